This is an optimization exercise on Yosys and OpenROAD, whose aim is small area, not a production implementation. Function was checked by simulation only, so behaviour that the tests miss may differ from the original. Order is by start time. A run may have started before the one above it ended, and the first run may already hold edits. Not every run is shown, and edits may drop behaviour that the tests do not exercise. In runs 5 to 10 the design's own scripts or RTL, not TritonCTS, make the clock network. No driver is modelled on the clock port, so clock power and skew are understated where the tree is cut down; a real chip needs a root buffer or a tree. No activity file was given, so power comes from the tool's default toggle rates.

`config.mk`:
```
export PLATFORM = sky130hd
export DESIGN_NAME = main
export DESIGN_NICKNAME = main
export VERILOG_FILES = /design/flow/design.v
export SDC_FILE = /design/flow/constraint.sdc
export NUM_CORES = 4
export LEC_CHECK = 0
export CAP_MARGIN = 20
export CORE_MARGIN = 2
export CORE_UTILIZATION = 40
export SLEW_MARGIN = 20
```
`constraint.sdc`:
```
create_clock -name core_clock -period 14.0 [get_ports {clk}]
set_input_delay 2.8000 -clock core_clock [delete_from_list [all_inputs] [get_ports {clk}]]
set_output_delay 2.8000 -clock core_clock [all_outputs]
set_load 0.01 [all_outputs]
```
`design.v`:
```
`timescale 1ns / 1ps
module frequency_divider
    # ( parameter
        freq = 1000
    )
    (
        input  wire clk100MHz,  
        input  wire rst,        
        output reg  clk_div,    
        output wire tick        
    );
    localparam LOOP_COUNTER_AT = 100_000_000 / freq / 2 ;
    reg [clog2(LOOP_COUNTER_AT)-1:0] count;
    always @( posedge(clk100MHz) )
    begin
        if(rst)
        begin : counter_reset
            count   <= 0;
            clk_div <= 1'b0;
        end
        else
        begin : counter_operate
            if (count == (LOOP_COUNTER_AT - 1))
            begin : counter_loop
                count   <= 0;
                clk_div <= ~clk_div;
            end
            else
            begin : counter_increment
                count   <= count + 1;
                clk_div <= clk_div;
            end
        end
    end
    assign tick = (count == (LOOP_COUNTER_AT - 1)) && !clk_div;
    function integer clog2(input integer number);
        begin
            clog2 = 0;
            while (number)
            begin
                clog2  = clog2 + 1;
                number = number >> 1;
            end
        end
    endfunction
endmodule
`timescale 1ns / 1ps
module clock_managment_unit(
    input wire clk,
    input wire rst,
    output wire clk_100MHz,
    output wire clk_40MHz,
    output wire clk_1KHz,
    output wire tick_40MHz,   
    output wire tick_1KHz     
    );
    frequency_divider 
    #(
        .freq(1000000)   
    )    
    my_1K_divider(
        .clk100MHz(clk),
        .rst(rst),
        .clk_div(clk_1KHz),
        .tick(tick_1KHz)
    );
    frequency_divider 
    #(
        .freq(40000000)
    )    
    my_40M_divider(
        .clk100MHz(clk),
        .rst(rst),
        .clk_div(clk_40MHz),
        .tick(tick_40MHz)
    );
     assign clk_100MHz =clk;
endmodule
`timescale 1ns / 1ps
module sensor_handler(
    input wire clk,
    input wire rst,
    input wire [3:0] sensors,
    output reg [10:0] position
    );
reg [10:0] position_nxt;
always @(posedge clk) begin
    if(rst)
        position <= 0;
    else 
        position <= position_nxt;
end
always @(*) begin
    case(sensors)
    4'b1001:    position_nxt = 500;
    4'b0111:    position_nxt = 1000;
    4'b0011:    position_nxt = 750;
    4'b1110:    position_nxt = 1;
    4'b1100:    position_nxt = 250;
    4'b1011:    position_nxt = 625;
    4'b1101:    position_nxt = 375;
    4'b0001:    position_nxt = 666;
    4'b1000:    position_nxt = 333;
    default:    position_nxt = 1023;    
endcase
end
endmodule
`timescale 1ns / 1ps
module pid(
    input wire clk,
    input wire en,   
    input wire rst,
    input wire [10:0] position,
    input wire kp_sw, ki_sw, kd_sw,  
    output reg [10:0] pid_output
    );
reg signed [10:0] error, error_nxt, error_sum, error_sum_nxt, error_dif, error_dif_nxt, error_prev;
reg signed [12:0] p, p_nxt, i, i_nxt, d, d_nxt;
reg signed [10:0] output_loaded_nxt, output_buf, output_buf_nxt;
localparam  
    K_P      = 1,
    K_P_DEN  = 2,
    K_I      = 5,
    K_I_DEN  = 100,
    K_D      = 1,
    K_D_DEN  = 200,
    TIME_DIV = 100;
always @(posedge clk) begin
    if(rst) begin
        error         <= 0;
        error_sum     <= 0;
        error_dif     <= 0;
        error_prev    <= 0;
        p             <= 0;
        i             <= 0;
        d             <= 0;
        output_buf    <= 0;
        pid_output    <= 0;
    end
    else if(en) begin 
        error         <= error_nxt;
        error_sum     <= error_sum_nxt;
        error_dif     <= error_dif_nxt;
        error_prev    <= error;
        p             <= p_nxt;
        i             <= i_nxt;
        d             <= d_nxt;
        output_buf    <= output_buf_nxt;
        pid_output    <= output_loaded_nxt;
    end
end
always @(*) begin
    error_nxt = 500 - position;
    error_sum_nxt = (error == 0) ? 0 : (error_sum + error);
    error_dif_nxt = error - error_prev;
    p_nxt = kp_sw ? (K_P * error)/K_P_DEN : 0;
    i_nxt = ki_sw ? (K_I * error_sum)/(TIME_DIV * K_I_DEN) : 0;
    d_nxt = kd_sw ? (K_D * error_dif * TIME_DIV)/K_D_DEN : 0;
    output_buf_nxt = p + i + d + 500;
    if(output_buf < 0) output_loaded_nxt = 0;
    else if(output_buf > 1000) output_loaded_nxt = 0;
    else output_loaded_nxt = output_buf;
end
endmodule
`timescale 1ns / 1ps
module servo_handler(
    input  wire clk,
    input  wire en,   
    input  wire rst,
    input  wire [10:0] pid_output,
    output reg  [7:0] servo_l,
    output reg  [7:0] servo_r
    );
reg [7:0] servo_l_nxt;
reg [7:0] servo_r_nxt;
reg [3:0] state,state_nxt;
reg [20:0] counter,counter_nxt;
reg [10:0] pid_buf;
localparam        
    idle              = 3'b000,
    turn_left         = 3'b001,
    turn_right        = 3'b010,
    stop              = 3'b111,
    servo_l_on        = 8'd157,
    servo_r_on        = 8'd137,
    servo_off         = 1'd0;
always @(posedge clk) begin
    if(rst) begin
        servo_l <=0;
        servo_r <=0;
        state   <=0;
        counter <=0;
        pid_buf <=0;
    end
    else if(en) begin
        servo_l <= servo_l_nxt;
        servo_r <= servo_r_nxt;
        state   <= state_nxt;
        counter <= counter_nxt;
        pid_buf <= pid_output;
    end
end
always @(*) begin
    servo_l_nxt = 0;
    servo_r_nxt = 0;
    counter_nxt = 0;
    case (state)
        idle: begin 
            counter_nxt=0;          
            if(pid_buf == 239) begin
                state_nxt =stop;
            end
            else if(pid_buf > 500) begin
                state_nxt=turn_left;
            end  
            else if(pid_buf < 500) begin
                state_nxt=turn_right;
            end
            else begin
                state_nxt=idle;
                servo_l_nxt = servo_l_on;
                servo_r_nxt = servo_r_on; 
            end    
        end      
        turn_right: begin
            counter_nxt=counter+1;
            servo_l_nxt = servo_l_on;
            servo_r_nxt =servo_off;
            if(counter >= pid_buf)
                state_nxt=idle;
            else
                state_nxt=turn_right;
        end
        turn_left: begin
            counter_nxt=counter+1;
            servo_l_nxt = servo_off;
            servo_r_nxt =servo_r_on;
            if(pid_buf < 500 || counter >= pid_buf - 500)
                state_nxt=idle;
            else
                state_nxt=turn_left;
        end
        stop: begin
            servo_l_nxt = servo_off;
            servo_r_nxt =servo_off;
            if(pid_buf == 239)
                state_nxt =stop;
            else 
                state_nxt=idle;
        end     
        default: state_nxt=idle;        
    endcase    
end
endmodule
`timescale 1ns / 1ps
module servo_to_PWM(
   input wire clk,
   input wire rst,
   input wire [7:0] servo_L,
   input wire [7:0] servo_R,
   output reg PWM_L,
   output reg PWM_R
   );
reg PWM_L_nxt;
reg PWM_R_nxt;
reg [19:0] counter,counter_nxt;
reg [20:0] servo_l_mul,servo_r_mul;
reg [7:0] servo_L_buf, servo_R_buf;
always@ (posedge clk) begin
   if(rst) begin
      counter <=0;
      PWM_L   <=0;
      PWM_R   <=0;
   end
   else begin
      counter <=counter_nxt;
      PWM_L   <=PWM_L_nxt;
      PWM_R   <=PWM_R_nxt;
   end
end 
always @* begin
   servo_l_mul =servo_L *1000;
   servo_r_mul =servo_R *1000;
   counter_nxt = counter+1;
   if(counter > 1000000) begin
      counter_nxt=0;
   end
   if(counter > servo_l_mul) begin
      PWM_L_nxt=0;
   end
   else begin
      PWM_L_nxt =1;
   end
   if(counter >servo_r_mul) begin
      PWM_R_nxt=0;
   end
   else begin
      PWM_R_nxt =1;
   end
end 
endmodule
`timescale 1ns / 1ps
module main(
    input wire clk,
    input wire rst,
    input wire [3:0] sensor,
    input wire [2:0] sw,
    output wire [1:0] servo
    );
wire [7:0] Servo_R;
wire [7:0] Servo_L;
wire clk_40MHz;
wire clk_1KHz;
wire clk_100MHz;
wire tick_40MHz;
wire tick_1KHz;
wire [10:0] pid_output, position;
servo_handler my_servo (
    .clk(clk_100MHz),
    .en(tick_1KHz),
    .rst(rst),
    .servo_l(Servo_L),
    .servo_r(Servo_R),
    .pid_output(pid_output)
);       
servo_to_PWM my_PWM(
    .clk(clk_100MHz),
    .rst(rst),
    .servo_L(Servo_L),
    .servo_R(Servo_R),
    .PWM_L(servo[0]),
    .PWM_R(servo[1])
);
clock_managment_unit my_clk(
.clk(clk),
.rst(rst),
.clk_100MHz(clk_100MHz),
.clk_40MHz(clk_40MHz),
.clk_1KHz(clk_1KHz),
.tick_40MHz(tick_40MHz),
.tick_1KHz(tick_1KHz)
);
pid my_pid(
    .kp_sw(sw[0]),
    .ki_sw(sw[1]),
    .kd_sw(sw[2]),
    .clk(clk_100MHz),
    .en(tick_40MHz),
    .rst(rst),
    .position(position),
    .pid_output(pid_output)
);
sensor_handler my_sensors(
    .clk(clk_100MHz),
    .rst(rst),
    .sensors(sensor),
    .position(position)
);
endmodule
```
`run.sh`:
```
#!/bin/bash
# synth_recipe.tcl (not shown) runs the flow's synth.tcl, then flattens the netlist and writes it again
# the make line also repeats each setting of config.mk as NAME=value (left out here)
make -C /OpenROAD-flow-scripts/flow DESIGN_CONFIG=/design/flow/config.mk WORK_HOME=/design/flow/orfs CLKGATE_MAP_FILE= SYNTH_SCRIPT=/design/flow/synth_recipe.tcl finish
```
==> flow_summary.yaml, run 1 <==
synth:
  synth_seq_area_share_pct: 20.6
  synth_area_um2: 17000
  syn_nets: 2321
  ys_seq_elements: 175
  postSynthCellCount: 2132
  synth.avg_cell_area_um2: 7.98
  ys_warn_count: 6
  synthFlopType: "dfxtp_1"
  synth_cell_types: 129
  async_flop_share_pct: 0
  synth_edf_count: 0
clock_tree:
  cts_hold_buf: 0
  h-tree-depth: 4
  cts_tree: "done"
  path_clk_slew_ns: 0.07
  clock_sinks: 175
  worstSkewPairLatency_ns: 0.44
  clockRootBuffer: "clkbuf_16"
  cts_buffer_depth: 2
  numCtsBuffers: 17
run_status:
  outcome: "complete, no violations"
critical_path:
  worstPathArrival_ns: 13.61
  cp_slowest_stage_delay_ns: 0.58
  critPathMaxFanout: 11
  crit_required_ns: 14.29
  critPathKind: "flop to flop"
  end_kind: "flop"
  cp_slowest_cell: "or4_4"
  crit_top_cell: "ha_1"
  critPathLaunchType: "flop"
detailed_routing:
  vias: 15800
  ant_nets: 0
  dr.pass1.iters: 5
  drc_errors: 0
  drt-total-wl_um: 45100
  wl_per_cell_um: 16.7
  viasPerCell: 5.83
  drtIter0Drc: 1151
global_route:
  grt_max_degree: 81
  grt_pass1_wl_um: 74200
  grt_pass1_vias: 14500
  antenna_found_initial: 0
  grt_overflow: 0
  track_usage_pct: 20.2
final_layout:
  synthToLayoutAreaGrowth_pct: 11.1
  drive_above_1_share_pct: 13.0
  nets: 2340
  diodes: 0
  final_cells: 2703
placed_design:
  hpwl_um: 34200
  dp_slack_ns: -0.0947
  placed_cells: 2659
  io_buffers: 10
  gp_congestion: 0.956
sta:
  slew_violations: 0
  relSlewSlack_pct: 42.2
  setup_tns_ns: 0
  worst_hold_slack_ns: 0.448
  finalSetupViolCount: 0
  fin_ws_ns: 0.676
  period_share_pct: 95.2
  tightest_slew_ns: 0.867
  fin_skew_ns: 0.00930
  fmax_mhz: 75.1
  period_needed_ns: 13.32
  finalHoldViolations: 0
floorplanning:
  die_area_um2: 44200
  dieHeight_um: 210
  core_um2: 41900
  std_cell_rows: 75
  initial_utilization_pct: 40.5
  ios: 11
  die_w_um: 210
min_path:
  hp-class: "flop to flop"
run:
  drv_cap: 0
==> area by class of cell <==
cell class                 count  area, um2
clock buffer                  19        453
clock inverter                13        174
fill                        4138      23000
inverter                     106        398
multi-input combinational   1767      13000
sequential                   175       3500
tap                          539        674
timing repair buffer          84        653
==> cells in the mapped netlist (8+ instances only) <==
master / instances / area, um2
o21ai_0: 73 / 365
buf_2: 10 / 50.1
buf_1: 9 / 33.8
clkbuf_1: 51 / 191
nand3_1: 75 / 375
xnor2_1: 99 / 867
o21ai_2: 10 / 87.6
ha_1: 157 / 1960
or2_2: 12 / 75.1
a22oi_1: 29 / 218
nand4_1: 25 / 156
nand2_1: 231 / 867
a211o_1: 9 / 78.8
buf_4: 11 / 82.6
inv_1: 106 / 398
a21oi_1: 170 / 851
nand2b_1: 19 / 119
o22ai_1: 9 / 56.3
or3_1: 17 / 106
o21ai_1: 24 / 120
nor2_1: 186 / 698
fa_1: 23 / 460
and3_1: 21 / 131
dfxtp_1: 175 / 3500
o21a_1: 15 / 113
o211ai_1: 17 / 128
nor4_1: 23 / 144
a211oi_1: 23 / 173
xor2_1: 58 / 508
o31a_1: 8 / 70.1
mux2i_1: 15 / 150
nor3b_1: 9 / 67.6
a31oi_1: 21 / 131
a21o_1: 38 / 285
o31ai_1: 9 / 67.6
and2_1: 18 / 113
nor2b_1: 18 / 113
o21bai_1: 15 / 113
a311oi_1: 8 / 70.1
nor3_1: 47 / 235
==> timing repair <==
item	in CTS	in global routing
resized for setup	1	50
pin swaps	0	8
setup endpoints to repair	1	10
setup buffers	0	11
cloned	0	1
==> stage by stage <==
step | instance area, um2 | utilization (%)
3_3_place_gp | 17900 | 42.6
5_1_grt | 18900 | 45.1
6_report | 18900 | 45.1
3_5_place_dp | 17900 | 42.6
4_1_cts | 18500 | 44.1
2_1_floorplan | 17000 | -
==> worst paths after layout <==
check	end	startpoint	slack, ns	depth (start not counted)
setup reg to reg	my_pid.d[10]	my_pid.error_dif[8]	0.68	48
setup / recovery	my_pid.d[10]	my_pid.error_dif[8]	0.68	48
hold reg to reg	my_pid.d[7]	my_pid.d[7]	0.45	2
hold / removal	my_pid.d[7]	my_pid.d[7]	0.45	2
==> cell usage in the layout, fill, tap and decap left out, drive strengths merged, types with 10 or more instances in the layout <==
cell	n
o21ai	109
o21bai	15
o2111ai	11
dfxtp	175
and2	19
a211oi	33
nand4	26
or2	15
nor4	28
xnor2	103
nor3	51
xor2	60
o31ai	11
inv	112
mux2	10
nor2b	18
o21a	18
buf	75
nand3	78
and3	22
clkbuf	19
a22oi	29
nor2	191
nand2b	19
a21o	39
fa	23
a2111oi	12
o211ai	22
a31oi	23
a311oi	10
nand2	233
a21oi	178
ha	157
or4	14
o22ai	12
mux2i	17
or3	17
==> cell families after synthesis <==
family | synth area share [%]
buffers and inverters | 4.71
muxes | 1.99
DFF | 20.6
and+or+nand+nor | 22.2
adders and majority gates | 14.3
xor gates and xnor gates | 8.66
other | 0.0442
AOI/OAI and AO/OA | 27.5
==> flip-flops by register name (all words and copies together) (netlist names), 11 cells and up <==
name / count
my_pid.d: 11
my_pid.output_buf: 11
my_pid.error_prev: 11
my_servo.counter: 21
my_pid.error_sum: 11
my_PWM.counter: 20
my_pid.i: 11
my_pid.error_dif: 11
my_pid.error: 11
my_pid.p: 11
==> metal layers <==
metal / up-vias / part of all wire [%] / track usage [%]
met1: 7522 / 49 / 28.2
met5: - / 0 / 0
li1: 7834 / - / -
met2: 345 / 46 / 33.2
met3: 49 / 4.0 / 2.67
met4: 0 / 1.2 / 4.21
==> critical path: cells and delay by family, from the launching register on <==
| family | cells | cell delay [ns] |
|---|---|---|
| AOI/OAI and AO/OA | 21 | 5.38 |
| xor gates and xnor gates | 3 | 0.61 |
| adders and majority gates | 5 | 1.71 |
| buffers and inverters | 3 | 0.63 |
| DFF | 1 | 0.47 |
| and+or+nand+nor | 16 | 4.33 |
Power of run 1 is not shown: default switching activity piles up to over one toggle a cycle in this logic, so the estimate is an artifact.
==> run 2, diff against run 1 <==
==> design.v (replaced) <==
`timescale 1ns / 1ps
module main(
    input  wire       clk,
    input  wire       rst,
    input  wire [3:0] sensor,
    input  wire [2:0] sw,
    output wire [1:0] servo
    );
localparam [1:0] IDLE = 2'd0, RIGHT = 2'd1, LEFT = 2'd2, STOP = 2'd3;
reg  [6:0] ph;
wire ph_end = ph[6] & ph[5] & ph[1] & ph[0];    
always @(posedge clk)
    if (rst || ph_end) ph <= 7'd0;
    else               ph <= ph + 7'd1;
wire tick  = (ph == 7'd49);                      
wire first = (ph == 7'd81);                      
wire last  = (ph == 7'd91);
wire [3:0] idx = ph[3:0];                        
reg [3:0] sa, sb, sc;        
reg       kp, kd;            
always @(posedge clk) begin
    if (ph == 7'd37) sa <= sensor;
    if (ph == 7'd39) sb <= sensor;
    if (ph == 7'd41) sc <= sensor;
    if (ph == 7'd44) begin kp <= sw[0]; kd <= sw[2]; end
end
function [10:0] err;
    input [3:0] s;
    err = (s == 4'b1001) ? 11'd0    :
          (s == 4'b0111) ? 11'd1548 :    
          (s == 4'b0011) ? 11'd1798 :    
          (s == 4'b1110) ? 11'd499  :
          (s == 4'b1100) ? 11'd250  :
          (s == 4'b1011) ? 11'd1923 :    
          (s == 4'b1101) ? 11'd125  :
          (s == 4'b0001) ? 11'd1882 :    
          (s == 4'b1000) ? 11'd167  : 11'd1525;   
endfunction
function [10:0] half;
    input [3:0] s;
    half = (s == 4'b1001) ? 11'd0    :
           (s == 4'b0111) ? 11'd1798 :   
           (s == 4'b0011) ? 11'd1923 :   
           (s == 4'b1110) ? 11'd249  :
           (s == 4'b1100) ? 11'd125  :
           (s == 4'b1011) ? 11'd1986 :   
           (s == 4'b1101) ? 11'd62   :
           (s == 4'b0001) ? 11'd1965 :   
           (s == 4'b1000) ? 11'd83   : 11'd1787;   
endfunction
function [3:0] rank;
    input [3:0] s;
    rank = (s == 4'b0111) ? 4'd1 :
           (s == 4'b0011) ? 4'd2 :
           (s == 4'b0001) ? 4'd3 :
           (s == 4'b1011) ? 4'd4 :
           (s == 4'b1001) ? 4'd5 :
           (s == 4'b1101) ? 4'd6 :
           (s == 4'b1000) ? 4'd7 :
           (s == 4'b1100) ? 4'd8 :
           (s == 4'b1110) ? 4'd9 : 4'd0;
endfunction
wire [10:0] ea_v = err(sa);
wire [10:0] eb_v = err(sb);
wire [10:0] pc_v = half(sc);
wire [11:0] ea_x = {ea_v[10], ea_v};
wire [11:0] eb_x = {eb_v[10], eb_v};
wire ea = ea_x[idx];                 
wire eb = eb_x[idx];
wire pc = pc_v[idx - 4'd1];          
wire odd_d  = ea_v[0] ^ eb_v[0];
wire corr_d = odd_d && (rank(sb) < rank(sa));    
reg c1, c2, c3, c4, c5, ck, f0, f239;
reg [9:0] kr;                
reg [1:0] st, nx;            
reg       sl, sr;            
localparam [10:0] C500 = 11'd500, C1000 = 11'd1000, CM261 = 11'd1787;
wire c500  = C500[idx - 4'd1];
wire c1000 = C1000[idx - 4'd1];
wire cm261 = CM261[idx - 4'd1];
wire c1e = first ? (eb_v[0] | ~ea_v[0]) : c1;
wire xb  = eb ^ ~ea ^ c1e;
wire c1n = (eb & ~ea) | (eb & c1e) | (~ea & c1e);
wire dj  = kd & xb;
wire pj  = kp & pc;
wire c2e = first ? (kd & corr_d) : c2;
wire qj  = pj ^ dj ^ c2e;
wire c2n = (pj & dj) | (pj & c2e) | (dj & c2e);
wire c3e = first ? 1'b0 : c3;
wire bj  = qj ^ c500 ^ c3e;
wire c3n = (qj & c500) | (qj & c3e) | (c500 & c3e);
wire cont = sl ^ sr;
wire cke  = first | ck;
wire kh   = kr[0];
wire knew = cont ? (kh ^ cke) : ((st == LEFT) & c500);
wire ckn  = kh & cke;
wire kj   = last ? 1'b0 : knew;
wire c4e = first | c4;
wire c4n = (kj & ~bj) | (kj & c4e) | (~bj & c4e);
wire c5e = first | c5;
wire c5n = (c1000 & ~bj) | (c1000 & c5e) | (~bj & c5e);
wire f0n   = (first | f0) & ~qj;
wire f239n = (first | f239) & (qj == cm261);
always @(posedge clk) begin
    c1 <= c1n; c2 <= c2n; c3 <= c3n; c4 <= c4n; c5 <= c5n; ck <= ckn;
    f0 <= f0n; f239 <= f239n;
    kr <= {(first | (ph > 7'd81 && ph < 7'd91)) ? knew : kh, kr[9:1]};
end
wire in_range = ~bj & c5n;
reg  [1:0] nx_new;
always @(*) begin
    case (st)
        IDLE:    nx_new = f239n ? STOP : f0n ? IDLE : (in_range & ~qj) ? LEFT : RIGHT;
        RIGHT:   nx_new = (~in_range | c4n) ? IDLE : RIGHT;
        LEFT:    nx_new = (~in_range | c4n) ? IDLE : LEFT;
        default: nx_new = f239n ? STOP : IDLE;
    endcase
end
always @(posedge clk)
    if (rst)       nx <= RIGHT;      
    else if (last) nx <= nx_new;
always @(posedge clk)
    if (rst) begin
        st <= IDLE;
        sl <= 1'b0;
        sr <= 1'b0;
    end
    else if (tick) begin
        st <= nx;
        sl <= (st == RIGHT) || (st == IDLE && nx == IDLE);
        sr <= (st == LEFT)  || (st == IDLE && nx == IDLE);
    end
reg  [19:0] n;           
wire n_end = n[19] & n[18] & n[17] & n[16] & n[14] & n[9] & n[6] & n[0];  
always @(posedge clk)
    if (rst || n_end) n <= 20'd0;
    else              n <= n + 20'd1;
reg pwm_l, pwm_r;
always @(posedge clk)
    if (rst) begin
        pwm_l <= 1'b0;
        pwm_r <= 1'b0;
    end
    else begin
        pwm_l <= (n == 20'd0) || (sl && n <= 20'd157000);
        pwm_r <= (n == 20'd0) || (sr && n <= 20'd137000);
    end
assign servo = {pwm_r, pwm_l};
endmodule
--- a/config.mk
+++ b/config.mk
@@ -7,2 +7,3 @@
 export LEC_CHECK = 0
+export ABC_AREA = 1
 export CAP_MARGIN = 20
==> flow_summary.yaml, run 2 <==
floorplanning:
  dieHeight_um: 103
  std_cell_rows: 36
  die_w_um: 103
  die_area_um2: 10700
  ios: 11
  initial_utilization_pct: 40.8
  core_um2: 9680
global_route:
  top_usage_layer: "met2"
  grt_use_met3_pct: 3.83
  grt_overflow: 0
  met1_usage_pct: 25.9
  track_usage_pct: 18.4
  grt_max_degree: 15
  grt_pass1_vias: 3366
  grt_pass1_wl_um: 15500
  use_met2_pct: 28.4
  antenna_found_initial: 0
placed_design:
  placed_area_um2: 4160
  gp_congestion: 0.877
  hpwl_um: 6810
  io_buffers: 9
  placed_cells: 695
sta:
  tightest_slew_ns: 0.964
  worst_hold_slack_ns: 0.320
  fmax_mhz: 220
  finalHoldViolations: 0
  slew_violations: 0
  period_needed_ns: 4.54
  rsz0062_at_grt: "no"
  setup_tns_ns: 0
  fin_skew_ns: 0.0146
  finalSetupViolCount: 0
  relSlewSlack_pct: 35.2
  period_share_pct: 32.4
synth:
  ys_warn_count: 1
  synthXorXnorAreaFrac_pct: 0.887
  async_flop_share_pct: 0
  synth_top_area_share_pct: 26.9
  ys_seq_elements: 67
  synth_compound_area_share_pct: 14.3
  synth_cell_types: 46
  synth_common_cells: "nand2_1 (113), inv_1 (86), nor2_1 (61), dfxtp_1 (53), a21oi_1 (36)"
  synth_mux_area_share_pct: 0
  yosys.area_share.simple_pct: 31.8
  synth_area_leaders: "dfxtp_1 (27%), nand2_1 (11%), edfxtp_1 (11%)"
  syn_nets: 586
  synth-adder-area-share_pct: 5.32
  synth_seq_area_share_pct: 37.5
  synthFlopType: "dfxtp_1"
  synth.avg_cell_area_um2: 7.03
  postSynthCellCount: 562
  synth_area_um2: 3950
  synth_top_area_cell: "dfxtp_1"
  synth_edf_count: 14
  synth_top_family_by_area: "simple AND/OR/NAND/NOR gates"
  synth.most_common_cell: "nand2_1"
detailed_routing:
  vias: 3604
  ant_nets: 0
  drt-total-wl_um: 9050
  wl_per_cell_um: 12.7
  drc_errors: 0
  viasPerCell: 5.07
  drtIter0Drc: 229
  dr.pass1.iters: 5
run:
  drv_cap: 0
final_layout:
  reg.largest.list: "n: 20 flops, kr: 10 flops, ph: 7 flops"
  fillers: 1001
  drive_above_1_share_pct: 8.30
  final_common_cell: "nand2_1"
  largest_reg_flops: 20
  final_cells: 711
  regMostFlops: "n"
  fin_area_um2: 4350
  synthToLayoutAreaGrowth_pct: 10.2
  diodes: 0
  layout_common_cells: "nand2_1 (113), inv_1 (86), nor2_1 (61)"
  nets: 597
critical_path:
  worstPathArrival_ns: 4.84
  startpoint: "ph[0]"
  critPathMaxFanout: 14
  end_kind: "flop"
  ff2ff_path_depth: 21
  r2r_setup_slack_ns: 9.46
  timing.rr.end: "nx[0]"
  r2r-start: "ph[0]"
  crit_chain: "inv_1 -> ha_1 -> nand2_1 -> inv_1 -> nor3_1 -> a21oi_1 -> o31ai_1 -> nand3_1 -> fa_1 -> inv_1 -> fa_1 -> inv_1 -> o21ai_0 -> inv_1 -> nand2_1 -> nand4_1 -> nand2_1 -> inv_1 -> nand2_1 -> nand2_1 -> nand2_1"
  crit_required_ns: 14.29
  critPathKind: "flop to flop"
  crit_end: "nx[0]"
  cp_slowest_stage_delay_ns: 0.68
  cp_slowest_cell: "dfxtp_1"
  critPathLaunchType: "flop"
clock_tree:
  cts_resized: 0
  clockRootBuffer: "clkbuf_8"
  clock_sinks: 67
  numCtsBuffers: 9
  cts_tree: "done"
  cts_buffer_depth: 2
  worstSkewPairLatency_ns: 0.35
  cts_hold_buf: 0
  h-tree-depth: 3
  path_clk_slew_ns: 0.08
  cts_setup_buffers: 0
min_path:
  hp-class: "flop to flop"
power:
  power_leakage_nw: 1.89
  total_power_w: 0.000446
  p_per_area_nw_per_um2: 102
  max-vdd-ir-drop_v: 0.0000430
run_status:
  outcome: "complete, no violations"
==> run 2: worst min path at each step <==
stage          startpoint    end  slack [ns]  cells past startpoint
4_1_cts             kr[2]  kr[1]        0.33                      0
5_1_grt             kr[6]  kr[5]        0.34                      0
2_1_floorplan       kr[1]  kr[0]        0.31                      0
6_report            kr[2]  kr[1]        0.32                      0
3_3_place_gp        kr[3]  kr[2]        0.31                      0
3_5_place_dp        kr[3]  kr[2]        0.31                      0
==> run 2: kinds of logic after synthesis <==
logic type               Yosys count
AND/OR/NAND/NOR                  274
buffers and inverters            104
XOR/XNOR                           4
AO/OA/AOI/OAI                     98
flip-flops                        67
adder cells (fa/ha/maj)           15
==> run 2: area by class of cell <==
class | instances | area (um2) | area share, %
Sequential cell | 67 | 1480 | 34.0
Multi-Input combinational cell | 391 | 2060 | 47.4
Timing Repair Buffer | 9 | 90.1 | 2.07
Tap cell | 133 | 166 | 3.82
Clock buffer | 11 | 163 | 3.74
Clock inverter | 5 | 32.5 | 0.747
Inverter | 95 | 357 | 8.19
==> run 2: stage by stage <==
| step | utilization [%] | worst slack, ns |
|---|---|---|
| after floorplan | - | 10.14 |
| after global placement | 42.9 | 9.39 |
| after detailed placement | 42.9 | 9.43 |
| after CTS | 45.0 | 9.47 |
| after global routing | 45.0 | 9.02 |
| final | 45.0 | 9.46 |
==> run 2: report_power, final <==
part | leakage, nW | total [W] | switching, W | internal [W]
Sequential | 0.556 | 0.000208 | 0.00000481 | 0.000203
Combinational | 1.23 | 0.0000786 | 0.0000484 | 0.0000302
Clock | 0.101 | 0.000159 | 0.0000792 | 0.0000800
Total | 1.89 | 0.000446 | 0.000132 | 0.000314
==> run 2: critical path, delay by kind of cell, from the launching register on <==
kind	cells	cell delay, ns
buffers and inverters	6	0.69
AOI/OAI and AO/OA	3	0.49
DFF	1	0.68
and+or+nand+nor	9	0.87
adders and majority gates	3	1.73
==> run 2: layer usage <==
metal | routed length, um | up-vias
met1 | 4660 | 1648
met5 | 0 | -
met4 | 84 | 0
li1 | - | 1874
met3 | 418 | 7
met2 | 3880 | 75
==> run 3, diff against run 2 <==
--- a/config.mk
+++ b/config.mk
@@ -11,2 +11,5 @@
 export CORE_UTILIZATION = 40
+export CTS_BUF_LIST = sky130_fd_sc_hd__clkbuf_8
+export CTS_CLUSTER_DIAMETER = 200
+export CTS_CLUSTER_SIZE = 50
 export SLEW_MARGIN = 20
==> flow_summary.yaml, run 3 <==
run_status:
  outcome: "complete, no violations"
sta:
  fmax_mhz: 220
  period_share_pct: 32.5
  slew_violations: 0
  finalSetupViolCount: 0
  finalHoldViolations: 0
  period_needed_ns: 4.55
  relSlewSlack_pct: 33.7
  rsz0062_at_grt: "no"
  fin_skew_ns: 0.0136
  setup_tns_ns: 0
  tightest_slew_ns: 0.986
critical_path:
  cp_slowest_cell: "dfxtp_1"
  end_kind: "flop"
  critPathKind: "flop to flop"
  cp_slowest_stage_delay_ns: 0.68
  crit_required_ns: 14.29
  critPathMaxFanout: 14
  r2r-start: "ph[0]"
  worstPathArrival_ns: 4.84
  ff2ff_path_depth: 21
  crit_chain: "inv_1 -> ha_1 -> nand2_1 -> inv_1 -> nor3_1 -> a21oi_1 -> o31ai_1 -> nand3_1 -> fa_1 -> inv_1 -> fa_1 -> inv_1 -> o21ai_0 -> inv_1 -> nand2_1 -> nand4_1 -> nand2_1 -> inv_1 -> nand2_1 -> nand2_1 -> nand2_1"
  critPathLaunchType: "flop"
  timing.rr.end: "nx[0]"
  critPathBufInv: 6
  r2r_setup_slack_ns: 9.45
  cpLargestDelayFamily: "adder cells"
global_route:
  grt_overflow: 0
  antenna_found_initial: 0
  track_usage_pct: 18.4
  grt_pass1_vias: 3366
  grt_pass1_wl_um: 15500
  grt_max_degree: 15
final_layout:
  layout_common_cells: "nand2_1 (113), inv_1 (86), nor2_1 (61)"
  final_cells: 711
  largest_reg_flops: 20
  postLayoutCoreUtil_pct: 45.0
  final_common_cell: "nand2_1"
  multi_input_area_um2: 2060
  regMostFlops: "n"
  synthToLayoutAreaGrowth_pct: 10.4
  seq_area_um2: 1480
  reg.largest.list: "n: 20 flops, kr: 10 flops, ph: 7 flops"
  drive_above_1_share_pct: 8.30
  nets: 597
  fin_area_um2: 4360
  diodes: 0
  fillers: 1000
floorplanning:
  dieHeight_um: 103
  die_w_um: 103
  std_cell_rows: 36
  ios: 11
  die_area_um2: 10700
  core_um2: 9680
  initial_utilization_pct: 40.8
synth:
  synth_seq_area_share_pct: 37.5
  synth_top_area_share_pct: 26.9
  async_flop_share_pct: 0
  postSynthCellCount: 562
  synth_area_um2: 3950
  syn_nets: 586
  ys_seq_elements: 67
  ys_warn_count: 1
  synthFlopType: "dfxtp_1"
  synth_edf_count: 14
  synth_common_cells: "nand2_1 (113), inv_1 (86), nor2_1 (61), dfxtp_1 (53), a21oi_1 (36)"
  synth.most_common_cell: "nand2_1"
  synth_cell_types: 46
  synth.avg_cell_area_um2: 7.03
  synth_area_leaders: "dfxtp_1 (27%), nand2_1 (11%), edfxtp_1 (11%)"
  synth_top_area_cell: "dfxtp_1"
power:
  internal-power_w: 0.000321
  p_per_area_nw_per_um2: 104
  p_switching_w: 0.000133
  power_leakage_nw: 1.89
  clkPwrFrac_pct: 36.8
  p_comb_share_pct: 17.3
  pwr-share-seq_pct: 45.9
  max-vdd-ir-drop_v: 0.0000431
  total_power_w: 0.000453
  sw_frac_of_total_pct: 29.2
clock_tree:
  clockRootBuffer: "clkbuf_8"
  cts_hold_buf: 0
  path_clk_slew_ns: 0.08
  cts_tree: "done"
  cts_buffer_depth: 2
  worstSkewPairLatency_ns: 0.35
  cts_setup_buffers: 0
  clock_sinks: 67
  numCtsBuffers: 9
  h-tree-depth: 3
  cts_resized: 0
detailed_routing:
  wl_per_cell_um: 12.7
  ant_nets: 0
  drc_errors: 0
  drt-total-wl_um: 9050
  drtIter0Drc: 228
  vias: 3603
  viasPerCell: 5.07
  dr.pass1.iters: 5
placed_design:
  gp_congestion: 0.877
  io_buffers: 9
  placed_area_um2: 4160
  placed_cells: 695
  hpwl_um: 6810
min_path:
  holdPathEnd: "kr[1]"
  hp-start: "kr[2]"
  hp-class: "flop to flop"
  min_path_cells: 0
run:
  drv_cap: 0
-- run 3: power groups by stage --
| stage | Combinational [W] | Sequential [W] | Clock (W) |
|---|---|---|---|
| final | 0.0000786 | 0.000208 | 0.000167 |
| after global routing | 0.0000922 | 0.000209 | 0.000181 |
| after CTS | 0.0000788 | 0.000208 | 0.000172 |
| after detailed placement | 0.0000783 | 0.000213 | 0 |
| after floorplan | 0.0000630 | 0.000211 | 0 |
| after global placement | 0.0000770 | 0.000212 | 0 |
-- run 3: worst reg2reg max path, delay by kind of cell (launching register included) --
kind	cells	cell delay, ns
compound gates	3	0.49
fa+ha+maj	3	1.74
flops	1	0.68
buf+inv	6	0.70
simple gates	9	0.87
-- run 3: layer usage --
layer | vias up | share of wire, % | track usage, % | wire (um)
met4 | 0 | 0.88 | 5.26 | 80
met5 | - | 0 | 0 | 0
met3 | 7 | 4.6 | 3.83 | 416
li1 | 1871 | - | - | -
met1 | 1650 | 52 | 26.0 | 4660
met2 | 75 | 43 | 28.5 | 3890
-- run 3: metrics by stage --
step	hold WS, ns	setup WS, ns
after CTS	0.326	9.47
after global routing	0.337	9.02
after global placement	0.313	9.39
final	0.321	9.45
after detailed placement	0.313	9.43
after floorplan	0.310	10.14
-- run 3: how the worst max path moves through the flow --
stage | slack (ns) | start | end | depth (start not counted)
2_1_floorplan | 10.14 | sa[2] | nx[0] | 29
3_3_place_gp | 9.39 | rst | n[8] | 5
3_5_place_dp | 9.43 | rst | n[8] | 5
4_1_cts | 9.47 | ph[0] | nx[0] | 21
5_1_grt | 9.02 | ph[0] | nx[0] | 21
6_report | 9.45 | ph[0] | nx[0] | 21
-- run 3: cells by family (layout without fill, tap and decap cells) --
group / after synthesis / after routing / synth area share (%)
AOI/OAI and AO/OA: 98 / 98 / 14.3
xor gates and xnor gates: 4 / 4 / 0.887
adders and majority gates: 15 / 15 / 5.32
buffers and inverters: 104 / 120 / 10.2
DFF: 67 / 67 / 37.5
and+or+nand+nor: 274 / 274 / 31.8
-- run 3: cell type report --
cell class	instances	share of cell area [%]
Clock buffer	10	3.16
Inverter	95	8.18
Tap cell	133	3.82
Clock inverter	6	1.44
Sequential cell	67	34.0
Timing Repair Buffer	9	2.07
Multi-Input combinational cell	391	47.4
==> run 4, diff against run 3 <==
--- a/config.mk
+++ b/config.mk
@@ -11,5 +11,5 @@
 export CORE_UTILIZATION = 40
-export CTS_BUF_LIST = sky130_fd_sc_hd__clkbuf_8
-export CTS_CLUSTER_DIAMETER = 200
-export CTS_CLUSTER_SIZE = 50
+export CTS_BUF_LIST = sky130_fd_sc_hd__clkbuf_16
+export CTS_CLUSTER_DIAMETER = 500
+export CTS_CLUSTER_SIZE = 100
 export SLEW_MARGIN = 20
==> flow_summary.yaml, run 4 <==
run_status:
  outcome: "complete, no violations"
final_layout:
  seq_area_um2: 1480
  postLayoutCoreUtil_pct: 45.9
  final_common_cell: "nand2_1"
  layout_common_cells: "nand2_1 (113), inv_1 (86), nor2_1 (61)"
  reg.largest.list: "n: 20 flops, kr: 10 flops, ph: 7 flops"
  diodes: 0
  regMostFlops: "n"
  drive_above_1_share_pct: 8.13
  fin_area_um2: 4450
  largest_reg_flops: 20
  fillers: 989
  multi_input_area_um2: 2060
  nets: 597
  synthToLayoutAreaGrowth_pct: 12.5
sta:
  worst_hold_slack_ns: 0.321
  slew_violations: 0
  finalHoldViolations: 0
  period_needed_ns: 4.53
  rsz0062_at_grt: "no"
  tightest_slew_ns: 0.953
  fin_skew_ns: 0.00649
  relSlewSlack_pct: 35.9
  finalSetupViolCount: 0
  period_share_pct: 32.4
  setup_tns_ns: 0
  fmax_mhz: 221
critical_path:
  r2r-start: "ph[0]"
  critPathMaxFanout: 14
  end_kind: "flop"
  crit_required_ns: 14.28
  critPathKind: "flop to flop"
  r2r_setup_slack_ns: 9.47
  critPathLaunchType: "flop"
  worstPathArrival_ns: 4.81
  startpoint: "ph[0]"
  ff2ff_path_depth: 21
clock_tree:
  cts_hold_buf: 0
  path_clk_slew_ns: 0.06
  numCtsBuffers: 9
  clockRootBuffer: "clkbuf_16"
  cts_resized: 0
  cts_setup_buffers: 0
  worstSkewPairLatency_ns: 0.33
  cts_tree: "done"
  h-tree-depth: 3
  clock_sinks: 67
  cts_buffer_depth: 2
detailed_routing:
  viasPerCell: 5.05
  vias: 3590
  dr.pass1.iters: 4
  ant_nets: 0
  drtIter0Drc: 224
  wl_per_cell_um: 12.7
  drc_errors: 0
  drt-total-wl_um: 9020
power:
  total_power_w: 0.000502
  p_comb_share_pct: 15.6
  pwr-share-seq_pct: 41.5
  internal-power_w: 0.000364
  max-vdd-ir-drop_v: 0.0000638
  p_switching_w: 0.000139
  clkPwrFrac_pct: 42.9
  p_per_area_nw_per_um2: 113
  power_leakage_nw: 1.93
  sw_frac_of_total_pct: 27.6
synth:
  synth_top_area_share_pct: 26.9
  postSynthCellCount: 562
  synth_compound_area_share_pct: 14.3
  syn_nets: 586
  synth.avg_cell_area_um2: 7.03
  ys_warn_count: 1
  synthFlopType: "dfxtp_1"
  synth_area_leaders: "dfxtp_1 (27%), nand2_1 (11%), edfxtp_1 (11%)"
  synth.most_common_cell: "nand2_1"
  ys_seq_elements: 67
  async_flop_share_pct: 0
  synthXorXnorAreaFrac_pct: 0.887
  synth_cell_types: 46
  synth_top_area_cell: "dfxtp_1"
  synth-adder-area-share_pct: 5.32
  yosys.area_share.simple_pct: 31.8
  synth_seq_area_share_pct: 37.5
  synth_area_um2: 3950
  synth_edf_count: 14
  synth_mux_area_share_pct: 0
  synth_common_cells: "nand2_1 (113), inv_1 (86), nor2_1 (61), dfxtp_1 (53), a21oi_1 (36)"
  synth_top_family_by_area: "simple AND/OR/NAND/NOR gates"
min_path:
  min_path_cells: 0
  hp-class: "flop to flop"
  hp-start: "kr[2]"
run:
  drv_cap: 0
global_route:
  grt_overflow: 0
  track_usage_pct: 18.5
  grt_pass1_wl_um: 15400
  antenna_found_initial: 0
  grt_pass1_vias: 3354
  grt_max_degree: 15
floorplanning:
  die_area_um2: 10700
  dieHeight_um: 103
  initial_utilization_pct: 40.8
  die_w_um: 103
  core_um2: 9680
  std_cell_rows: 36
  ios: 11
placed_design:
  hpwl_um: 6810
  placed_area_um2: 4160
  io_buffers: 9
  gp_congestion: 0.877
==> run 4: cell count changes in the layout (fill, tap and decap cells not counted) <==
cell / change
clkinv_1: +1
clkbuf_8: -10
bufinv_16: -1
clkbuf_16: +10
==> run 4: layout make-up <==
cell class,count,share of cell area (%)
Inverter,95,8.02
Multi-Input combinational cell,391,46.4
Clock inverter,6,0.816
Timing Repair Buffer,9,2.03
Tap cell,133,3.74
Sequential cell,67,33.3
Clock buffer,10,5.63
==> run 4: worst max-delay path, stage by stage (launching register included) <==
cell and delay [ns]:
dfxtp_1 0.67, inv_1 0.37, ha_1 0.47, nand2_1 0.10, inv_1 0.08, nor3_1 0.18, a21oi_1 0.06, o31ai_1 0.29
nand3_1 0.17, fa_1 0.63, inv_1 0.10, fa_1 0.63, inv_1 0.07, o21ai_0 0.15, inv_1 0.05, nand2_1 0.10
nand4_1 0.09, nand2_1 0.07, inv_1 0.03, nand2_1 0.05, nand2_1 0.05, nand2_1 0.06
==> run 4: per-layer routing <==
layer	GRT usage [%]	part of all wire, %
met1	26.1	51
met4	6.78	1.5
met5	0	0
met2	28.2	43
met3	3.43	4.8
==> run 4: cells by family after synthesis <==
family	count (synthesis)
AOI/OAI and AO/OA	98
xor gates and xnor gates	4
adders and majority gates	15
buffers and inverters	104
DFF	67
and+or+nand+nor	274
==> run 4: power by group through the flow <==
stage | logic, W | registers, W | clock network [W]
floorplan | 0.0000630 | 0.000211 | 0
global placement | 0.0000770 | 0.000212 | 0
detailed placement | 0.0000783 | 0.000213 | 0
CTS | 0.0000788 | 0.000208 | 0.000222
global route | 0.0000922 | 0.000209 | 0.000230
finish | 0.0000785 | 0.000208 | 0.000215
==> run 4: path summary, 6_finish.rpt <==
path                               to
worst max-delay path            nx[0]
worst min-delay path            kr[1]
worst max register to register  nx[0]
worst min register to register  kr[1]
==> run 4: through the flow <==
| stage | setup slack (ns) | cells |
|---|---|---|
| after floorplan | 10.14 | 562 |
| after global placement | 9.39 | 695 |
| after detailed placement | 9.43 | 695 |
| after CTS | 9.47 | 711 |
| after global routing | 9.03 | 711 |
| final | 9.47 | 711 |
==> run 5, diff against run 4 <==
==> flow/run.sh (new file) <==
#!/bin/bash
# Own layout flow:
#  2. the combinational logic between the registers, which stay untouched, is
#     re-mapped by ABC with an area-oriented script;
#  3. ORFS floorplan .. finish, with buf_1 port buffers and one clock buffer
#     in place of TritonCTS's tree (flow/cts_pre.tcl).
# Each tool writes its full output to a log file of its own in this folder.
set -euo pipefail
W=$(pwd)
F=$W/flow
R=$W/orfs/results/${FLOW_PLATFORM:-sky130hd}/main/base
LIB=$FLOW_HOME/platforms/sky130hd/lib/sky130_fd_sc_hd__tt_025C_1v80.lib

bash standard.sh synth > $W/log_1_synth.txt 2>&1
cp $R/1_2_yosys.v $W/std_synth.v

sed -e "s|@LIB@|$LIB|g" -e "s|@IN@|$W/std_synth.v|g" -e "s|@OUT@|$W/remap.v|g" \
    $F/remap.ys > $W/remap_run.ys
yosys -s $W/remap_run.ys > $W/log_2_remap.txt 2>&1
cp $W/remap.v $R/1_2_yosys.v
rm -f $R/1_synth.odb

export OWN_CLK_BUF=sky130_fd_sc_hd__clkbuf_8
export OWN_CLK_GROUPS=4
export OWN_CLK_PORT=clk
bash standard.sh "BUFFER_PORTS_ARGS=-buffer_cell sky130_fd_sc_hd__buf_1" \
    "PRE_CTS_TCL=$F/cts_pre.tcl" finish > $W/log_3_layout.txt 2>&1
==> flow/cts_pre.tcl (new file) <==
# PRE_CTS hook: replace TritonCTS's H-tree by a one-level clock tree. The
# register clock pins are split into OWN_CLK_GROUPS groups by position (halves
# by x median, then by y median); each group gets one clock buffer at its
# centre, driven straight from the clock port. Every register sees the same
# single buffer stage. The rest of ORFS's cts.tcl (placement legalisation,
# repair_timing) runs unchanged.
rename clock_tree_synthesis orfs_clock_tree_synthesis

proc own_split { pts axis } {
  # pts: list of {iterm x y}; split into two halves by the median on axis
  set idx [expr {$axis == "x" ? 1 : 2}]
  set s [lsort -integer -index $idx $pts]
  set h [expr {[llength $s] / 2}]
  return [list [lrange $s 0 [expr {$h - 1}]] [lrange $s $h end]]
}

proc clock_tree_synthesis { args } {
  set db [ord::get_db]
  set block [ord::get_db_block]
  set clk_net [$block findNet $::env(OWN_CLK_PORT)]
  set master [$db findMaster $::env(OWN_CLK_BUF)]
  $clk_net setSigType CLOCK
  set pts {}
  foreach iterm [$clk_net getITerms] {
    set box [[$iterm getInst] getBBox]
    lappend pts [list $iterm [expr {([$box xMin] + [$box xMax]) / 2}] [expr {([$box yMin] + [$box yMax]) / 2}]]
  }
  set groups [list $pts]
  set n $::env(OWN_CLK_GROUPS)
  set axis x
  while {[llength $groups] < $n} {
    set ng {}
    foreach g $groups {
      foreach h [own_split $g $axis] { lappend ng $h }
    }
    set groups $ng
    set axis [expr {$axis == "x" ? "y" : "x"}]
  }
  set k 0
  foreach g $groups {
    set inst [odb::dbInst_create $block $master clkbuf_own_$k]
    set net [odb::dbNet_create $block clknet_own_$k]
    $net setSigType CLOCK
    set sx 0; set sy 0
    foreach p $g {
      set it [lindex $p 0]
      $it disconnect
      $it connect $net
      set sx [expr {$sx + [lindex $p 1]}]
      set sy [expr {$sy + [lindex $p 2]}]
    }
    [$inst findITerm A] connect $clk_net
    [$inst findITerm X] connect $net
    $inst setLocation [expr {$sx / [llength $g]}] [expr {$sy / [llength $g]}]
    $inst setPlacementStatus PLACED
    puts "own CTS: $::env(OWN_CLK_BUF) clkbuf_own_$k drives [llength $g] clock sinks"
    incr k
  }
}
==> flow/remap.ys (new file) <==
read_liberty -ignore_miss_func @LIB@
read_verilog @IN@
hierarchy -top main
# registers (and any sequential or delay cell) stay as instances
setattr -mod -set keep_hierarchy 1 sky130_fd_sc_hd__*df* sky130_fd_sc_hd__*dl* sky130_fd_sc_hd__conb*
flatten
opt -purge
abc -liberty @LIB@ -dont_use sky130_fd_sc_hd__probe_p_8 -dont_use sky130_fd_sc_hd__probec_p_8 -dont_use sky130_fd_sc_hd__lpflow_* -script +strash;&get,-n;&deepsyn,-T,30;&put;dch,-f;amap;topo
opt_clean -purge
setundef -zero
hilomap -singleton -hicell sky130_fd_sc_hd__conb_1 HI -locell sky130_fd_sc_hd__conb_1 LO
insbuf -buf sky130_fd_sc_hd__buf_4 A X
splitnets
opt_clean -purge
setattr -mod -set blackbox 1 sky130_fd_sc_hd__*
stat
write_verilog -noattr -nohex -nodec @OUT@
==> standard.sh (new file) <==
#!/bin/bash
# synth_recipe.tcl (not shown) runs the flow's synth.tcl, then flattens the netlist and writes it again
# the make line also repeats each setting of config.mk as NAME=value (left out here)
make -C /OpenROAD-flow-scripts/flow DESIGN_CONFIG=/design/flow/config.mk WORK_HOME=/design/flow/orfs CLKGATE_MAP_FILE= SYNTH_SCRIPT=/design/flow/synth_recipe.tcl "${@:-finish}"
--- a/config.mk
+++ b/config.mk
@@ -7,3 +7,2 @@
 export LEC_CHECK = 0
-export ABC_AREA = 1
 export CAP_MARGIN = 20
@@ -11,5 +10,2 @@
 export CORE_UTILIZATION = 40
-export CTS_BUF_LIST = sky130_fd_sc_hd__clkbuf_16
-export CTS_CLUSTER_DIAMETER = 500
-export CTS_CLUSTER_SIZE = 100
 export SLEW_MARGIN = 20
removed: run.sh
==> flow_summary.yaml, run 5 <==
floorplanning:
  core_um2: 7330
  ios: 11
  std_cell_rows: 31
  die_w_um: 91.5
  die_area_um2: 8380
  initial_utilization_pct: 41.8
  dieHeight_um: 91.5
synth:
  synth.avg_cell_area_um2: 7.96
  postSynthCellCount: 385
  synth_area_um2: 3070
  ys_warn_count: 1
  syn_nets: 394
power:
  max-vdd-ir-drop_v: 0.0000708
  p_per_area_nw_per_um2: 96.4
  power_leakage_nw: 1.06
global_route:
  grt_pass1_vias: 2407
  grt_max_degree: 18
  track_usage_pct: 16.1
  grt_overflow: 0
  antenna_found_initial: 0
  grt_pass1_wl_um: 11400
critical_path:
  critPathLaunchType: "flop"
  r2r-start: "ph[0]"
  critPathKind: "flop to flop"
  worstPathArrival_ns: 5.19
  crit_required_ns: 14.10
  critPathMaxFanout: 11
  end_kind: "flop"
  startpoint: "ph[0]"
min_path:
  hp-class: "flop to flop"
  hp-start: "kr[1]"
sta:
  fin_skew_ns: 0.0127
  fin_ws_ns: 8.91
  period_needed_ns: 5.09
  finalHoldViolations: 0
  finalSetupViolCount: 0
  rsz0062_at_grt: "no"
  fmax_mhz: 196
  slew_violations: 0
  tightest_slew_ns: 0.783
  relSlewSlack_pct: 47.1
  period_share_pct: 36.4
  setup_tns_ns: 0
detailed_routing:
  viasPerCell: 5.25
  drt-total-wl_um: 6460
  dr.pass1.iters: 4
  drtIter0Drc: 267
  ant_nets: 0
  wl_per_cell_um: 13.0
  vias: 2600
  drc_errors: 0
final_layout:
  final_common_cell: "nor2_1"
  reg.largest.list: "n: 20 flops, kr: 10 flops, ph: 7 flops"
  drive_above_1_share_pct: 1.01
  synthToLayoutAreaGrowth_pct: 6.45
  layout_common_cells: "nor2_1 (78), dfxtp_1 (53), clkinv_1 (48)"
  nets: 407
  largest_reg_flops: 20
  regMostFlops: "n"
  fillers: 738
  diodes: 0
clock_tree:
  cts_hold_buf: 0
  worstSkewPairLatency_ns: 0.16
  cts_setup_buffers: 0
  cts_resized: 0
  path_clk_slew_ns: 0.11
run:
  drv_cap: 0
placed_design:
  gp_congestion: 0.913
  dp_slack_ns: 9.04
  io_buffers: 9
  hpwl_um: 4900
run_status:
  outcome: "complete, no violations"
## run 5: final timing paths
kind	endpoint	slack, ns	cells past startpoint
setup / recovery	nx[1]	8.91	20
hold / removal	kr[0]	0.33	0
setup reg to reg	nx[1]	8.91	20
hold reg to reg	kr[0]	0.33	0
## run 5: worst max-delay path, stage by stage, from the launching register on
cell and delay (ns):
dfxtp_1 0.61, clkinv_1 0.35, nor2_1 0.57, clkinv_1 0.47
o32ai_1 0.47, clkinv_1 0.12, o211ai_1 0.18, a31oi_1 0.15
nor2_1 0.13, a21oi_1 0.06, o211ai_1 0.27, nor2_1 0.08
a21oi_1 0.38, nor2_1 0.12, a21oi_1 0.23, nor2_1 0.08
a31oi_1 0.18, nor2_1 0.06, nor3_1 0.20, a311oi_1 0.13
nor3_1 0.17
## run 5: layer usage
metal	GRT usage (%)	vias to the layer above	part of all wire, %
met5	0	-	0
met4	2.27	0	1.2
met3	0.830	9	4.8
met2	23.8	52	41
met1	26.2	1148	53
li1	-	1391	-
## run 5: area by class of cell
type / instances / area (um2) / area share [%]
Buffer: 4 / 55.1 / 1.69
Inverter: 48 / 180 / 5.52
Multi-Input combinational cell: 268 / 1390 / 42.6
Sequential cell: 67 / 1480 / 45.4
Tap cell: 99 / 124 / 3.80
Timing Repair Buffer: 9 / 33.8 / 1.04
## run 5: through the flow
step                      hold WS (ns)  power (W)  area, um2  utilization (%)  instances
after floorplan                  0.310   0.000236       3070                -        385
after global placement           0.311   0.000244       3210             43.8        491
after detailed placement         0.312   0.000244       3210             43.8        491
after CTS                        0.312   0.000299       3260             44.5        495
after global routing             0.340   0.000332       3260             44.5        495
final                            0.327   0.000314       3260             44.5        495
## run 5: power by group
group          leakage, nW  total (W)  switching (W)  internal, W
logic                0.474  0.0000348      0.0000226    0.0000122
registers            0.555   0.000205     0.00000299     0.000202
clock network       0.0288  0.0000746      0.0000480    0.0000266
==> run 6, diff against run 5 <==
--- a/design.v
+++ b/design.v
@@ -132,17 +132,18 @@
     end
-reg  [19:0] n;           
-wire n_end = n[19] & n[18] & n[17] & n[16] & n[14] & n[9] & n[6] & n[0];  
+localparam [19:0] L0 = 20'hfffff, L137K = 20'h9338b, L157K = 20'hb510f, LEND = 20'hf142b;
+reg  [19:0] l;
+wire ld = rst | (l == LEND);
 always @(posedge clk)
-    if (rst || n_end) n <= 20'd0;
-    else              n <= n + 20'd1;
+    l <= ld ? L0 : {l[18:0], l[19] ^ l[16]};
+reg n0, le137, le157;
+always @(posedge clk) begin
+    n0    <= ld;
+    le137 <= ld | (le137 & (l != L137K));
+    le157 <= ld | (le157 & (l != L157K));
+end
 reg pwm_l, pwm_r;
-always @(posedge clk)
-    if (rst) begin
-        pwm_l <= 1'b0;
-        pwm_r <= 1'b0;
-    end
-    else begin
-        pwm_l <= (n == 20'd0) || (sl && n <= 20'd157000);
-        pwm_r <= (n == 20'd0) || (sr && n <= 20'd137000);
-    end
+always @(posedge clk) begin
+    pwm_l <= !rst & (n0 | (sl & le157));
+    pwm_r <= !rst & (n0 | (sr & le137));
+end
 assign servo = {pwm_r, pwm_l};
--- a/flow/run.sh
+++ b/flow/run.sh
@@ -22,4 +22,4 @@
 
-export OWN_CLK_BUF=sky130_fd_sc_hd__clkbuf_8
-export OWN_CLK_GROUPS=4
+export OWN_CLK_BUF=${OWN_CLK_BUF:-sky130_fd_sc_hd__clkbuf_8}
+export OWN_CLK_GROUPS=${OWN_CLK_GROUPS:-4}
 export OWN_CLK_PORT=clk
==> flow_summary.yaml, run 6 <==
final_layout:
  final_cells: 463
  fin_area_um2: 3130
  largest_reg_flops: 20
  drive_above_1_share_pct: 1.10
  nets: 375
  synthToLayoutAreaGrowth_pct: 6.73
  regMostFlops: "l"
  diodes: 0
  final_common_cell: "nor2_1"
  layout_common_cells: "nor2_1 (60), dfxtp_1 (56), clkinv_1 (48)"
  reg.largest.list: "l: 20 flops, kr: 10 flops, ph: 7 flops"
floorplanning:
  dieHeight_um: 89.7
  die_w_um: 89.7
  std_cell_rows: 31
  initial_utilization_pct: 40.9
  ios: 11
  core_um2: 7180
  die_area_um2: 8040
global_route:
  grt_max_degree: 19
  grt_overflow: 0
  grt_pass1_wl_um: 10000
  grt_pass1_vias: 2191
  antenna_found_initial: 0
  track_usage_pct: 15.1
power:
  power_leakage_nw: 1.03
  max-vdd-ir-drop_v: 0.0000543
  p_per_area_nw_per_um2: 105
  total_power_w: 0.000328
detailed_routing:
  wl_met3_um: 223
  viasPerCell: 5.26
  drt-total-wl_um: 5910
  drc_errors: 0
  vias: 2437
  ant_nets: 0
  wl_per_cell_um: 12.8
  wl_met1_um: 2940
  dr.pass1.iters: 6
  drtIter0Drc: 310
  wl_met2_um: 2670
  maxUsedRoutingLayer: "met4"
min_path:
  min_path_cells: 0
  hp-class: "flop to flop"
  holdPathEnd: "kr[0]"
  hp-start: "kr[1]"
sta:
  tightest_slew_ns: 0.868
  rsz0062_at_grt: "no"
  slew_violations: 0
  setup_tns_ns: 0
  finalSetupViolCount: 0
  fin_skew_ns: 0.0145
  period_share_pct: 31.7
  finalHoldViolations: 0
  fmax_mhz: 225
  relSlewSlack_pct: 41.5
  period_needed_ns: 4.44
synth:
  syn_nets: 362
  synth.avg_cell_area_um2: 8.32
  postSynthCellCount: 353
  ys_warn_count: 1
  synth_area_um2: 2940
clock_tree:
  cts_setup_buffers: 0
  path_clk_slew_ns: 0.11
  cts_hold_buf: 0
  worstSkewPairLatency_ns: 0.16
  cts_resized: 0
run:
  drv_cap: 0
critical_path:
  ff2ff_path_depth: 20
  worstPathArrival_ns: 4.54
  critPathMaxFanout: 13
  r2r-start: "ph[0]"
  critPathKind: "flop to flop"
  r2r_setup_slack_ns: 9.56
  timing.rr.end: "nx[0]"
  critPathLaunchType: "flop"
  end_kind: "flop"
  crit_required_ns: 14.10
placed_design:
  placed_cells: 459
  io_buffers: 9
  gp_congestion: 0.870
  placed_area_um2: 3080
  hpwl_um: 4480
run_status:
  outcome: "complete, no violations"
run 6: critical path: stages (launching register included):
cell and delay (ns):
dfxtp_1 0.65, clkinv_1 0.33, nor2_1 0.47, a21oi_1 0.13, o32a_1 0.21, nor2_1 0.10, nor3_1 0.05, nor3_1 0.39
nand2_1 0.08, o21ai_0 0.15, nor2_1 0.09, a211oi_1 0.29, nor2_1 0.09, a21oi_1 0.23, clkinv_1 0.17, a21oi_1 0.25
a21oi_1 0.07, nor2_1 0.14, nand2b_1 0.09, o2111a_1 0.24, o21ai_0 0.14
run 6: how the worst max path moves through the flow:
stage / end / start / cells after the start / slack [ns]
2_1_floorplan: l[0] / rst / 4 / 10.29
3_3_place_gp: l[0] / rst / 5 / 9.36
3_5_place_dp: l[0] / rst / 5 / 9.34
4_1_cts: l[0] / rst / 5 / 9.33
5_1_grt: nx[0] / ph[0] / 19 / 8.96
6_report: nx[0] / ph[0] / 20 / 9.56
run 6: cell type report:
cell class	instances	area, um2
buffer	4	55.1
fill	723	4040
inverter	48	180
tap	99	124
sequential	70	1540
timing repair buffer	9	33.8
multi-input combinational	233	1200
run 6: report_power, final:
part | total (W) | switching (W) | internal (W)
logic | 0.0000388 | 0.0000248 | 0.0000140
registers | 0.000215 | 0.00000391 | 0.000211
clock network | 0.0000744 | 0.0000479 | 0.0000266
run 6: metal layers:
metal  global-route usage [%]  vias up
met4                     2.17        0
met5                        0        -
met1                     22.4     1123
met2                     24.7       51
met3                    0.914        8
li1                         -     1255
run 6: metrics by stage:
stage	util, %	setup slack (ns)	hold WS, ns
floorplan	-	10.29	0.310
finish	43.7	9.56	0.336
CTS	43.7	9.33	0.320
global placement	42.9	9.36	0.313
global route	43.7	8.96	0.348
detailed placement	42.9	9.34	0.314
==> run 7, diff against run 6 <==
--- a/design.v
+++ b/design.v
@@ -38,13 +38,13 @@
 endfunction
-function [10:0] half;
+function [10:0] half5;
     input [3:0] s;
-    half = (s == 4'b1001) ? 11'd0    :
-           (s == 4'b0111) ? 11'd1798 :   
-           (s == 4'b0011) ? 11'd1923 :   
-           (s == 4'b1110) ? 11'd249  :
-           (s == 4'b1100) ? 11'd125  :
-           (s == 4'b1011) ? 11'd1986 :   
-           (s == 4'b1101) ? 11'd62   :
-           (s == 4'b0001) ? 11'd1965 :   
-           (s == 4'b1000) ? 11'd83   : 11'd1787;   
+    half5 = (s == 4'b1001) ? 11'd500 :
+            (s == 4'b0111) ? 11'd250 :
+            (s == 4'b0011) ? 11'd375 :
+            (s == 4'b1110) ? 11'd749 :
+            (s == 4'b1100) ? 11'd625 :
+            (s == 4'b1011) ? 11'd438 :
+            (s == 4'b1101) ? 11'd562 :
+            (s == 4'b0001) ? 11'd417 :
+            (s == 4'b1000) ? 11'd583 : 11'd239;
 endfunction
@@ -64,3 +64,3 @@
 wire [10:0] eb_v = err(sb);
-wire [10:0] pc_v = half(sc);
+wire [10:0] pc_v = half5(sc);
 wire [11:0] ea_x = {ea_v[10], ea_v};
@@ -72,3 +72,3 @@
 wire corr_d = odd_d && (rank(sb) < rank(sa));    
-reg c1, c2, c3, c4, c5, ck, f0, f239;
+reg c1, c2, c4, c5, ck, f500, f239;
 reg [9:0] kr;                
@@ -76,6 +76,6 @@
 reg       sl, sr;            
-localparam [10:0] C500 = 11'd500, C1000 = 11'd1000, CM261 = 11'd1787;
+localparam [10:0] C500 = 11'd500, C1000 = 11'd1000, C239 = 11'd239;
 wire c500  = C500[idx - 4'd1];
 wire c1000 = C1000[idx - 4'd1];
-wire cm261 = CM261[idx - 4'd1];
+wire c239  = C239[idx - 4'd1];
 wire c1e = first ? (eb_v[0] | ~ea_v[0]) : c1;
@@ -84,13 +84,10 @@
 wire dj  = kd & xb;
-wire pj  = kp & pc;
+wire pj  = kp ? pc : c500;
 wire c2e = first ? (kd & corr_d) : c2;
-wire qj  = pj ^ dj ^ c2e;
+wire bj  = pj ^ dj ^ c2e;
 wire c2n = (pj & dj) | (pj & c2e) | (dj & c2e);
-wire c3e = first ? 1'b0 : c3;
-wire bj  = qj ^ c500 ^ c3e;
-wire c3n = (qj & c500) | (qj & c3e) | (c500 & c3e);
-wire cont = sl ^ sr;
+wire cont = (sl ^ sr) & (st[0] ^ st[1]);
 wire cke  = first | ck;
 wire kh   = kr[0];
-wire knew = cont ? (kh ^ cke) : ((st == LEFT) & c500);
+wire knew = cont ? (kh ^ cke) : ((st != RIGHT) & c500);
 wire ckn  = kh & cke;
@@ -101,7 +98,7 @@
 wire c5n = (c1000 & ~bj) | (c1000 & c5e) | (~bj & c5e);
-wire f0n   = (first | f0) & ~qj;
-wire f239n = (first | f239) & (qj == cm261);
+wire f500n = (first | f500) & (bj == c500);
+wire f239n = (first | f239) & (bj == c239);
 always @(posedge clk) begin
-    c1 <= c1n; c2 <= c2n; c3 <= c3n; c4 <= c4n; c5 <= c5n; ck <= ckn;
-    f0 <= f0n; f239 <= f239n;
+    c1 <= c1n; c2 <= c2n; c4 <= c4n; c5 <= c5n; ck <= ckn;
+    f500 <= f500n; f239 <= f239n;
     kr <= {(first | (ph > 7'd81 && ph < 7'd91)) ? knew : kh, kr[9:1]};
@@ -112,3 +109,3 @@
     case (st)
-        IDLE:    nx_new = f239n ? STOP : f0n ? IDLE : (in_range & ~qj) ? LEFT : RIGHT;
+        IDLE:    nx_new = f239n ? STOP : f500n ? IDLE : (in_range & ~c4n) ? LEFT : RIGHT;
         RIGHT:   nx_new = (~in_range | c4n) ? IDLE : RIGHT;
--- a/flow/run.sh
+++ b/flow/run.sh
@@ -16,5 +16,28 @@
 
-sed -e "s|@LIB@|$LIB|g" -e "s|@IN@|$W/std_synth.v|g" -e "s|@OUT@|$W/remap.v|g" \
-    $F/remap.ys > $W/remap_run.ys
-yosys -s $W/remap_run.ys > $W/log_2_remap.txt 2>&1
+# several ABC seeds in parallel; keep the smallest result
+for S in 1 2 3 4; do
+  sed -e "s|@LIB@|$LIB|g" -e "s|@IN@|$W/std_synth.v|g" -e "s|@OUT@|$W/remap_$S.v|g" \
+      -e "s|@SEED@|$S|g" $F/remap.ys > $W/remap_run_$S.ys
+  yosys -s $W/remap_run_$S.ys > $W/log_2_remap_$S.txt 2>&1 &
+done
+wait
+# order the seeds by area; use the smallest result that yosys proves
+# equivalent to the standard synthesis (same registers), else the latter
+for S in 1 2 3 4; do
+  a=$(grep "Chip area for module" $W/log_2_remap_$S.txt | tail -1 | awk '{print $NF}')
+  echo "${a:-999999} $S"
+done | sort -g > $W/remap_order.txt
+sed 's/^module main(/module gold(/' $W/std_synth.v > $W/eq_gold.v
+cp $W/std_synth.v $W/remap.v
+while read -r a S; do
+  sed -e 's/^module main(/module gate(/' -e 's/\b_\([0-9][0-9]*\)_\b/rr_\1_/g' $W/remap_$S.v > $W/eq_gate_$S.v
+  sed -e "s|@LIB@|$LIB|g" -e "s|@GOLD@|$W/eq_gold.v|g" -e "s|@GATE@|$W/eq_gate_$S.v|g" \
+      $F/equiv.ys > $W/equiv_run_$S.ys
+  if yosys -s $W/equiv_run_$S.ys > $W/log_2_equiv_$S.txt 2>&1; then
+    echo "chosen seed $S (area $a)" >> $W/log_2_remap_choice.txt
+    cp $W/remap_$S.v $W/remap.v
+    break
+  fi
+  echo "seed $S not proven equivalent" >> $W/log_2_remap_choice.txt
+done < $W/remap_order.txt
 cp $W/remap.v $R/1_2_yosys.v
==> flow/equiv.ys (new file) <==
read_liberty -ignore_miss_func @LIB@
read_verilog @GOLD@
read_verilog @GATE@
hierarchy -check
flatten gold gate
opt_clean
equiv_make gold gate equiv
equiv_simple -seq 2
equiv_induct
equiv_status -assert
--- a/flow/remap.ys
+++ b/flow/remap.ys
@@ -7,3 +7,3 @@
 opt -purge
-abc -liberty @LIB@ -dont_use sky130_fd_sc_hd__probe_p_8 -dont_use sky130_fd_sc_hd__probec_p_8 -dont_use sky130_fd_sc_hd__lpflow_* -script +strash;&get,-n;&deepsyn,-T,30;&put;dch,-f;amap;topo
+abc -liberty @LIB@ -dont_use sky130_fd_sc_hd__probe_p_8 -dont_use sky130_fd_sc_hd__probec_p_8 -dont_use sky130_fd_sc_hd__lpflow_* -script +strash;&get,-n;&deepsyn,-T,30,-S,@SEED@;&put;dch,-f;amap;topo
 opt_clean -purge
@@ -15,3 +15,3 @@
 setattr -mod -set blackbox 1 sky130_fd_sc_hd__*
-stat
+stat -liberty @LIB@
 write_verilog -noattr -nohex -nodec @OUT@
==> flow_summary.yaml, run 7 <==
run_status:
  outcome: "complete, no violations"
min_path:
  hp-class: "flop to flop"
  hp-start: "kr[8]"
  holdPathEnd: "kr[7]"
  min_path_cells: 0
power:
  power_leakage_nw: 0.959
  max-vdd-ir-drop_v: 0.0000618
  p_per_area_nw_per_um2: 103
critical_path:
  critPathMaxFanout: 13
  ff2ff_path_depth: 20
  end_kind: "flop"
  worstPathArrival_ns: 4.56
  crit_required_ns: 14.10
  critPathKind: "flop to flop"
  timing.rr.end: "nx[0]"
  r2r_setup_slack_ns: 9.54
  r2r-start: "ph[0]"
  critPathLaunchType: "flop"
final_layout:
  regMostFlops: "l"
  synthToLayoutAreaGrowth_pct: 7.04
  diodes: 0
  drive_above_1_share_pct: 1.45
  nets: 357
  fillers: 650
  layout_common_cells: "dfxtp_1 (55), clkinv_1 (49), nor2_1 (47)"
  largest_reg_flops: 20
  final_common_cell: "dfxtp_1"
  reg.largest.list: "l: 20 flops, kr: 10 flops, ph: 7 flops"
global_route:
  antenna_found_initial: 0
  grt_max_degree: 19
  grt_pass1_wl_um: 9990
  grt_overflow: 0
  grt_pass1_vias: 2129
  track_usage_pct: 15.5
sta:
  slew_violations: 0
  fin_skew_ns: 0.0110
  fin_ws_ns: 9.54
  rsz0062_at_grt: "no"
  finalSetupViolCount: 0
  fmax_mhz: 224
  period_needed_ns: 4.46
  relSlewSlack_pct: 56.8
  period_share_pct: 31.9
  setup_tns_ns: 0
  finalHoldViolations: 0
  tightest_slew_ns: 0.643
detailed_routing:
  viasPerCell: 5.16
  vias: 2282
  drtIter0Drc: 166
  drt-total-wl_um: 5910
  drc_errors: 0
  ant_nets: 0
  dr.pass1.iters: 4
  wl_per_cell_um: 13.4
placed_design:
  io_buffers: 9
  hpwl_um: 4420
  gp_congestion: 0.876
  dp_slack_ns: 9.56
clock_tree:
  worstSkewPairLatency_ns: 0.16
  cts_hold_buf: 0
  path_clk_slew_ns: 0.11
  cts_setup_buffers: 0
  cts_resized: 0
floorplanning:
  ios: 11
  initial_utilization_pct: 41.6
  die_area_um2: 7840
  std_cell_rows: 30
  die_w_um: 88.6
  dieHeight_um: 88.6
  core_um2: 6870
synth:
  synth.avg_cell_area_um2: 8.56
  postSynthCellCount: 334
  synth_area_um2: 2860
  ys_warn_count: 1
  syn_nets: 343
run:
  drv_cap: 0
run 7: power by group:
part / internal [W] / total (W) / switching (W)
Combinational: 0.00000999 / 0.0000287 / 0.0000187
Sequential: 0.000207 / 0.000210 / 0.00000330
Clock: 0.0000266 / 0.0000751 / 0.0000485
run 7: final cells by class:
class / instances / area (um2) / share of cell area [%]
multi-input cells: 214 / 1140 / 37.2
well taps: 96 / 120 / 3.92
flip-flops and latches: 69 / 1520 / 49.7
repair buffers: 10 / 41.3 / 1.35
plain buffers: 4 / 55.1 / 1.80
inverters: 49 / 184 / 6.01
run 7: worst max-delay path by stage:
stage,start,end,slack (ns)
2_1_floorplan,rst,st[1],10.14
3_3_place_gp,ph[0],nx[0],9.52
5_1_grt,ph[0],nx[0],8.91
6_report,ph[0],nx[0],9.54
3_5_place_dp,rst,sl,9.56
4_1_cts,rst,sl,9.56
run 7: critical path, stage by stage, from the launching register on:
cell	delay (ns)
dfxtp_1	0.54
clkinv_1	0.43
nor2_1	0.58
clkinv_1	0.38
a21oi_1	0.23
nor2_1	0.06
nor2_1	0.12
a22oi_1	0.09
nor3_1	0.13
o21ai_0	0.17
nor2_1	0.13
a21oi_1	0.06
o211ai_1	0.27
nor2_1	0.07
a21oi_1	0.30
clkinv_1	0.20
o22ai_1	0.18
a21oi_1	0.08
o21ai_0	0.17
a31oi_1	0.10
o21ai_0	0.14
run 7: per-layer routing:
metal  up-vias  wire (um)  track usage (%)  part of all wire [%]
met3         7        262            0.746                   4.4
met4         0         63             1.65                   1.1
li1       1210          -                -                     -
met5         -          0                0                     0
met2        46       2500             24.1                    42
met1      1019       3080             24.6                    52
run 7: through the flow:
stage / cells / hold WS (ns) / utilization, % / total power, W / cell area (um2)
after floorplan: 334 / 0.310 / - / 0.000236 / 2860
after global placement: 438 / 0.312 / 43.8 / 0.000243 / 3010
after detailed placement: 438 / 0.315 / 43.8 / 0.000243 / 3010
after CTS: 442 / 0.312 / 44.6 / 0.000299 / 3060
after global routing: 442 / 0.339 / 44.6 / 0.000327 / 3060
final: 442 / 0.336 / 44.6 / 0.000314 / 3060
==> run 8, diff against run 7 <==
--- a/design.v
+++ b/design.v
@@ -19,8 +19,9 @@
 reg [3:0] sa, sb, sc;        
-reg       kp, kd;            
+wire cap = (ph == 7'd37) || (ph == 7'd39) || (ph == 7'd41);
+wire sws = (ph == 7'd44);
 always @(posedge clk) begin
-    if (ph == 7'd37) sa <= sensor;
-    if (ph == 7'd39) sb <= sensor;
-    if (ph == 7'd41) sc <= sensor;
-    if (ph == 7'd44) begin kp <= sw[0]; kd <= sw[2]; end
+    if (cap || (sws && !sw[2])) sa <= sb;
+    if (cap) sb <= sc;
+    if (cap) sc <= sensor;
+    else if (sws && !sw[0]) sc <= 4'b1001;
 end
@@ -83,5 +84,5 @@
 wire c1n = (eb & ~ea) | (eb & c1e) | (~ea & c1e);
-wire dj  = kd & xb;
-wire pj  = kp ? pc : c500;
-wire c2e = first ? (kd & corr_d) : c2;
+wire dj  = xb;
+wire pj  = pc;
+wire c2e = first ? corr_d : c2;
 wire bj  = pj ^ dj ^ c2e;
--- a/flow/remap.ys
+++ b/flow/remap.ys
@@ -7,3 +7,3 @@
 opt -purge
-abc -liberty @LIB@ -dont_use sky130_fd_sc_hd__probe_p_8 -dont_use sky130_fd_sc_hd__probec_p_8 -dont_use sky130_fd_sc_hd__lpflow_* -script +strash;&get,-n;&deepsyn,-T,30,-S,@SEED@;&put;dch,-f;amap;topo
+abc -liberty @LIB@ -dont_use sky130_fd_sc_hd__probe_p_8 -dont_use sky130_fd_sc_hd__probec_p_8 -dont_use sky130_fd_sc_hd__lpflow_* -script +strash;&get,-n;&deepsyn,-T,120,-S,@SEED@;&put;dch,-f;amap;topo
 opt_clean -purge
@@ -11,3 +11,4 @@
 hilomap -singleton -hicell sky130_fd_sc_hd__conb_1 HI -locell sky130_fd_sc_hd__conb_1 LO
-insbuf -buf sky130_fd_sc_hd__buf_4 A X
+rename -hide w:*.*
+opt_clean -purge
 splitnets
==> flow_summary.yaml, run 8 <==
sta:
  period_share_pct: 34.4
  fin_ws_ns: 9.18
  slew_violations: 0
  worst_hold_slack_ns: 0.334
  setup_tns_ns: 0
  fin_skew_ns: 0.0192
  tightest_slew_ns: 0.778
  fmax_mhz: 208
  rsz0062_at_grt: "no"
  finalSetupViolCount: 0
  finalHoldViolations: 0
  relSlewSlack_pct: 48.1
  period_needed_ns: 4.82
power:
  clkPwrFrac_pct: 23.8
  pwr-share-seq_pct: 65.5
  p_per_area_nw_per_um2: 104
  p_comb_share_pct: 10.6
  internal-power_w: 0.000239
  power_leakage_nw: 0.954
  p_switching_w: 0.0000723
  max-vdd-ir-drop_v: 0.0000725
  sw_frac_of_total_pct: 23.2
detailed_routing:
  ant_nets: 0
  viasPerCell: 5.19
  drtIter0Drc: 206
  drc_errors: 0
  drt-total-wl_um: 5570
  dr.pass1.iters: 4
  wl_per_cell_um: 12.5
  vias: 2305
final_layout:
  final_common_cell: "dfxtp_1"
  synthToLayoutAreaGrowth_pct: 7.48
  final_cells: 444
  fillers: 667
  nets: 359
  largest_reg_flops: 20
  reg.largest.list: "l: 20 flops, kr: 10 flops, ph: 7 flops"
  layout_common_cells: "dfxtp_1 (55), nor2_1 (53), clkinv_1 (51)"
  diodes: 0
  drive_above_1_share_pct: 1.15
  fin_area_um2: 3000
  regMostFlops: "l"
min_path:
  hp-class: "flop to flop"
critical_path:
  crit_chain: "clkinv_1 -> nor2_1 -> nor2_1 -> o32ai_1 -> clkinv_1 -> o41ai_1 -> nor2_1 -> a21o_1 -> a21oi_1 -> clkinv_1 -> a221oi_1 -> o21ai_0 -> a31o_1 -> o21a_1 -> or2_0"
  cp_slowest_stage_delay_ns: 0.67
  end_kind: "flop"
  cpLargestDelayFamily: "compound AO/OA/AOI/OAI gates"
  crit_required_ns: 14.06
  critPathMaxFanout: 9
  critPathLaunchType: "flop"
  critPathBufInv: 3
  critPathKind: "flop to flop"
  cp_slowest_cell: "o41ai_1"
  worstPathArrival_ns: 4.87
global_route:
  grt_pass1_vias: 2150
  antenna_found_initial: 0
  grt_overflow: 0
  track_usage_pct: 15.2
  grt_max_degree: 19
  grt_pass1_wl_um: 9830
placed_design:
  dp_slack_ns: 9.17
  io_buffers: 9
  placed_area_um2: 2950
  placed_cells: 440
  gp_congestion: 0.836
  hpwl_um: 4130
clock_tree:
  cts_hold_buf: 0
  worstSkewPairLatency_ns: 0.17
  cts_resized: 0
  cts_setup_buffers: 0
  path_clk_slew_ns: 0.11
synth:
  postSynthCellCount: 335
  ys_warn_count: 1
  synth_area_um2: 2800
  syn_nets: 344
  synth.avg_cell_area_um2: 8.34
run:
  drv_cap: 0
floorplanning:
  core_um2: 6790
  std_cell_rows: 30
  ios: 11
  die_w_um: 87.6
  die_area_um2: 7670
  dieHeight_um: 87.6
  initial_utilization_pct: 41.1
run_status:
  outcome: "complete, no violations"
==> run 8: routing by layer <==
metal	track usage [%]	share of wire (%)
met1	23.2	49
met2	24.4	44
met3	1.32	5.3
met4	1.54	1.1
met5	0	0
==> run 8: layout make-up <==
| cell class | count | area [um2] | area share [%] |
|---|---|---|---|
| repair buffers | 9 | 33.8 | 1.12 |
| inverters | 51 | 191 | 6.37 |
| plain buffers | 4 | 55.1 | 1.83 |
| well taps | 96 | 120 | 4.00 |
| multi-input cells | 217 | 1140 | 38.0 |
| flip-flops and latches | 67 | 1460 | 48.6 |
==> run 8: worst register-to-register path, stage by stage, from the launching register on <==
cell and delay, ns:
dfxtp_1 0.53, clkinv_1 0.32, nor2_1 0.49, nor2_1 0.13, o32ai_1 0.46, clkinv_1 0.28, o41ai_1 0.67, nor2_1 0.14
a21o_1 0.19, a21oi_1 0.24, clkinv_1 0.21, a221oi_1 0.39, o21ai_0 0.13, a31o_1 0.24, o21a_1 0.09, or2_0 0.18
==> run 8: stage by stage <==
| stage | power [W] | utilization, % |
|---|---|---|
| 2_1_floorplan | 0.000233 | - |
| 3_3_place_gp | 0.000240 | 43.4 |
| 3_5_place_dp | 0.000241 | 43.4 |
| 4_1_cts | 0.000296 | 44.2 |
| 5_1_grt | 0.000325 | 44.2 |
| 6_report | 0.000311 | 44.2 |
==> run 8: path summary, 6_finish.rpt <==
path                            start    end  slack (ns)  cells after the start
worst min register to register  kr[7]  kr[6]        0.33                      0
worst max-delay path            ph[1]  nx[0]        9.18                     15
worst min-delay path            kr[7]  kr[6]        0.33                      0
worst max register to register  ph[1]  nx[0]        9.18                     15
==> run 8: power by group through the flow <==
stage | logic (W) | clock network (W) | registers (W)
CTS | 0.0000329 | 0.0000550 | 0.000208
finish | 0.0000331 | 0.0000742 | 0.000204
floorplan | 0.0000251 | 0 | 0.000207
global route | 0.0000385 | 0.0000817 | 0.000204
global placement | 0.0000317 | 0 | 0.000208
detailed placement | 0.0000326 | 0 | 0.000208
==> run 9, diff against run 8 <==
--- a/design.v
+++ b/design.v
@@ -131,6 +131,8 @@
 localparam [19:0] L0 = 20'hfffff, L137K = 20'h9338b, L157K = 20'hb510f, LEND = 20'hf142b;
-reg  [19:0] l;
+localparam [19:0] LM = 20'haaaaa;
+reg  [19:0] ls;
+wire [19:0] l = ls ^ LM;
 wire ld = rst | (l == LEND);
 always @(posedge clk)
-    l <= ld ? L0 : {l[18:0], l[19] ^ l[16]};
+    ls <= (ld ? L0 : {l[18:0], l[19] ^ l[16]}) ^ LM;
 reg n0, le137, le157;
--- a/flow/run.sh
+++ b/flow/run.sh
@@ -17,3 +17,3 @@
 # several ABC seeds in parallel; keep the smallest result
-for S in 1 2 3 4; do
+for S in 1 2 3 4 5 6 7 8; do
   sed -e "s|@LIB@|$LIB|g" -e "s|@IN@|$W/std_synth.v|g" -e "s|@OUT@|$W/remap_$S.v|g" \
@@ -25,3 +25,3 @@
 # equivalent to the standard synthesis (same registers), else the latter
-for S in 1 2 3 4; do
+for S in 1 2 3 4 5 6 7 8; do
   a=$(grep "Chip area for module" $W/log_2_remap_$S.txt | tail -1 | awk '{print $NF}')
--- a/flow/remap.ys
+++ b/flow/remap.ys
@@ -7,3 +7,3 @@
 opt -purge
-abc -liberty @LIB@ -dont_use sky130_fd_sc_hd__probe_p_8 -dont_use sky130_fd_sc_hd__probec_p_8 -dont_use sky130_fd_sc_hd__lpflow_* -script +strash;&get,-n;&deepsyn,-T,120,-S,@SEED@;&put;dch,-f;amap;topo
+abc -liberty @LIB@ -dont_use sky130_fd_sc_hd__probe_p_8 -dont_use sky130_fd_sc_hd__probec_p_8 -dont_use sky130_fd_sc_hd__lpflow_* -script +strash;&get,-n;&deepsyn,-T,150,-S,@SEED@;&put;dch,-f;amap;topo
 opt_clean -purge
==> flow_summary.yaml, run 9 <==
detailed_routing:
  wl_met1_um: 2440
  vias: 2263
  maxUsedRoutingLayer: "met4"
  drt-total-wl_um: 5510
  drtIter0Drc: 160
  viasPerCell: 5.44
  dr.pass1.iters: 4
  ant_nets: 0
  wl_met2_um: 2690
  drc_errors: 0
  wl_met3_um: 304
  wl_per_cell_um: 13.3
floorplanning:
  ios: 11
  dieHeight_um: 86.9
  die_w_um: 86.9
  std_cell_rows: 30
  initial_utilization_pct: 40.9
  core_um2: 6720
  die_area_um2: 7550
critical_path:
  timing.rr.end: "nx[0]"
  crit_end: "nx[0]"
  crit_required_ns: 14.05
  end_kind: "flop"
  critPathBufInv: 2
  worstPathArrival_ns: 4.56
  critPathLaunchType: "flop"
  cp.depth: 17
  cp_slowest_cell: "o21ai_0"
  critPathKind: "flop to flop"
  ff2ff_path_depth: 17
  r2r_setup_slack_ns: 9.49
  cp_slowest_stage_delay_ns: 0.62
  crit_top_cell: "o21ai_0"
  r2r-start: "ph[0]"
  startpoint: "ph[0]"
  crit_chain: "clkinv_1 -> nor2_1 -> clkinv_1 -> nor2_1 -> o22ai_1 -> o21ai_0 -> nor2_1 -> a21o_1 -> nor2_1 -> a21oi_1 -> o21ai_0 -> o21ai_0 -> o21ai_0 -> o21ai_0 -> a31o_1 -> o21a_1 -> or2_0"
  cpLargestDelayFamily: "compound AO/OA/AOI/OAI gates"
  critPathMaxFanout: 10
final_layout:
  synthToLayoutAreaGrowth_pct: 6.88
  reg.largest.list: "ls: 20 flops, kr: 10 flops, ph: 7 flops"
  diodes: 0
  drive_above_1_share_pct: 1.19
  regMostFlops: "ls"
  postLayoutCoreUtil_pct: 43.7
  largest_reg_flops: 20
  layout_common_cells: "nor2_1 (57), dfxtp_1 (55), clkinv_1 (40)"
  final_cells: 416
  nets: 347
  fillers: 678
  final_common_cell: "nor2_1"
sta:
  finalSetupViolCount: 0
  slew_violations: 0
  period_needed_ns: 4.51
  period_share_pct: 32.2
  relSlewSlack_pct: 51.6
  tightest_slew_ns: 0.718
  fin_ws_ns: 9.49
  rsz0062_at_grt: "no"
  finalHoldViolations: 0
  setup_tns_ns: 0
  fin_skew_ns: 0.0141
  fmax_mhz: 221
clock_tree:
  path_clk_slew_ns: 0.11
  cts_hold_buf: 0
  cts_setup_buffers: 0
  worstSkewPairLatency_ns: 0.16
  cts_resized: 0
placed_design:
  io_buffers: 9
  dp_slack_ns: 9.54
  hpwl_um: 4200
  placed_cells: 412
  gp_congestion: 0.913
global_route:
  antenna_found_initial: 0
  grt_overflow: 0
  grt_max_degree: 18
  grt_pass1_vias: 2261
  grt_pass1_wl_um: 9980
  track_usage_pct: 15.6
min_path:
  hp-start: "kr[5]"
  hp-class: "flop to flop"
run_status:
  outcome: "complete, no violations"
synth:
  ys_warn_count: 1
  postSynthCellCount: 323
  synth_area_um2: 2750
  synth.avg_cell_area_um2: 8.51
  syn_nets: 332
run:
  drv_cap: 0
power:
  p_per_area_nw_per_um2: 106
  power_leakage_nw: 0.960
  max-vdd-ir-drop_v: 0.0000677
-- run 9: worst min-delay path by stage --
| stage | slack, ns | endpoint | depth (start not counted) |
|---|---|---|---|
| 2_1_floorplan | 0.31 | kr[0] | 0 |
| 3_3_place_gp | 0.31 | kr[5] | 0 |
| 3_5_place_dp | 0.31 | kr[1] | 0 |
| 4_1_cts | 0.31 | kr[1] | 0 |
| 5_1_grt | 0.34 | kr[1] | 0 |
| 6_report | 0.33 | kr[4] | 0 |
-- run 9: area by class of cell --
cell class	count	area, um2	share of cell area, %
buffer	4	55.1	1.87
inverter	40	150	5.11
multi-input combinational	216	1140	38.7
sequential	67	1460	49.8
tap	80	100	3.41
timing repair buffer	9	33.8	1.15
-- run 9: metal layers --
layer  global-route usage, %  vias up
met5                       0        -
met2                    27.8       48
li1                        -     1163
met4                    2.70        0
met3                    1.52        5
met1                    20.9     1047
-- run 9: power breakdown --
part	switching (W)	total, W	internal [W]	leakage (nW)
combinational	0.0000217	0.0000341	0.0000124	0.378
sequential	0.00000352	0.000204	0.000200	0.554
clock	0.0000456	0.0000721	0.0000265	0.0288
-- run 9: per-stage QoR --
step	power (W)	hold WS [ns]	instance area (um2)
5_1_grt	0.000326	0.341	2940
4_1_cts	0.000298	0.314	2940
6_report	0.000310	0.333	2940
3_5_place_dp	0.000242	0.314	2880
3_3_place_gp	0.000241	0.312	2880
2_1_floorplan	0.000234	0.310	2750
==> run 10, diff against run 9 <==
--- a/design.v
+++ b/design.v
@@ -73,3 +73,3 @@
 wire corr_d = odd_d && (rank(sb) < rank(sa));    
-reg c1, c2, c4, c5, ck, f500, f239;
+reg c1, c2, c4, c5b, ck, f500, f239;    
 reg [9:0] kr;                
@@ -97,3 +97,3 @@
 wire c4n = (kj & ~bj) | (kj & c4e) | (~bj & c4e);
-wire c5e = first | c5;
+wire c5e = first | ~c5b;
 wire c5n = (c1000 & ~bj) | (c1000 & c5e) | (~bj & c5e);
@@ -102,5 +102,5 @@
 always @(posedge clk) begin
-    c1 <= c1n; c2 <= c2n; c4 <= c4n; c5 <= c5n; ck <= ckn;
+    c1 <= c1n; c2 <= c2n; c4 <= c4n; c5b <= ~c5n; ck <= ckn;
     f500 <= f500n; f239 <= f239n;
-    kr <= {(first | (ph > 7'd81 && ph < 7'd91)) ? knew : kh, kr[9:1]};
+    kr <= {(ph >= 7'd81 && ph <= 7'd91) ? knew : kh, kr[9:1]};
 end
==> flow_summary.yaml, run 10 <==
critical_path:
  critPathLaunchType: "primary input"
  end_kind: "flop"
  cpLargestDelayFamily: "simple AND/OR/NAND/NOR gates"
  crit_required_ns: 14.05
  critPathBufInv: 1
  critPathMaxFanout: 9
  critPathKind: "primary input to flop"
  timing.rr.end: "nx[0]"
  cp_slowest_stage_delay_ns: 0.65
  crit_chain: "buf_1 -> a31oi_1 -> o211ai_1 -> nor4_1 -> or2_0 -> o21ai_0"
  r2r_setup_slack_ns: 9.84
  cp_slowest_cell: "nor4_1"
  r2r-start: "ph[0]"
  worstPathArrival_ns: 4.42
  ff2ff_path_depth: 17
sta:
  relSlewSlack_pct: 44.4
  finalHoldViolations: 0
  fmax_mhz: 229
  fin_skew_ns: 0.0158
  period_needed_ns: 4.37
  tightest_slew_ns: 0.826
  fin_ws_ns: 9.63
  rsz0062_at_grt: "no"
  finalSetupViolCount: 0
  setup_tns_ns: 0
  slew_violations: 0
  period_share_pct: 31.2
  worst_hold_slack_ns: 0.316
detailed_routing:
  wl_per_cell_um: 13.1
  maxUsedRoutingLayer: "met4"
  drt-total-wl_um: 5380
  wl_met2_um: 2440
  ant_nets: 0
  wl_met3_um: 136
  drtIter0Drc: 145
  drc_errors: 0
  dr.pass1.iters: 5
  vias: 2207
  wl_met1_um: 2740
  viasPerCell: 5.38
global_route:
  track_usage_pct: 14.7
  grt_pass1_vias: 2041
  grt_pass1_wl_um: 9330
  grt_overflow: 0
  grt_max_degree: 18
  antenna_found_initial: 0
final_layout:
  multi_input_area_um2: 1120
  reg.largest.list: "ls: 20 flops, kr: 10 flops, ph: 7 flops"
  fillers: 663
  final_common_cell: "nor2_1"
  regMostFlops: "ls"
  fin_area_um2: 2910
  layout_common_cells: "nor2_1 (60), dfxtp_1 (55), clkinv_1 (37)"
  nets: 341
  seq_area_um2: 1460
  diodes: 0
  synthToLayoutAreaGrowth_pct: 7.23
  largest_reg_flops: 20
  drive_above_1_share_pct: 1.52
run_status:
  outcome: "complete, no violations"
min_path:
  holdPathEnd: "kr[0]"
  min_path_cells: 0
  hp-start: "kr[1]"
  hp-class: "flop to flop"
clock_tree:
  cts_resized: 0
  cts_setup_buffers: 0
  cts_hold_buf: 0
  worstSkewPairLatency_ns: 0.16
  path_clk_slew_ns: 0.11
power:
  max-vdd-ir-drop_v: 0.0000714
  power_leakage_nw: 0.948
  p_per_area_nw_per_um2: 108
placed_design:
  io_buffers: 9
  gp_congestion: 0.869
  placed_area_um2: 2860
  dp_slack_ns: 9.45
  hpwl_um: 4000
floorplanning:
  core_um2: 6680
  std_cell_rows: 30
  die_area_um2: 7470
  ios: 11
  die_w_um: 86.4
  dieHeight_um: 86.4
  initial_utilization_pct: 40.7
synth:
  synth_area_um2: 2720
  ys_warn_count: 1
  postSynthCellCount: 316
  syn_nets: 325
  synth.avg_cell_area_um2: 8.60
run:
  drv_cap: 0
-- run 10: metrics by stage --
stage / std cells / total power, W / utilization (%)
finish: 410 / 0.000314 / 43.6
global route: 410 / 0.000331 / 43.6
CTS: 410 / 0.000301 / 43.6
detailed placement: 406 / 0.000246 / 42.8
global placement: 406 / 0.000245 / 42.8
floorplan: 316 / 0.000237 / -
-- run 10: worst max path at each step --
stage | from | depth (start not counted) | slack, ns | end
3_5_place_dp | rst | 6 | 9.45 | st[0]
6_report | rst | 6 | 9.63 | sl
4_1_cts | rst | 6 | 9.44 | sl
5_1_grt | ph[0] | 17 | 9.13 | nx[0]
2_1_floorplan | rst | 5 | 10.08 | st[1]
3_3_place_gp | rst | 6 | 9.48 | st[0]
-- run 10: final cells by class --
| cell class | instances | area share, % |
|---|---|---|
| Inverter | 37 | 4.77 |
| Timing Repair Buffer | 10 | 1.42 |
| Tap cell | 80 | 3.44 |
| Sequential cell | 67 | 50.2 |
| Multi-Input combinational cell | 212 | 38.3 |
| Buffer | 4 | 1.89 |
-- run 10: where the power goes --
part	switching (W)	leakage [nW]	total, W	internal [W]
clock network	0.0000457	0.0288	0.0000722	0.0000265
registers	0.00000449	0.554	0.000206	0.000201
logic	0.0000229	0.365	0.0000358	0.0000128
total	0.0000731	0.948	0.000314	0.000241
-- run 10: worst reg2reg max path, stage by stage (launching register included) --
cell	delay (ns)
dfxtp_1	0.63
nand2_1	0.17
nor3_1	0.28
clkinv_1	0.14
nor2_1	0.47
clkinv_1	0.25
nor4_1	0.22
o22ai_1	0.10
a21boi_0	0.17
nand2_1	0.08
o21ai_0	0.12
o21ai_0	0.38
clkinv_1	0.22
or3_1	0.42
nor2_1	0.10
nor2_1	0.05
a21oi_1	0.16
o21ai_0	0.09
-- run 10: metal layers --
metal | up-vias | GRT usage, %
met5 | - | 0
met4 | 0 | 1.42
met3 | 5 | 0.857
met2 | 34 | 25.1
met1 | 1021 | 21.5
li1 | 1147 | -

[afterwards: timing with drivers on the ports]
The flow's constraints put no driver on any port. The routed layouts listed below were extracted and timed again, unchanged, in two steps. Step 1, drivers: a clkbuf_16 drives clk and a buf_2 each remaining input, both assumed. Step 2, shift: input delay + t, output delay - t, t = (earliest + latest rising clock arrival at the registers) / 2. This alone moves slack from input paths to output paths. Three values: ideal ports, drivers, drivers and shift; two values: the first two.
run | t (ns) | slack for setup (ns) | slew at the worst register clock pin (ns) | cell pins on the clock port's net
run 1 | 0.490 | 0.676 / 0.676 / 0.676 | 0.07 / 0.07 | 1
run 2 | 0.376 | 9.457 / 9.457 / 9.366 | 0.08 / 0.08 | 1
run 3 | 0.376 | 9.455 / 9.455 / 9.365 | 0.08 / 0.08 | 1
run 4 | 0.368 | 9.468 / 9.468 / 9.435 | 0.06 / 0.06 | 1
run 5 | 0.214 | 8.908 / 8.908 / 8.908 | 0.11 / 0.11 | 4
run 6 | 0.211 | 9.556 / 9.556 / 9.417 | 0.11 / 0.11 | 4
run 7 | 0.211 | 9.536 / 9.536 / 9.536 | 0.11 / 0.11 | 4
run 8 | 0.214 | 9.183 / 9.183 / 9.183 | 0.11 / 0.11 | 4
run 9 | 0.215 | 9.485 / 9.485 / 9.485 | 0.11 / 0.11 | 4
run 10 | 0.211 | 9.630 / 9.667 / 9.456 | 0.11 / 0.11 | 4
After both steps setup and hold are still met in every run listed. For run 10, which loses most, drivers alone change the setup slack by +0.037 ns; drivers and shift together by -0.174 ns.
